Background: an optimization exercise with open tools, aiming at small area, a short achievable clock period and few clock cycles. Do not read the settings as production practice.
RTL that was checked went through simulation tests only; none was proved equivalent to the original.
The runs stand in the order in which they began. Some may have run side by side, so a run need not build on the results above it, and the first need not be the original design.
Not every run is shown, and edits may drop behaviour that the tests do not exercise.
Only the layout flow was run in runs 2, 3 and 5 to 7; the RTL was not checked for function there.
No activity file was given, so power comes from the tool's default toggle rates.

$ cat flow/config.mk
export PLATFORM = sky130hd
export DESIGN_NAME = mips_pipeline
export DESIGN_NICKNAME = mips_pipeline
export VERILOG_FILES = /design/flow/design.v
export SDC_FILE = /design/flow/constraint.sdc
export NUM_CORES = 4
export LEC_CHECK = 0
export CAP_MARGIN = 20
export CORE_MARGIN = 2
export CORE_UTILIZATION = 40
export PLACE_DENSITY = 0.6
export SLEW_MARGIN = 20
$ cat flow/constraint.sdc
create_clock -name core_clock -period 10.0 [get_ports {clk}]
set_input_delay 2.0000 -clock core_clock [delete_from_list [all_inputs] [get_ports {clk}]]
set_output_delay 2.0000 -clock core_clock [all_outputs]
set_load 0.01 [all_outputs]
$ cat flow/design.v
module sign_ext (d_in, d_out);
  input [15:0] d_in;
  output [31:0] d_out;
  assign d_out = {{16{d_in[15]}}, d_in};
endmodule
module shl2_32b (d_in, d_out);
  input [31:0] d_in;
  output [31:0] d_out;
  assign d_out = d_in << 2;
endmodule
module shl2_26b (d_in, d_out);
  input [25:0] d_in;
  output [27:0] d_out;
  assign d_out = {d_in,2'b00};
endmodule
module adder_32b (a , b, cin, cout, sum);
  input [31:0] a, b;
  input cin;
  output cout;
  output [31:0] sum;
  assign {cout, sum} = a + b + cin;
endmodule
module mux2to1_32b (i0, i1, sel, y);
  input [31:0] i0, i1;
  input sel;
  output [31:0] y;
  assign y = (sel==1'b1) ? i1 : i0;
endmodule
module mux2to1_5b (i0, i1, sel, y);
  input [4:0] i0, i1;
  input sel;
  output [4:0] y;
  assign y = (sel==1'b1) ? i1 : i0;
endmodule
module mux2to1_9b (i0, i1, sel, y);
  input [8:0] i0, i1;
  input sel;
  output [8:0] y;
  assign y = (sel==1'b1) ? i1 : i0;
endmodule
module mux4to1_32b (i0, i1, i2, i3, sel, y);
  input [31:0] i0, i1, i2, i3;
  input[1:0] sel;
  output [31:0] y;
  assign y = (sel==2'b00) ? i0:
         (sel==2'b01) ? i1:
         (sel==2'b10) ? i2:i3;
endmodule
module reg_32b (d_in, sclr, ld, clk, d_out);
  input [31:0] d_in;
  input sclr, ld, clk;
  output [31:0] d_out;
  reg [31:0] d_out;
  always @(posedge clk)
  begin
    if (sclr==1'b1)
      d_out <= 32'd0;
    else if (ld)
      d_out <= d_in;
    else
      d_out <= d_out;
  end
endmodule
module reg_64b (d_in, asclr, ld, clk, d_out);
  input [63:0] d_in;
  input asclr, ld, clk;
  output reg[63:0] d_out;
  always @(posedge clk)
  begin
    if (asclr==1'b1)
      d_out <= 64'd0;
    else if (ld)
      d_out <= d_in;
  end
endmodule
module reg_120b (d_in, sclr, ld, clk, d_out);
  input [119:0] d_in;
  input sclr, ld, clk;
  output reg[119:0] d_out;
  always @(posedge clk)
  begin
    if (sclr==1'b1)
      d_out <= 120'd0;
    else if (ld)
      d_out <= d_in;
  end
endmodule
module reg_74b (d_in, sclr, ld, clk, d_out);
  input [73:0] d_in;
  input sclr, ld, clk;
  output reg[73:0] d_out;
  always @(posedge clk)
  begin
    if (sclr==1'b1)
      d_out <= 74'd0;
    else if (ld)
      d_out <= d_in;
  end
endmodule
module reg_71b (d_in, sclr, ld, clk, d_out);
  input [70:0] d_in;
  input sclr, ld, clk;
  output reg[70:0] d_out;
  always @(posedge clk)
  begin
    if (sclr==1'b1)
      d_out <= 71'd0;
    else if (ld)
      d_out <= d_in;
  end
endmodule
module alu (a, b, ctrl, y, zero);
  input [31:0] a, b;
  input [2:0] ctrl;
  output [31:0] y;
  output zero;
  assign y =  (ctrl == 3'b000) ? (a & b) :
              (ctrl == 3'b001) ? (a | b) : 
              (ctrl == 3'b010) ? (a + b) :
              (ctrl == 3'b110) ? (a - b) : (($signed(a)<$signed(b)) ? 32'd1: 32'd0);
  assign zero = (y == 32'd0) ? 1'b1 : 1'b0;
endmodule
module alu_controller (alu_op, func, operation);
  input [1:0] alu_op;
  input [5:0] func;
  output [2:0] operation;
  reg [2:0] operation;
  always @(*)
  begin
    operation = 3'b000;
    if (alu_op == 2'b00)         
      operation = 3'b010;
    else if (alu_op == 2'b01)    
      operation = 3'b110;
    else if (alu_op == 2'b11)    
      operation = 3'b111;
    else
      begin
        case (func)
          6'b100000: operation = 3'b010;   
          6'b100011: operation = 3'b110;   
          6'b100100: operation = 3'b000;   
          6'b100101: operation = 3'b001;   
          6'b101010: operation = 3'b111;   
          default:   operation = 3'b000;
        endcase
      end
  end
endmodule
module reg_file (wr_data, rd_reg1, rd_reg2, wr_reg, reg_write, rst, clk, rd_data1, rd_data2);
  input [31:0] wr_data;
  input [4:0] rd_reg1, rd_reg2, wr_reg;
  input reg_write, rst, clk;
  output [31:0] rd_data1, rd_data2;
  reg [31:0] register_file [1:31];
  integer i;
  always @(posedge clk)begin
    if (rst == 1'b1)
      for (i=1; i<32 ; i=i+1 )
        register_file[i] <= 32'd0;
    else if (reg_write == 1'b1 && wr_reg != 5'd0)
      register_file[wr_reg] <= wr_data;
  end
  assign rd_data1 = (rd_reg1 == 5'd0) ? 32'd0 :
                    (reg_write == 1'b1 && wr_reg == rd_reg1) ? wr_data : register_file[rd_reg1];
  assign rd_data2 = (rd_reg2 == 5'd0) ? 32'd0 :
                    (reg_write == 1'b1 && wr_reg == rd_reg2) ? wr_data : register_file[rd_reg2];
endmodule
module forwarding_unit (ID_EX_rs, ID_EX_rt, EX_MEM_rd, MEM_WB_rd, EX_MEM_reg_write, MEM_WB_reg_write, forward1, forward2);
  input[4:0] ID_EX_rs, ID_EX_rt, EX_MEM_rd, MEM_WB_rd;
  input EX_MEM_reg_write, MEM_WB_reg_write;
  output reg[1:0] forward1, forward2;
  always @(*)
  begin
    forward1 = 2'b0;
    if( EX_MEM_reg_write == 1'b1 && EX_MEM_rd == ID_EX_rs && EX_MEM_rd != 5'b0)
      forward1 = 2'b01;
    else if( MEM_WB_reg_write == 1'b1 && MEM_WB_rd == ID_EX_rs && MEM_WB_rd != 5'b0)
      forward1 = 2'b10;
  end
  always @(*)
  begin
    forward2 = 2'b0;
    if( EX_MEM_reg_write == 1'b1 && EX_MEM_rd == ID_EX_rt && EX_MEM_rd != 5'b0)
      forward2 = 2'b01;
    else if( MEM_WB_reg_write == 1'b1 && MEM_WB_rd == ID_EX_rt && MEM_WB_rd != 5'b0)
      forward2 = 2'b10;
  end
endmodule
module new_forwarding_unit (IF_ID_rs, IF_ID_rt, ID_EX_reg_write, ID_EX_rd, EX_MEM_rd, EX_MEM_reg_write, MEM_WB_rd, MEM_WB_reg_write, forward3, forward4);
  input[4:0] IF_ID_rs, IF_ID_rt, ID_EX_rd, EX_MEM_rd, MEM_WB_rd;
  input ID_EX_reg_write, EX_MEM_reg_write, MEM_WB_reg_write;
  output reg[1:0] forward3, forward4;
  always @(*)
  begin
    forward3 = 2'b0;
    if(ID_EX_reg_write == 1'b1 && IF_ID_rs == ID_EX_rd && ID_EX_rd != 5'b0)
      forward3 = 2'b01;
    else if(EX_MEM_reg_write == 1'b1 && IF_ID_rs == EX_MEM_rd && EX_MEM_rd != 5'b0)
      forward3 = 2'b10;
    else if(MEM_WB_reg_write == 1'b1 && IF_ID_rs == MEM_WB_rd && MEM_WB_rd != 5'b0)
      forward3 = 2'b11;
  end
  always @(*)
  begin
    forward4 = 2'b0;
    if(ID_EX_reg_write == 1'b1 && IF_ID_rt == ID_EX_rd && ID_EX_rd != 5'b0)
      forward4 = 2'b01;
    else if(EX_MEM_reg_write == 1'b1 && IF_ID_rt == EX_MEM_rd && EX_MEM_rd != 5'b0)
      forward4 = 2'b10;
    else if(MEM_WB_reg_write == 1'b1 && IF_ID_rt == MEM_WB_rd && MEM_WB_rd != 5'b0)
      forward4 = 2'b11;
  end
endmodule
module hazard_unit (ID_EX_rt, IF_ID_rs, IF_ID_rt, ID_EX_memread, pc_en, IF_ID_en, c_or_nop);
  input[4:0] ID_EX_rt, IF_ID_rs, IF_ID_rt;
  input ID_EX_memread;
  output reg pc_en, IF_ID_en, c_or_nop;
  always @(*)
  begin
    {pc_en, IF_ID_en, c_or_nop} = 3'b110;
    if(ID_EX_memread == 1 && (ID_EX_rt == IF_ID_rs || ID_EX_rt == IF_ID_rt))
      begin
        pc_en = 1'b0;
        IF_ID_en = 1'b0;
        c_or_nop = 1'b1;
      end
  end
endmodule
module new_hazard_unit(opcode, ID_EX_rd, EX_MEM_rd, IF_ID_rs, IF_ID_rt, ID_EX_memread, EX_MEM_memread, h1_pce, IF_ID_en, ID_flush, apply);
 input[4:0] ID_EX_rd, EX_MEM_rd, IF_ID_rs, IF_ID_rt;
 input[5:0] opcode;
 input ID_EX_memread, EX_MEM_memread;
 output reg h1_pce, IF_ID_en, ID_flush, apply;
  always@(*)
  begin
    {h1_pce, IF_ID_en, ID_flush, apply} = 4'b1101;
    if(opcode == 6'b000100 || opcode == 6'b000110)begin
     if(ID_EX_memread == 1 && (IF_ID_rs == ID_EX_rd || IF_ID_rt == ID_EX_rd) && ID_EX_rd != 5'b0)
        begin
          h1_pce = 1'b0;
          IF_ID_en = 1'b0;
          ID_flush = 1'b1;
          apply = 1'b0;
        end
      else if(EX_MEM_memread == 1 && (IF_ID_rs == EX_MEM_rd || IF_ID_rt == EX_MEM_rd) && EX_MEM_rd != 5'b0)
        begin
          h1_pce = 1'b0;
          IF_ID_en = 1'b0;
          ID_flush = 1'b1;
          apply = 1'b0;
        end
    end
  end
endmodule
module controller (pc_en,c_or_nop, IF_ID_en, IF_flush, ID_flush, pc_src, forwarda, forwardb, forwardc, forwardd, jump,
                      control_signals, are_equal, zero, ID_EX_memread, EX_MEM_memread, ID_EX_reg_write, EX_MEM_reg_write, MEM_WB_reg_write,
                      ID_EX_rs, ID_EX_rt, ID_EX_rd, IF_ID_rs, IF_ID_rt, EX_MEM_rd, MEM_WB_rd,
                      opcode, func);
    output pc_en, c_or_nop, IF_ID_en, ID_flush;
    output reg IF_flush, pc_src;
    output reg [1:0] jump;
    output[1:0] forwarda, forwardb, forwardc, forwardd;
    output [8:0] control_signals;
    input are_equal, zero, ID_EX_memread, EX_MEM_memread, ID_EX_reg_write, EX_MEM_reg_write, MEM_WB_reg_write;
    input[4:0] ID_EX_rs, ID_EX_rt, ID_EX_rd, IF_ID_rs, IF_ID_rt, EX_MEM_rd, MEM_WB_rd;
    input [5:0] opcode;
    input [5:0] func;
    reg reg_write, reg_dst, mem_read, mem_write, alu_src_b, ID_flush_taken, mem_to_reg;        
    reg [1:0] alu_op;
    wire h1_pce, h2_pce, h1_ie, h2_ie, ID_flush_stall, apply;        
    wire [2:0] operation;
assign control_signals = {mem_to_reg, reg_write, mem_write, mem_read, alu_src_b, operation, reg_dst}; 
    assign pc_en = h1_pce & h2_pce;
    assign IF_ID_en = h1_ie & h2_ie;
    assign ID_flush = ID_flush_stall | ID_flush_taken;
    alu_controller ALU_CTRL(
                           .alu_op(alu_op), 
                           .func(func), 	
			   .operation(operation)	
                           );
    forwarding_unit EX_FU(
			   .ID_EX_rs(ID_EX_rs), 
                           .ID_EX_rt(ID_EX_rt), 
                           .EX_MEM_rd(EX_MEM_rd), 
                           .MEM_WB_rd(MEM_WB_rd), 
                           .EX_MEM_reg_write(EX_MEM_reg_write), 
                           .MEM_WB_reg_write(MEM_WB_reg_write), 
                           .forward1(forwarda), 
                           .forward2(forwardb)
                          );
    hazard_unit MEMORY_HU(
                           .ID_EX_rt(ID_EX_rt), 
                           .IF_ID_rs(IF_ID_rs), 
                           .IF_ID_rt(IF_ID_rt), 
                           .ID_EX_memread(ID_EX_memread), 
                           .pc_en(h1_pce),
                           .IF_ID_en(h1_ie),
                           .c_or_nop(c_or_nop)
                          );
   new_forwarding_unit ID_FU(
                           .IF_ID_rs(IF_ID_rs), 
                           .IF_ID_rt(IF_ID_rt), 
                           .ID_EX_reg_write(ID_EX_reg_write), 
                           .ID_EX_rd(ID_EX_rd), 
                           .EX_MEM_rd(EX_MEM_rd), 
                           .EX_MEM_reg_write(EX_MEM_reg_write), 
                           .MEM_WB_rd(MEM_WB_rd), 
                           .MEM_WB_reg_write(MEM_WB_reg_write), 
                           .forward3(forwardc), 
                           .forward4(forwardd)
                           );
    new_hazard_unit BRANCH_HU(
                           .opcode(opcode),
                           .ID_EX_rd(ID_EX_rd), 
                           .EX_MEM_rd(EX_MEM_rd), 
                           .IF_ID_rs(IF_ID_rs), 
                           .IF_ID_rt(IF_ID_rt), 
                           .ID_EX_memread(ID_EX_memread), 
                           .EX_MEM_memread(EX_MEM_memread), 
                           .h1_pce(h2_pce), 
                           .IF_ID_en(h2_ie), 
                           .ID_flush(ID_flush_stall), 
                           .apply(apply)
                           );
    always @(*)
    begin
      {IF_flush, ID_flush_taken, mem_to_reg, reg_write, mem_write, mem_read, alu_src_b, reg_dst, alu_op, pc_src, jump} = 13'd0;
      case (opcode)
        6'b000000 : {mem_to_reg, reg_dst, reg_write, alu_op} = 5'b11110;   
        6'b100011 : {alu_src_b, reg_write, mem_read} = 3'b111; 
        6'b101011 : {mem_to_reg, alu_src_b, mem_write} = 3'b111;                                 
        6'b000100 : {pc_src, IF_flush, ID_flush_taken} = (are_equal & apply == 1'b1) ? 3'b111 : 1'b000; 
        6'b001001: {mem_to_reg, reg_write, alu_src_b} = 3'b111; 
        6'b001010: {mem_to_reg, reg_write, alu_src_b, alu_op} = 5'b11111;
        6'b000010: {pc_src, jump, ID_flush_taken, IF_flush} = 5'b10111;    
        6'b000110: {pc_src, jump, ID_flush_taken, IF_flush} = 5'b11011;
      endcase
      if (pc_en == 1'b0)
        {pc_src, IF_flush, ID_flush_taken} = 3'b000; 
    end
endmodule
module datapath ( clk, rst, control_signals, pc_en, c_or_nop, IF_ID_en, IF_flush, ID_flush, pc_src,
                  jump, ID_EX_memread, EX_MEM_memread, ID_EX_rd, IF_ID_rs, IF_ID_rt, ID_EX_rs,
                  ID_EX_rt, EX_MEM_rd,ID_EX_reg_write, EX_MEM_reg_write, MEM_WB_reg_write,MEM_WB_rd,
                  forwarda, forwardb, forwardc, forwardd, mem_read, mem_write, are_equal, zero, inst_adr, data_adr,
                  data_out, inst, data_in, opcode, func);
  input clk, rst;
  input pc_en, c_or_nop, IF_ID_en, IF_flush, ID_flush, pc_src;
  input[1:0] jump, forwarda, forwardb, forwardc, forwardd;
  input[8:0] control_signals;
  input[31:0] inst, data_in;
  output are_equal, zero, ID_EX_memread, EX_MEM_memread, ID_EX_reg_write, EX_MEM_reg_write, MEM_WB_reg_write, mem_read, mem_write;
  output[5:0] opcode, func;
  output[4:0] ID_EX_rs, ID_EX_rt, ID_EX_rd, IF_ID_rs, IF_ID_rt, EX_MEM_rd, MEM_WB_rd;
  output[31:0] inst_adr, data_adr, data_out;
  wire[31:0] mux1_out;
  wire[31:0] mux2_out;
  wire[8:0] mux3_out;
  wire[31:0] mux4_out;
  wire[31:0] mux5_out;
  wire[31:0] mux5_0_out;
  wire[4:0]  mux6_out;
  wire[31:0] mux7_out;
  wire[31:0] mux8_out;
  wire[31:0] mux9_out;
  wire[63:0] IF_ID_out; 
  wire[119:0] ID_EX_out;
  wire[73:0] EX_MEM_out;
  wire[70:0] MEM_WB_out;
  wire[31:0] pc_out;
  wire[31:0] read_data1, read_data2;
  wire[31:0] adder1_out, adder2_out, alu_out;
  wire[31:0] sgn_ext_out;
  wire[31:0] shl2_32_out;
  wire[27:0] shl2_26_out;
  wire cout;
      reg_32b PC(
                 .d_in(mux1_out), 
                 .sclr(rst), 
                 .ld(pc_en), 
                 .clk(clk), 
                 .d_out(pc_out)
                );
     adder_32b ADDER_1(
                 .a(pc_out),
                 .b(32'd4),
                 .cin(1'b0),
                 .cout(cout),
                 .sum(adder1_out)
                      );
    reg_64b IF_ID_reg(
                 .d_in({adder1_out, inst}), 
                 .asclr((rst | IF_flush)), 
                 .ld(IF_ID_en), 
                 .clk(clk), 
                 .d_out(IF_ID_out)
);
   mux2to1_32b MUX1(
                 .i0(adder1_out), 
                 .i1(mux2_out), 
                 .sel(pc_src), 
                 .y(mux1_out)
                   );
  mux4to1_32b MUX2(
                 .i0(adder2_out),
                 .i1({IF_ID_out[63:60],shl2_26_out}),
                 .i2(mux8_out),
                 .i3(32'd0),
                 .sel(jump),
                 .y(mux2_out)
                   );
  reg_file  RF(
                 .wr_data(mux7_out),
                 .rd_reg1(IF_ID_out[25:21]),
                 .rd_reg2(IF_ID_out[20:16]),
                 .wr_reg(MEM_WB_out[4:0]),
                 .reg_write(MEM_WB_out[69]),
                 .rst(rst),
                 .clk(clk),
                 .rd_data1(read_data1),
                 .rd_data2(read_data2)
                  );
  sign_ext SGN_EXT(
                 .d_in(IF_ID_out[15:0]),
                 .d_out(sgn_ext_out)
);
  shl2_32b SHL2_32(
                 .d_in(sgn_ext_out),
                 .d_out(shl2_32_out)
);
  shl2_26b SHL2_26(
                 .d_in(IF_ID_out[25:0]),
                 .d_out(shl2_26_out)
);
  adder_32b ADDER_2(
                 .a(IF_ID_out[63:32]),
                 .b(shl2_32_out),
                 .cin(1'b0),
                 .cout(),
                 .sum(adder2_out)
                  );
  mux2to1_9b MUX3(.i0(control_signals),.i1(9'b0),.sel(c_or_nop),.y(mux3_out)
);
  mux4to1_32b MUX8(
                 .i0(read_data1),
                 .i1(alu_out),
                 .i2(EX_MEM_out[68:37]),
                 .i3(mux7_out),
                 .sel(forwardc),
                 .y(mux8_out)
);
  mux4to1_32b MUX9(
                .i0(read_data2),
                .i1(alu_out),
                .i2(EX_MEM_out[68:37]),
                .i3(mux7_out),
                .sel(forwardd),
                .y(mux9_out));
  reg_120b ID_EX_reg(
               .d_in({mux3_out,sgn_ext_out,read_data1,read_data2,IF_ID_out[25:11]}),
               .sclr((rst | ID_flush)),
               .ld(1'b1),
               .clk(clk),
               .d_out(ID_EX_out)
);
  mux4to1_32b MUX4(
               .i0(ID_EX_out[78:47]),
               .i1(EX_MEM_out[68:37]),
               .i2(mux7_out),
               .i3(32'd0),
               .sel(forwarda),
               .y(mux4_out)
);
  mux4to1_32b MUX5(
               .i0(ID_EX_out[46:15]),
               .i1(EX_MEM_out[68:37]),
               .i2(mux7_out),
               .i3(32'd0),
               .sel(forwardb),
               .y(mux5_out)
);
  mux2to1_32b MUX5_0(
               .i0(mux5_out),
               .i1(ID_EX_out[110:79]),
               .sel(ID_EX_out[115]),
               .y(mux5_0_out)
);
  alu ALU(
               .a(mux4_out),
               .b(mux5_0_out),
               .ctrl(ID_EX_out[114:112]),
               .y(alu_out),
               .zero(zero)
);
  mux2to1_5b MUX6(
               .i0(ID_EX_out[9:5]),
               .i1(ID_EX_out[4:0]),
               .sel(ID_EX_out[111]),
               .y(mux6_out)
);
  reg_74b EX_MEM_reg(
               .d_in({ID_EX_out[119:116],zero,alu_out,mux5_out,mux6_out}),
               .sclr(rst),
               .ld(1'b1),
               .clk(clk),
               .d_out(EX_MEM_out)
);
  reg_71b MEM_WB_reg(
               .d_in({EX_MEM_out[73:72], data_in, EX_MEM_out[68:37], EX_MEM_out[4:0]}),
               .sclr(rst),
               .ld(1'b1),
               .clk(clk),
               .d_out(MEM_WB_out)
);
  mux2to1_32b MUX7(
              .i0(MEM_WB_out[68:37]),
              .i1(MEM_WB_out[36:5]),
              .sel(MEM_WB_out[70]),
              .y(mux7_out)
);
  assign ID_EX_reg_write = ID_EX_out[118];
  assign EX_MEM_memread = EX_MEM_out[70];
  assign MEM_WB_reg_write = MEM_WB_out[69];
  assign MEM_WB_rd = MEM_WB_out[4:0]; 
  assign mem_read = EX_MEM_out[70];
  assign mem_write = EX_MEM_out[71];
  assign opcode = IF_ID_out[31:26];
  assign func = IF_ID_out[5:0];
  assign IF_ID_rs = IF_ID_out[25:21];
  assign IF_ID_rt = IF_ID_out[20:16];
  assign EX_MEM_rd = EX_MEM_out[4:0];
  assign EX_MEM_reg_write = EX_MEM_out[72];
  assign inst_adr = pc_out;
  assign data_adr = EX_MEM_out[68:37];
  assign data_out = EX_MEM_out[36:5];
  assign are_equal = (mux8_out == mux9_out) ? 1'b1 : 1'b0;
  assign ID_EX_memread = ID_EX_out[116];
  assign ID_EX_rs = ID_EX_out[14:10];
  assign ID_EX_rt = ID_EX_out[9:5];
  assign ID_EX_rd = mux6_out;
endmodule
module mips_pipeline (rst, clk, inst_adr, inst, data_adr, data_in, data_out, mem_read, mem_write);
  input rst, clk;
  output [31:0] inst_adr;
  input  [31:0] inst;
  output [31:0] data_adr;
  input  [31:0] data_in;
  output [31:0] data_out;
  output mem_read, mem_write;
  wire pc_en, c_or_nop, IF_ID_en, IF_flush, ID_flush, pc_src, ID_EX_memread, EX_MEM_memread, ID_EX_reg_write, EX_MEM_reg_write, MEM_WB_reg_write,
         are_equal, zero;
  wire[1:0] jump, forwarda, forwardb, forwardc, forwardd;
  wire[4:0] ID_EX_rd, IF_ID_rs, IF_ID_rt, ID_EX_rs, ID_EX_rt, EX_MEM_rd, MEM_WB_rd;
  wire[5:0] opcode, func;
  wire[8:0] control_signals; 
  wire [2:0] alu_ctrl;
  datapath DP(  clk, rst, control_signals, pc_en, c_or_nop, IF_ID_en, IF_flush, ID_flush, pc_src,
                  jump, ID_EX_memread, EX_MEM_memread, ID_EX_rd, IF_ID_rs, IF_ID_rt, ID_EX_rs,
                  ID_EX_rt, EX_MEM_rd,ID_EX_reg_write, EX_MEM_reg_write, MEM_WB_reg_write,MEM_WB_rd,
                  forwarda, forwardb, forwardc, forwardd, mem_read, mem_write, are_equal, zero, inst_adr, data_adr,
                   data_out, inst, data_in, opcode, func
            );
  controller CU(  pc_en, c_or_nop, IF_ID_en, IF_flush, ID_flush, pc_src, forwarda, forwardb, forwardc, forwardd, jump,
                      control_signals, are_equal, zero, ID_EX_memread, EX_MEM_memread, ID_EX_reg_write, EX_MEM_reg_write, MEM_WB_reg_write,
                      ID_EX_rs, ID_EX_rt, ID_EX_rd, IF_ID_rs, IF_ID_rt, EX_MEM_rd, MEM_WB_rd,
                      opcode, func 
                );
endmodule
$ cat flow/run.sh
#!/bin/bash
# synth_recipe.tcl (not shown) runs the flow's synth.tcl, then flattens the netlist and writes it again
# the make line also repeats each setting of config.mk as NAME=value (left out here)
make -C /OpenROAD-flow-scripts/flow DESIGN_CONFIG=/design/flow/config.mk WORK_HOME=/design/flow/orfs CLKGATE_MAP_FILE= SYNTH_SCRIPT=/design/flow/synth_recipe.tcl finish
==> flow_summary.yaml, run 1 <==
yosys:
  synth_enable_flop_cells: 1024
  syn-cell-area_mm2: 0.0768
  synth_largest_area_cell: "edfxtp_1"
  synth-seq-cells: 1373
  synth_cell_types: 101
  yosysMostFrequentCell: "nor2_1"
  ys_warn_count: 12
  avgSynthCellArea_um2: 11.1
  synth_top_flop_cell: "edfxtp_1"
  synthTopCellsByArea: "edfxtp_1 40%, mux4_2 15%, dfxtp_1 9.1%"
  synth_common_cells: "1361 x nor2_1, 1024 x edfxtp_1, 511 x mux4_2, 465 x nand2_1, 443 x clkbuf_1"
  async_flop_share_pct: 0
  yosysSeqAreaShare_pct: 49.1
  yosysTopAreaCellShare_pct: 40.0
  postSynthCellCount: 6896
clock_network:
  cts.sinks: 1373
  post_cts_buffers: 0
  postCtsHoldBufs: 0
  post_cts_resized: 0
  cts_buffer_depth: 3
  cts_buffers: 154
  cts_root_buffer: "clkbuf_16"
  cts_tree: "done"
  path_clk_slew_ns: 0.06
  htree_levels: 4
  clkLatencyLatePin_ns: 0.85
setup_path:
  worst_setup_path_end_kind: "flop"
  path_max_fanout: 42
  cp-start-kind: "flop"
  worstPathCellList: "nor3_1 > nand2_1 > nand2_1 > nor4_1 > nand3_2 > a21oi_1 > o21ai_0 > ha_1 > nor2_1 > a2111oi_0 > o221a_2 > a21bo_2 > a211oi_1 > nor2_1 > mux2i_1 > a21oi_1 > nor4_1 > a21oi_1 > nand4_2 > nor2_4 > nor2_1 > buf_4 > nand4b_1 > a41oi_1"
  worst-path-buf-inv: 1
  cpPeakStageDelay_ns: 1.04
  critPathTopFamily: "simple AND/OR/NAND/NOR gates"
  crit_slowest_cell: "nor4_1"
  path_class: "flop to flop"
  cp_data_arrival_time_ns: 9.85
  required_ns: 10.76
timing:
  worstMarginPinSlew_ns: 1.26
  period_share_pct: 90.9
  maxSlewViolCount: 0
  rsz0062_at_grt: "no"
  worst_clock_skew_ns: 0.0584
  period_minus_slack_ns: 9.09
  finalSetupTns_ns: 0
  fmax_mhz: 110
  maxSlewHeadroom_pct: 15.5
  finalSetupViolCount: 0
  hold_viol_final: 0
power:
  p_total_mw: 14.9
  power_density_mw_per_mm2: 173
  p_leak_nw: 30.2
  ir_drop_v: 0.000194
run_status:
  outcome: "timing/DRC/antenna clean"
floorplan:
  die_w_um: 442
  start_util_pct: 40.3
  dieArea_mm2: 0.195
  num_io_pins: 164
  rows: 160
  die_h_um: 442
  coreArea_mm2: 0.190
global_route:
  grt_pass1_wl_um: 435000
  track_usage_pct: 30.8
  overflow: 0
  antenna_found_initial: 10
  grt_max_degree: 93
  grt_pass1_vias: 58805
place:
  port-buffer-count: 163
  hpwl_um: 205000
  place.gp.congestion: 0.965
final_layout:
  nets: 6981
  drive_gt1_share_pct: 16.7
  syn_to_final_growth_pct: 12.3
route:
  drt-total-wl_um: 308000
  ant_nets: 0
  route.detailed.drc: 0
  via_count: 60750
  drt_first_pass_iters: 9
  drt_iter0_drc: 9631
  wire_per_inst_um: 32.7
  vias_per_cell: 6.44
hold_path:
  hold_path_class: "flop to flop"
run:
  cap_violations: 0
-- worst register-to-register path, cell delays in order (launching register included) --
cell	delay [ns]
dfxtp_1	0.60
nor3_1	0.21
nand2_1	0.13
nand2_1	0.12
nor4_1	0.36
nand3_2	0.84
a21oi_1	0.48
o21ai_0	0.21
ha_1	0.62
nor2_1	0.14
a2111oi_0	0.95
o221a_2	0.42
a21bo_2	0.23
a211oi_1	0.14
nor2_1	0.28
mux2i_1	0.34
a21oi_1	0.10
nor4_1	1.04
a21oi_1	0.19
nand4_2	0.20
nor2_4	0.09
nor2_1	0.63
buf_4	0.32
nand4b_1	0.12
a41oi_1	0.25
-- worst paths after layout --
check,from,end,cells past startpoint,slack (ns)
max,DP.MEM_WB_reg.d_out[4]$_SDFF_PP0_,DP.PC.d_out[13]$_SDFFE_PP0P_,24,0.91
min,DP.EX_MEM_reg.d_out[73]$_SDFF_PP0_,DP.MEM_WB_reg.d_out[70]$_SDFF_PP0_,1,0.44
max reg2reg,DP.MEM_WB_reg.d_out[4]$_SDFF_PP0_,DP.PC.d_out[13]$_SDFFE_PP0P_,24,0.91
min reg2reg,DP.EX_MEM_reg.d_out[73]$_SDFF_PP0_,DP.MEM_WB_reg.d_out[70]$_SDFF_PP0_,1,0.44
-- per-stage QoR --
step	setup slack [ns]	util (%)	hold WS, ns	cell area [um2]	instances
after floorplan	3.30	-	0.414	76900	6927
after global placement	1.33	42.6	0.419	81100	9137
after detailed placement	1.32	42.6	0.432	81200	9140
after CTS	1.29	45.3	0.439	86200	9425
after global routing	0.558	45.3	0.458	86200	9426
final	0.912	45.3	0.436	86200	9427
-- cell usage in the layout, fill, tap and decap left out, drive strengths merged, types with 23 or more instances in the layout --
master	n
nor2b	125
a21oi	255
buf	225
o22ai	72
inv	188
edfxtp	1024
nand4	33
a22oi	131
nand3	97
a22o	31
nor4	38
mux4	511
or2	23
or3	28
and3	33
and2	62
nor2	1364
o211ai	34
clkinv	74
a31oi	37
dfxtp	349
nor3	76
xor2	60
o21ai	252
nand2	465
ha	126
a221o	25
o21a	23
mux2i	165
a221oi	50
nand2b	45
xnor2	82
a21o	29
a211oi	112
clkbuf	198
clkdlybuf4s50	162
conb	32
-- report_power, final --
part | total [mW] | internal (mW) | switching, mW
clock | 5.74 | 3.21 | 2.53
sequential | 6.56 | 6.34 | 0.221
combinational | 2.59 | 0.923 | 1.67
-- layout make-up --
cell class | instances | area [um2]
multi-input combinational | 4683 | 36100
tap | 2511 | 3140
clock inverter | 87 | 930
clock buffer | 198 | 4120
antenna | 1 | 2.50
timing repair buffer | 387 | 3490
inverter | 187 | 703
sequential | 1373 | 37800
fill | 17289 | 104000
-- layer usage --
layer	GRT usage, %	vias to the layer above	share of wire, %
li1	-	25184	-
met1	39.3	30369	36
met2	48.2	4334	45
met3	7.68	861	12
met4	16.7	2	6.3
met5	0	-	0.0068
-- registers in the layout, indices dropped and copies added (netlist names), named ones only --
signal               cells
DP.EX_MEM_reg.d_out     73
DP.PC.d_out             32
DP.MEM_WB_reg.d_out     71
DP.IF_ID_reg.d_out      64
DP.RF.register_file   1024
DP.ID_EX_reg.d_out      99
-- kinds of logic after synthesis --
kind of cell               synth area share (%)
other                                   0.00488
buffers and inverters                      4.87
muxes                                      17.4
xor gates and xnor gates                   1.62
DFF                                        49.1
adders and majority gates                  2.13
and+or+nand+nor                            14.0
AOI/OAI and AO/OA                          10.8
Testbench counts, summed over its fixed seeds: cycles 56,775.
==> run 2, diff against run 1 <==
==> flow/design.v (replaced) <==
module adder_32b (a, b, cin, sum);
  input  [31:0] a, b;
  input         cin;
  output [31:0] sum;
  wire [31:0] p0 = a ^ b;
  wire [31:0] g0 = a & b;
  wire [31:0] g1i = {g0[31:1], g0[0] | (p0[0] & cin)};
  wire [31:0] g [0:5];
  wire [31:0] p [0:5];
  assign g[0] = g1i;
  assign p[0] = p0;
  genvar l, k;
  generate
    for (l = 0; l < 5; l = l + 1) begin : g_lvl
      for (k = 0; k < 32; k = k + 1) begin : g_bit
        if (k >= (1 << l)) begin : g_op
          assign g[l+1][k] = g[l][k] | (p[l][k] & g[l][k - (1 << l)]);
          assign p[l+1][k] = p[l][k] & p[l][k - (1 << l)];
        end else begin : g_pass
          assign g[l+1][k] = g[l][k];
          assign p[l+1][k] = p[l][k];
        end
      end
    end
  endgenerate
  assign sum = p0 ^ {g[5][30:0], cin};
endmodule
module ks_add #(parameter W = 16) (a, b, cin, sum, cout);
  input  [W-1:0] a, b;
  input          cin;
  output [W-1:0] sum;
  output         cout;
  localparam L = $clog2(W);
  wire [W-1:0] g [0:L];
  wire [W-1:0] p [0:L];
  wire [W-1:0] x = a ^ b;
  assign g[0] = {a[W-1:1] & b[W-1:1], (a[0] & b[0]) | (x[0] & cin)};
  assign p[0] = x;
  genvar l, k;
  generate
    for (l = 0; l < L; l = l + 1) begin : g_lvl
      for (k = 0; k < W; k = k + 1) begin : g_bit
        if (k >= (1 << l)) begin : g_op
          assign g[l+1][k] = g[l][k] | (p[l][k] & g[l][k - (1 << l)]);
          assign p[l+1][k] = p[l][k] & p[l][k - (1 << l)];
        end else begin : g_pass
          assign g[l+1][k] = g[l][k];
          assign p[l+1][k] = p[l][k];
        end
      end
    end
  endgenerate
  assign sum  = x ^ {g[L][W-2:0], cin};
  assign cout = g[L][W-1];
endmodule
module reg_file (clk, we, wa, wd, ra1, ra2, rd1, rd2);
  input         clk, we;
  input  [4:0]  wa, ra1, ra2;
  input  [31:0] wd;
  output [31:0] rd1, rd2;
  wire [31:0] r [0:31];
  assign r[0] = 32'd0;
  genvar i;
  generate
    for (i = 1; i < 32; i = i + 1) begin : g_reg
      reg [31:0] q;
      always @(posedge clk)
        if (we && wa == i) q <= wd;
      assign r[i] = q;
    end
  endgenerate
  assign rd1 = r[ra1];
  assign rd2 = r[ra2];
endmodule
module mips_pipeline (rst, clk, inst_adr, inst, data_adr, data_in, data_out, mem_read, mem_write);
  input rst, clk;
  output [31:0] inst_adr;
  input  [31:0] inst;
  output [31:0] data_adr;
  input  [31:0] data_in;
  output [31:0] data_out;
  output mem_read, mem_write;
  localparam [5:0] OP_R = 6'b000000, OP_LW = 6'b100011, OP_SW = 6'b101011,
                   OP_BEQ = 6'b000100, OP_ADDI = 6'b001001, OP_SLTI = 6'b001010,
                   OP_J = 6'b000010, OP_JR = 6'b000110;
  reg [31:0] pc;
  reg [31:0] x_a, x_b, x_bt;
  reg [15:0] x_imm;
  reg        x_wen, x_load, x_store, x_beq, x_jr;
  reg [4:0]  x_dst;
  reg        x_sub, x_and, x_or, x_slt;
  reg        x_a_fw;                     
  reg        x_b_fw;                     
  reg        x_o_fw, x_o_rf, x_o_imm;    
  reg        x_d_ld;                     
  reg [31:0] m_res, m_sd;
  reg        m_wen, m_load, m_store;
  reg [4:0]  m_dst;
  wire [31:0] m_val = m_load ? data_in : m_res;
  assign data_adr  = m_res;
  assign data_out  = m_sd;
  assign mem_read  = m_load;
  assign mem_write = m_store;
  wire [31:0] x_se  = {{16{x_imm[15]}}, x_imm};
  wire [31:0] e_a   = x_a_fw ? m_res : x_a;
  wire [31:0] e_rt  = x_b_fw ? m_res : x_b;
  wire [31:0] e_b   = ({32{x_o_fw}} & m_res) | ({32{x_o_rf}} & x_b) | ({32{x_o_imm}} & x_se);
  wire        e_inv = x_sub | x_slt;
  wire [31:0] e_sum;
  adder_32b ALU_ADD (.a(e_a), .b(e_b ^ {32{e_inv}}), .cin(e_inv), .sum(e_sum));
  wire        e_lt  = (e_a[31] ^ e_b[31]) ? e_a[31] : e_sum[31];
  wire [31:0] e_res = x_and ? (e_a & e_b) :
                      x_or  ? (e_a | e_b) :
                      x_slt ? {31'd0, e_lt} : e_sum;
  wire        e_eq  = (e_a == e_rt);
  wire        e_taken = x_beq & e_eq;
  wire        redirect = e_taken | x_jr;
  wire [31:0] redirect_pc = x_jr ? e_a : x_bt;
  always @(posedge clk) begin
    if (rst) begin
      m_wen   <= 1'b0;
      m_load  <= 1'b0;
      m_store <= 1'b0;
    end else begin
      m_wen   <= x_wen;
      m_load  <= x_load;
      m_store <= x_store;
    end
    m_res <= e_res;
    m_sd  <= x_d_ld ? data_in : e_rt;
    m_dst <= x_dst;
  end
  assign inst_adr = pc;
  wire [5:0]  op    = inst[31:26];
  wire [4:0]  rs    = inst[25:21];
  wire [4:0]  rt    = inst[20:16];
  wire [4:0]  rd    = inst[15:11];
  wire [5:0]  funct = inst[5:0];
  wire [15:0] imm   = inst[15:0];
  wire is_r    = (op == OP_R);
  wire is_lw   = (op == OP_LW);
  wire is_sw   = (op == OP_SW);
  wire is_beq  = (op == OP_BEQ);
  wire is_addi = (op == OP_ADDI);
  wire is_slti = (op == OP_SLTI);
  wire is_j    = (op == OP_J);
  wire is_jr   = (op == OP_JR);
  wire [4:0] dst = is_r ? rd : rt;
  wire       wen = (is_r | is_lw | is_addi | is_slti) & (dst != 5'd0);
  wire f_add = is_r & (funct == 6'b100000);
  wire f_sub = is_r & (funct == 6'b100011);
  wire f_or  = is_r & (funct == 6'b100101);
  wire f_slt = is_r & (funct == 6'b101010);
  wire f_and = is_r & ~(f_add | f_sub | f_or | f_slt);
  wire use_rs = is_r | is_addi | is_slti | is_lw | is_sw | is_beq | is_jr;
  wire use_rt = is_r | is_beq;
  wire hit_rs = x_wen & (x_dst == rs);
  wire hit_rt = x_wen & (x_dst == rt);
  wire stall  = x_load & ((hit_rs & use_rs) | (hit_rt & use_rt));
  wire        w_en = m_wen;
  wire [31:0] rf_a, rf_b;
  reg_file RF (.clk(clk), .we(w_en), .wa(m_dst), .wd(m_val),
               .ra1(rs), .ra2(rt), .rd1(rf_a), .rd2(rf_b));
  wire [31:0] d_a = (w_en && m_dst == rs) ? m_val : rf_a;
  wire [31:0] d_b = (w_en && m_dst == rt) ? m_val : rf_b;
  wire [31:0] pc4 = pc + 32'd4;
  wire [13:0] hi    = pc[31:18];
  wire [13:0] hi_p1 = hi + 14'd1;
  wire [13:0] hi_m1 = hi - 14'd1;
  wire [16:0] lo;
  ks_add #(16) BT_ADD (.a(pc[17:2]), .b(imm), .cin(1'b1), .sum(lo[15:0]), .cout(lo[16]));
  wire        hi_0  = lo[16] ~^ imm[15];
  wire        hi_up = lo[16] & ~imm[15];
  wire        hi_dn = ~lo[16] & imm[15];
  wire [13:0] bt_hi = ({14{hi_0}} & hi) | ({14{hi_up}} & hi_p1) | ({14{hi_dn}} & hi_m1);
  wire [31:0] bt    = {bt_hi, lo[15:0], pc[1:0]};
  wire        beq_same = is_beq & (rs == rt);
  always @(posedge clk) begin
    if (rst)
      pc <= 32'd0;
    else if (redirect)
      pc <= redirect_pc;
    else if (stall)
      pc <= pc;
    else if (is_j)
      pc <= {pc4[31:28], inst[25:0], 2'b00};
    else if (beq_same)
      pc <= bt;
    else
      pc <= pc4;
  end
  wire kill = rst | redirect | stall;
  always @(posedge clk) begin
    if (kill) begin
      x_wen   <= 1'b0;
      x_load  <= 1'b0;
      x_store <= 1'b0;
      x_beq   <= 1'b0;
      x_jr    <= 1'b0;
    end else begin
      x_wen   <= wen;
      x_load  <= is_lw;
      x_store <= is_sw;
      x_beq   <= is_beq & ~beq_same;
      x_jr    <= is_jr;
    end
    x_a     <= d_a;
    x_b     <= d_b;
    x_bt    <= bt;
    x_imm   <= imm;
    x_dst   <= dst;
    x_sub   <= f_sub;
    x_and   <= f_and;
    x_or    <= f_or;
    x_slt   <= f_slt | is_slti;
    x_a_fw  <= hit_rs & ~x_load;
    x_b_fw  <= hit_rt & ~x_load;
    x_o_fw  <= is_r & hit_rt & ~x_load;
    x_o_rf  <= is_r & ~(hit_rt & ~x_load);
    x_o_imm <= ~is_r;
    x_d_ld  <= hit_rt & x_load;
  end
endmodule
--- a/flow/config.mk
+++ b/flow/config.mk
@@ -9,4 +9,5 @@
 export CORE_MARGIN = 2
-export CORE_UTILIZATION = 40
-export PLACE_DENSITY = 0.6
+export CORE_UTILIZATION = 35
+export PLACE_DENSITY = 0.55
+export SETUP_SLACK_MARGIN = 5
 export SLEW_MARGIN = 20
==> flow_summary.yaml, run 2 <==
power:
  p_clk_share_pct: 36.9
  p_sw_share_pct: 29.0
  p_int_mw: 9.70
  p_leak_nw: 21.4
  ir_drop_v: 0.000192
  power_density_mw_per_mm2: 208
  comb_power_share_pct: 15.4
  p_seq_share_pct: 47.7
  p_switching_mw: 3.97
final_layout:
  nets: 4678
  largest_reg_flops: 992
  fin_util_pct: 41.6
  final_cell_mix: "992 x edfxtp_1, 413 x a22oi_1, 263 x a221oi_1"
  drive_gt1_share_pct: 13.8
  final_common_cell: "edfxtp_1"
  largest-register: "RF.g.q"
  fill_cells: 14550
  syn_to_final_growth_pct: 18.0
setup_path:
  path_max_fanout: 20
  required_ns: 10.70
  r2r_slack_ns: 5.19
  cpPeakStageDelay_ns: 0.88
  worst_setup_path_end_kind: "flop"
  crit_slowest_cell: "nor2_4"
  r2r_end: "m_res[30]$_DFF_P_"
  cp_data_arrival_time_ns: 5.81
  worstPathCellList: "clkdlybuf4s50_1 > or3_1 > nor2_4 > buf_4 > a22o_1 > a221oi_1 > nand3_1 > nor3_2 > o22ai_1"
  reg2reg_depth: 13
  rr_startpoint: "x_a_fw$_DFF_P_"
  cp-start-kind: "primary input"
  path_class: "primary input to flop"
yosys:
  ys_warn_count: 4
  synth_common_cells: "992 x edfxtp_1, 414 x a22oi_1, 277 x clkbuf_1, 267 x a221oi_1, 246 x a22o_1"
  async_flop_share_pct: 0
  postSynthCellCount: 4404
  synthTopCellsByArea: "edfxtp_1 53%, dfxtp_1 8.5%, a22oi_1 5.6%"
  yosysTopAreaCellShare_pct: 53.4
  synth_cell_types: 86
  yosysMostFrequentCell: "edfxtp_1"
  synth_enable_flop_cells: 992
  syn-cell-area_mm2: 0.0558
  synth_largest_area_cell: "edfxtp_1"
  synth_top_flop_cell: "edfxtp_1"
  yosysSeqAreaShare_pct: 61.8
  synth-seq-cells: 1228
  avgSynthCellArea_um2: 12.7
timing:
  worstMarginPinSlew_ns: 1.25
  hold_viol_final: 0
  period_share_pct: 51.2
  rsz0062_at_grt: "yes"
  maxSlewViolCount: 0
  finalSetupTns_ns: 0
  worst_clock_skew_ns: 0.0371
  fmax_mhz: 195
  maxSlewHeadroom_pct: 14.6
  finalSetupViolCount: 0
  period_minus_slack_ns: 5.12
  postLayoutSetupSlackWorst_ns: 4.88
route:
  drt_iter0_drc: 9836
  via_count: 48199
  ant_nets: 0
  drt-total-wl_um: 280000
  drt_first_pass_iters: 13
  wire_per_inst_um: 41.6
  route.detailed.drc: 0
  vias_per_cell: 7.15
floorplan:
  coreArea_mm2: 0.158
  die_w_um: 403
  die_h_um: 403
  start_util_pct: 35.2
  dieArea_mm2: 0.163
  rows: 146
  num_io_pins: 164
hold_path:
  min_from: "pc[1]$_SDFFE_PP0P_"
  holdPathStages: 0
  hold_path_class: "flop to flop"
  hold_end: "x_bt[1]$_DFF_P_"
place:
  dp_slack_ns: 3.32
  place.gp.congestion: 0.964
  hpwl_um: 162000
  port-buffer-count: 163
clock_network:
  cts_buffer_depth: 3
  cts.sinks: 1228
  htree_levels: 4
  clkLatencyLatePin_ns: 0.80
  cts_buffers: 131
  path_clk_slew_ns: 0.06
  cts_tree: "done"
  cts_root_buffer: "clkbuf_16"
global_route:
  overflow: 0
  grt_pass1_wl_um: 376000
  grt_max_degree: 52
  antenna_found_initial: 8
  track_usage_pct: 33.3
  grt_pass1_vias: 45123
run:
  cap_violations: 0
run_status:
  outcome: "timing/DRC/antenna clean"
[run 2: changes by cell type after synthesis, moves of 178 or more]
cell / before / now
nor2_1: 1361 / 182
a221oi_1: 50 / 267
mux4_2: 511 / 0
nand2_1: 465 / 122
a22oi_1: 130 / 414
a21oi_1: 255 / 77
a22o_1: 31 / 246
[run 2: per-layer routing]
metal | share of wire, % | vias up | global-route usage, %
met5 | 0.21 | - | 1.34
met4 | 9.1 | 22 | 22.8
met3 | 16 | 1512 | 13.9
met2 | 41 | 4797 | 48.8
met1 | 33 | 23497 | 39.6
li1 | - | 18371 | -
[run 2: cell families (layout without fill, tap and decap cells)]
family	after synthesis	in the layout	synth area share, %
buf+inv	460	715	3.17
compound gates	1486	1486	20.6
fa+ha+maj	55	55	1.26
mux	141	141	2.63
simple gates	874	874	7.98
other cells	0	9	0
xor+xnor	160	160	2.51
flops	1228	1228	61.8
[run 2: final cells by class]
cell class | instances | area (um2) | area share [%]
flip-flops and latches | 1228 | 34500 | 52.4
diodes | 9 | 22.5 | 0.0342
multi-input cells | 2716 | 20800 | 31.5
clock inverters | 67 | 711 | 1.08
repair buffers | 349 | 3080 | 4.67
clock buffers | 168 | 3640 | 5.54
inverters | 131 | 519 | 0.789
well taps | 2072 | 2590 | 3.94
[run 2: power groups by stage]
stage	sequential, mW	clock [mW]	combinational [mW]
after floorplan	6.46	0	1.03
after global placement	6.62	0	1.97
after detailed placement	6.61	0	1.99
after CTS	6.51	5.03	1.99
after global routing	6.53	5.23	2.21
final	6.52	5.04	2.11
[run 2: what timing repair did]
| action | CTS | global route |
|---|---|---|
| gates cloned | 0 | 0 |
| setup endpoints to repair | 62 | 48 |
| pin swaps | 3 | 28 |
| gates resized for setup | 29 | 74 |
| buffers inserted | 9 | 16 |
| hold buffers | 0 | 0 |
[run 2: how the worst max path moves through the flow]
stage,end,startpoint,slack (ns),depth (start not counted)
detailed placement,pc[21]$_SDFFE_PP0P_,inst[0],3.32,23
global route,pc[18]$_SDFFE_PP0P_,inst[0],4.88,23
floorplan,pc[22]$_SDFFE_PP0P_,inst[0],4.77,23
CTS,x_b[10]$_DFF_P_,inst[16],5.00,10
global placement,pc[20]$_SDFFE_PP0P_,inst[0],3.38,24
finish,x_a[19]$_DFF_P_,inst[24],4.88,9
[run 2: worst max-delay path: cells and delay by family]
| family | cells | cell delay, ns |
|---|---|---|
| compound gates | 3 | 0.41 |
| buf+inv | 2 | 1.40 |
| simple gates | 4 | 1.95 |
[run 2: per-stage QoR]
stage	power, mW	area [um2]	cells	hold slack, ns
after floorplan	7.49	56000	4404	0.352
after global placement	8.59	60800	6470	0.359
after detailed placement	8.60	60800	6470	0.361
after CTS	13.5	65300	6714	0.366
after global routing	14.0	65800	6731	0.384
final	13.7	65800	6740	0.364
==> run 3, diff against run 2 <==
==> flow/flow/run.sh (new file) <==
#!/bin/bash
set -euo pipefail
bash standard.sh SETUP_SLACK_MARGIN=7 finish > standard_flow.log 2>&1
==> flow/standard.sh (new file) <==
#!/bin/bash
# synth_recipe.tcl (not shown) runs the flow's synth.tcl, then flattens the netlist and writes it again
# the make line also repeats each setting of config.mk as NAME=value (left out here)
make -C /OpenROAD-flow-scripts/flow DESIGN_CONFIG=/design/flow/config.mk WORK_HOME=/design/flow/orfs CLKGATE_MAP_FILE= SYNTH_SCRIPT=/design/flow/synth_recipe.tcl "${@:-finish}"
removed: flow/run.sh
==> flow_summary.yaml, run 3 <==
timing:
  period_share_pct: 47.4
  worst_clock_skew_ns: 0.0510
  hold_viol_final: 0
  fmax_mhz: 211
  maxSlewHeadroom_pct: 15.5
  hold_ws_ns: 0.398
  finalSetupTns_ns: 0
  maxSlewViolCount: 0
  finalSetupViolCount: 0
  period_minus_slack_ns: 4.74
  worstMarginPinSlew_ns: 1.27
  rsz0062_at_grt: "yes"
yosys:
  synth_enable_flop_cells: 992
  avgSynthCellArea_um2: 12.7
  syn-cell-area_mm2: 0.0558
  ys_warn_count: 4
  yosysTopAreaCellShare_pct: 53.4
  synth_cell_types: 86
  async_flop_share_pct: 0
  synthTopCellsByArea: "edfxtp_1 53%, dfxtp_1 8.5%, a22oi_1 5.6%"
  synth-seq-cells: 1228
  yosysMostFrequentCell: "edfxtp_1"
  synth_common_cells: "992 x edfxtp_1, 414 x a22oi_1, 277 x clkbuf_1, 267 x a221oi_1, 246 x a22o_1"
  synth_largest_area_cell: "edfxtp_1"
  synth_top_flop_cell: "edfxtp_1"
  yosysSeqAreaShare_pct: 61.8
  postSynthCellCount: 4404
clock_network:
  cts_buffers: 132
  path_clk_slew_ns: 0.06
  postCtsHoldBufs: 0
  clkLatencyLatePin_ns: 0.83
  cts.sinks: 1228
  htree_levels: 4
  cts_root_buffer: "clkbuf_16"
  cts_buffer_depth: 3
  cts_tree: "done"
final_layout:
  final_cell_mix: "992 x edfxtp_1, 583 x buf_4, 339 x a22oi_1"
  largest-register: "RF.g.q"
  drive_gt1_share_pct: 41.2
  final_common_cell: "edfxtp_1"
  final_area_mm2: 0.0818
  fill_cells: 12882
  nets: 5548
  syn_to_final_growth_pct: 46.6
  largest_reg_flops: 992
route:
  drt_iter0_drc: 11447
  route.detailed.drc: 0
  drt-total-wl_um: 339000
  vias_per_cell: 7.27
  wire_per_inst_um: 44.5
  wl_met3_um: 58600
  via_count: 55375
  ant_nets: 0
  drt_first_pass_iters: 14
  wl_met1_um: 106000
  dr_wl_met2_um: 133000
  top_layer_used: "met5"
place:
  hpwl_um: 166000
  place.gp.congestion: 0.982
  port-buffer-count: 163
  dpl_cell_area_mm2: 0.0624
setup_path:
  cp-start-kind: "primary input"
  worst_setup_path_end_kind: "flop"
  path_max_fanout: 12
  required_ns: 10.74
  cp_data_arrival_time_ns: 5.49
  path_class: "primary input to flop"
power:
  power_density_mw_per_mm2: 181
  ir_drop_v: 0.000148
  p_total_mw: 14.8
  p_leak_nw: 28.5
run_status:
  outcome: "timing/DRC/antenna clean"
floorplan:
  coreArea_mm2: 0.158
  start_util_pct: 35.2
  rows: 146
  dieArea_mm2: 0.163
  num_io_pins: 164
  die_w_um: 403
  die_h_um: 403
global_route:
  grt_max_degree: 50
  overflow: 0
  grt_pass1_wl_um: 441000
  antenna_found_initial: 19
  track_usage_pct: 39.6
  grt_pass1_vias: 51210
run:
  cap_violations: 0
hold_path:
  hold_path_class: "flop to flop"
## run 3: changes by cell type in the layout (fill, tap and decap cells not counted), sizes merged, moves of 3 or more
cell           change
clkbuf             +9
nand3              +4
clkinv            +10
clkinvlp          +57
inv               -32
dlygate4sd2        +4
clkdlybuf4s50    -121
buf              +914
bufbuf            +22
diode              +7
clkdlybuf4s15      +3
## run 3: what timing repair did
action | in CTS | in global routing
pin swaps | 359 | 259
resized for setup | 1730 | 261
cloned | 84 | 17
buffers inserted | 626 | 160
setup endpoints to repair | 1111 | 768
## run 3: report_power, final
part,switching [mW],internal [mW],leakage [nW],total (mW)
combinational,2.17,1.20,15.5,3.37
clock,2.21,2.79,2.07,5.00
sequential,0.204,6.23,10.9,6.43
## run 3: worst max-delay path, stage by stage
cell       delay, ns
buf_12          0.11
inv_12          0.04
ha_4            0.12
inv_2           0.04
fa_2            0.35
a21oi_2         0.17
o211ai_1        0.14
o41ai_2         0.42
o2111ai_2       0.18
nand2_2         0.11
a21oi_2         0.07
o21ai_1         0.14
nand2b_1        0.14
inv_2           0.10
ha_4            0.16
inv_6           0.07
o221a_2         0.30
a21oi_2         0.12
mux2i_1         0.08
o21ai_1         0.16
mux2i_1         0.10
o211ai_1        0.18
o211a_1         0.17
## run 3: kinds of logic (layout without fill, tap and decap cells)
logic type	count (synthesis)	count (layout)	share of synthesized area (%)
adders and majority gates	55	55	1.26
and+or+nand+nor	874	878	7.98
DFF	1228	1228	61.8
xor gates and xnor gates	160	160	2.51
buffers and inverters	460	1579	3.17
other	0	16	0
AOI/OAI and AO/OA	1486	1487	20.6
muxes	141	141	2.63
## run 3: path summary, 6_finish.rpt
kind	start	end	slack (ns)	cells past startpoint
max	inst[0]	pc[21]$_SDFFE_PP0P_	5.26	23
min	x_dst[1]$_DFF_P_	m_dst[1]$_DFF_P_	0.40	0
max reg2reg	pc[2]$_SDFFE_PP0P_	pc[21]$_SDFFE_PP0P_	6.11	22
min reg2reg	x_dst[1]$_DFF_P_	m_dst[1]$_DFF_P_	0.40	0
## run 3: stage by stage
stage	utilization [%]	instances	setup WS (ns)
global route	51.7	7604	5.02
floorplan	-	4404	4.78
detailed placement	39.4	6478	3.36
global placement	39.4	6477	3.45
finish	51.7	7616	5.26
CTS	49.8	7423	5.39
## run 3: area by class of cell
| cell class | instances | area (um2) | area share, % |
|---|---|---|---|
| Antenna cell | 16 | 40.0 | 0.0489 |
| Clock buffer | 166 | 3550 | 4.34 |
| Clock inverter | 69 | 707 | 0.864 |
| Inverter | 131 | 642 | 0.784 |
| Multi-Input combinational cell | 2721 | 25100 | 30.7 |
| Sequential cell | 1228 | 34800 | 42.5 |
| Tap cell | 2072 | 2590 | 3.17 |
| Timing Repair Buffer | 1181 | 14200 | 17.3 |
| Timing Repair inverter | 32 | 239 | 0.292 |
## run 3: metal layers
metal  vias to the layer above  GRT usage (%)
met5                         -          0.803
met4                        30           34.1
met3                      2233           21.2
met2                      6093           55.4
met1                     26771           43.7
li1                      20248              -
==> run 4, diff against run 3 <==
--- a/flow/design.v
+++ b/flow/design.v
@@ -26,30 +26,2 @@
   assign sum = p0 ^ {g[5][30:0], cin};
-endmodule
-module ks_add #(parameter W = 16) (a, b, cin, sum, cout);
-  input  [W-1:0] a, b;
-  input          cin;
-  output [W-1:0] sum;
-  output         cout;
-  localparam L = $clog2(W);
-  wire [W-1:0] g [0:L];
-  wire [W-1:0] p [0:L];
-  wire [W-1:0] x = a ^ b;
-  assign g[0] = {a[W-1:1] & b[W-1:1], (a[0] & b[0]) | (x[0] & cin)};
-  assign p[0] = x;
-  genvar l, k;
-  generate
-    for (l = 0; l < L; l = l + 1) begin : g_lvl
-      for (k = 0; k < W; k = k + 1) begin : g_bit
-        if (k >= (1 << l)) begin : g_op
-          assign g[l+1][k] = g[l][k] | (p[l][k] & g[l][k - (1 << l)]);
-          assign p[l+1][k] = p[l][k] & p[l][k - (1 << l)];
-        end else begin : g_pass
-          assign g[l+1][k] = g[l][k];
-          assign p[l+1][k] = p[l][k];
-        end
-      end
-    end
-  endgenerate
-  assign sum  = x ^ {g[L][W-2:0], cin};
-  assign cout = g[L][W-1];
 endmodule
@@ -90,7 +62,4 @@
   reg [4:0]  x_dst;
-  reg        x_sub, x_and, x_or, x_slt;
-  reg        x_a_fw;                     
-  reg        x_b_fw;                     
-  reg        x_o_fw, x_o_rf, x_o_imm;    
-  reg        x_d_ld;                     
+  reg        x_imm_sel, x_sub, x_and, x_or, x_slt;
+  reg        x_fa, x_fb;
   reg [31:0] m_res, m_sd;
@@ -103,6 +72,5 @@
   assign mem_write = m_store;
-  wire [31:0] x_se  = {{16{x_imm[15]}}, x_imm};
-  wire [31:0] e_a   = x_a_fw ? m_res : x_a;
-  wire [31:0] e_rt  = x_b_fw ? m_res : x_b;
-  wire [31:0] e_b   = ({32{x_o_fw}} & m_res) | ({32{x_o_rf}} & x_b) | ({32{x_o_imm}} & x_se);
+  wire [31:0] e_a   = x_fa ? m_val : x_a;
+  wire [31:0] e_rt  = x_fb ? m_val : x_b;
+  wire [31:0] e_b   = x_imm_sel ? {{16{x_imm[15]}}, x_imm} : e_rt;
   wire        e_inv = x_sub | x_slt;
@@ -129,3 +97,3 @@
     m_res <= e_res;
-    m_sd  <= x_d_ld ? data_in : e_rt;
+    m_sd  <= e_rt;
     m_dst <= x_dst;
@@ -154,7 +122,2 @@
   wire f_and = is_r & ~(f_add | f_sub | f_or | f_slt);
-  wire use_rs = is_r | is_addi | is_slti | is_lw | is_sw | is_beq | is_jr;
-  wire use_rt = is_r | is_beq;
-  wire hit_rs = x_wen & (x_dst == rs);
-  wire hit_rt = x_wen & (x_dst == rt);
-  wire stall  = x_load & ((hit_rs & use_rs) | (hit_rt & use_rt));
   wire        w_en = m_wen;
@@ -166,12 +129,4 @@
   wire [31:0] pc4 = pc + 32'd4;
-  wire [13:0] hi    = pc[31:18];
-  wire [13:0] hi_p1 = hi + 14'd1;
-  wire [13:0] hi_m1 = hi - 14'd1;
-  wire [16:0] lo;
-  ks_add #(16) BT_ADD (.a(pc[17:2]), .b(imm), .cin(1'b1), .sum(lo[15:0]), .cout(lo[16]));
-  wire        hi_0  = lo[16] ~^ imm[15];
-  wire        hi_up = lo[16] & ~imm[15];
-  wire        hi_dn = ~lo[16] & imm[15];
-  wire [13:0] bt_hi = ({14{hi_0}} & hi) | ({14{hi_up}} & hi_p1) | ({14{hi_dn}} & hi_m1);
-  wire [31:0] bt    = {bt_hi, lo[15:0], pc[1:0]};
+  wire [31:0] bt;
+  adder_32b BT_ADD (.a(pc4), .b({{14{imm[15]}}, imm, 2'b00}), .cin(1'b0), .sum(bt));
   wire        beq_same = is_beq & (rs == rt);
@@ -182,4 +137,2 @@
       pc <= redirect_pc;
-    else if (stall)
-      pc <= pc;
     else if (is_j)
@@ -191,3 +144,3 @@
   end
-  wire kill = rst | redirect | stall;
+  wire kill = rst | redirect;
   always @(posedge clk) begin
@@ -206,17 +159,14 @@
     end
-    x_a     <= d_a;
-    x_b     <= d_b;
-    x_bt    <= bt;
-    x_imm   <= imm;
-    x_dst   <= dst;
-    x_sub   <= f_sub;
-    x_and   <= f_and;
-    x_or    <= f_or;
-    x_slt   <= f_slt | is_slti;
-    x_a_fw  <= hit_rs & ~x_load;
-    x_b_fw  <= hit_rt & ~x_load;
-    x_o_fw  <= is_r & hit_rt & ~x_load;
-    x_o_rf  <= is_r & ~(hit_rt & ~x_load);
-    x_o_imm <= ~is_r;
-    x_d_ld  <= hit_rt & x_load;
+    x_a       <= d_a;
+    x_b       <= d_b;
+    x_bt      <= bt;
+    x_imm     <= imm;
+    x_dst     <= dst;
+    x_imm_sel <= ~is_r;
+    x_sub     <= f_sub;
+    x_and     <= f_and;
+    x_or      <= f_or;
+    x_slt     <= f_slt | is_slti;
+    x_fa      <= x_wen & (x_dst == rs);
+    x_fb      <= x_wen & (x_dst == rt);
   end
==> flow/run.sh (new file) <==
#!/bin/bash
# synth_recipe.tcl (not shown) runs the flow's synth.tcl, then flattens the netlist and writes it again
# the make line also repeats each setting of config.mk as NAME=value (left out here)
make -C /OpenROAD-flow-scripts/flow DESIGN_CONFIG=/design/flow/config.mk WORK_HOME=/design/flow/orfs CLKGATE_MAP_FILE= SYNTH_SCRIPT=/design/flow/synth_recipe.tcl finish
--- a/flow/config.mk
+++ b/flow/config.mk
@@ -9,4 +9,4 @@
 export CORE_MARGIN = 2
-export CORE_UTILIZATION = 35
-export PLACE_DENSITY = 0.55
+export CORE_UTILIZATION = 40
+export PLACE_DENSITY = 0.6
 export SETUP_SLACK_MARGIN = 5
removed: flow/flow/run.sh
removed: flow/standard.sh
==> flow_summary.yaml, run 4 <==
yosys:
  synth_enable_flop_cells: 992
  yosysSeqAreaShare_pct: 62.8
  synth-seq-cells: 1225
  synth_cell_types: 85
  postSynthCellCount: 4255
  synth_top_flop_cell: "edfxtp_1"
  async_flop_share_pct: 0
  yosysMostFrequentCell: "edfxtp_1"
  synth_common_cells: "992 x edfxtp_1, 403 x a22oi_1, 258 x clkbuf_1, 249 x a221oi_1, 249 x a22o_1"
  ys_warn_count: 3
  avgSynthCellArea_um2: 12.9
  yosysTopAreaCellShare_pct: 54.3
  synth_largest_area_cell: "edfxtp_1"
  synthTopCellsByArea: "edfxtp_1 54%, dfxtp_1 8.5%, a22oi_1 5.5%"
  syn-cell-area_mm2: 0.0549
timing:
  finalSetupTns_ns: 0
  maxSlewHeadroom_pct: 18.1
  hold_ws_ns: 0.381
  period_minus_slack_ns: 5.15
  worst_clock_skew_ns: 0.0352
  hold_viol_final: 0
  maxSlewViolCount: 0
  rsz0062_at_grt: "yes"
  worstMarginPinSlew_ns: 1.23
  postLayoutSetupSlackWorst_ns: 4.85
  finalSetupViolCount: 0
  fmax_mhz: 194
  period_share_pct: 51.5
route:
  ant_nets: 0
  wire_per_inst_um: 41.8
  route.detailed.drc: 0
  drt_iter0_drc: 9924
  drt-total-wl_um: 266000
  vias_per_cell: 7.47
  drt_first_pass_iters: 12
  via_count: 47423
setup_path:
  cpPeakStageDelay_ns: 0.82
  worstPathCellList: "clkdlybuf4s50_1 > or3b_2 > nor2_4 > buf_4 > buf_4 > a22oi_1 > nand4_1 > nor3_4 > o22ai_1"
  worst_setup_path_end_kind: "flop"
  crit_top_cell: "buf_4"
  critPathTopFamily: "simple AND/OR/NAND/NOR gates"
  required_ns: 10.67
  cp_data_arrival_time_ns: 5.82
  crit_slowest_cell: "clkdlybuf4s50_1"
  path_class: "primary input to flop"
  worst-path-buf-inv: 3
  path_max_fanout: 14
  cp-start-kind: "primary input"
final_layout:
  final_cell_mix: "992 x edfxtp_1, 403 x a22oi_1, 249 x a221oi_1, 249 x a22o_1, 229 x dfxtp_1"
  fin_util_pct: 47.9
  multiInputGateArea_mm2: 0.0204
  nets: 4597
  largest-register: "RF.g.q"
  largest_reg_flops: 992
  final_cells: 6349
  final_common_cell: "edfxtp_1"
  fill_cells: 11909
  final-seq-area_mm2: 0.0345
  drive_gt1_share_pct: 14.7
  syn_to_final_growth_pct: 18.5
place:
  port-buffer-count: 163
  place.gp.congestion: 0.991
  hpwl_um: 149000
  dp_slack_ns: 3.57
  place_inst: 6046
clock_network:
  cts_tree: "done"
  cts_buffer_depth: 3
  cts.sinks: 1225
  cts_buffers: 131
  clkLatencyLatePin_ns: 0.79
  path_clk_slew_ns: 0.06
  htree_levels: 4
  cts_root_buffer: "clkbuf_16"
global_route:
  track_usage_pct: 36.5
  grt_max_degree: 53
  overflow: 0
  grt_pass1_wl_um: 356000
  antenna_found_initial: 13
  grt_pass1_vias: 44004
run:
  cap_violations: 0
floorplan:
  rows: 135
  dieArea_mm2: 0.140
  num_io_pins: 164
  die_h_um: 374
  start_util_pct: 40.4
  die_w_um: 374
  coreArea_mm2: 0.136
power:
  ir_drop_v: 0.000167
  p_leak_nw: 21.5
  power_density_mw_per_mm2: 212
run_status:
  outcome: "timing/DRC/antenna clean"
hold_path:
  hold_path_class: "flop to flop"
run 4: changes by cell type in the layout (fill, tap and decap cells not counted), sizes merged, moves of 34 or more:
| cell | before | now |
|---|---|---|
| a21o | 14 | 48 |
| mux2 | 42 | 6 |
| clkdlybuf4s50 | 34 | 159 |
| a21oi | 77 | 137 |
| buf | 1101 | 194 |
| clkinvlp | 67 | 32 |
run 4: cells by family (layout without fill, tap and decap cells):
group                    count (synthesis)  in the layout  synth area share, %
other                                    0              2                    0
flip-flops                            1225           1225                 62.8
multiplexers                            97             97                 2.08
XOR/XNOR                               172            172                 2.74
AND/OR/NAND/NOR                        821            821                 7.53
AO/OA/AOI/OAI                         1470           1470                 20.4
adder cells (fa/ha/maj)                 71             71                 1.65
buffers and inverters                  399            710                 2.87
run 4: repair_timing:
action | 4_1_cts | 5_1_grt
buffers inserted | 21 | 25
setup endpoints to repair | 83 | 51
resized for setup | 100 | 68
pin swaps | 2 | 12
gates cloned | 14 | 0
hold buffers | 0 | 0
run 4: worst paths after layout:
check	start	end	slack [ns]	cells after the start
worst max-delay path	inst[19]	x_b[21]$_DFF_P_	4.85	9
worst min-delay path	pc[1]$_SDFFE_PP0P_	x_bt[1]$_DFF_P_	0.38	0
worst max register to register	m_load$_SDFF_PP0_	pc[9]$_SDFF_PP0_	5.30	11
worst min register to register	pc[1]$_SDFFE_PP0P_	x_bt[1]$_DFF_P_	0.38	0
run 4: routing by layer:
layer	track usage, %	up-vias	share of wire [%]
li1	-	17864	-
met2	51.1	5153	39
met4	23.3	25	8.9
met1	44.5	22865	33
met3	17.8	1516	18
met5	0.377	-	0.21
run 4: area by class of cell:
class	instances	share of cell area, %
inverters	100	0.693
flip-flops and latches	1225	53.0
repair inverters	14	0.108
clock buffers	166	5.43
diodes	2	0.00770
clock inverters	73	1.14
repair buffers	357	4.86
well taps	1781	3.43
multi-input cells	2631	31.4
run 4: per-stage QoR:
stage | cell area (um2) | power, mW
floorplan | 54900 | 7.42
global placement | 59400 | 8.43
detailed placement | 59500 | 8.45
CTS | 64500 | 13.5
global route | 65000 | 14.0
finish | 65000 | 13.8
run 4: report_power, final:
group          leakage, nW  internal (mW)  switching (mW)
clock network         2.08           2.85            2.11
registers             10.9           6.21           0.132
logic                 8.59          0.740            1.72
total                 21.5           9.80            3.97
Testbench counts for the RTL of run 4, summed over its fixed seeds: cycles 45,965.
==> run 5, diff against run 4 <==
--- a/flow/design.v
+++ b/flow/design.v
@@ -27,2 +27,49 @@
 endmodule
+module ks_add #(parameter W = 16) (a, b, cin, sum, cout);
+  input  [W-1:0] a, b;
+  input          cin;
+  output [W-1:0] sum;
+  output         cout;
+  localparam L = $clog2(W);
+  wire [W-1:0] g [0:L];
+  wire [W-1:0] p [0:L];
+  wire [W-1:0] x = a ^ b;
+  assign g[0] = {a[W-1:1] & b[W-1:1], (a[0] & b[0]) | (x[0] & cin)};
+  assign p[0] = x;
+  genvar l, k;
+  generate
+    for (l = 0; l < L; l = l + 1) begin : g_lvl
+      for (k = 0; k < W; k = k + 1) begin : g_bit
+        if (k >= (1 << l)) begin : g_op
+          assign g[l+1][k] = g[l][k] | (p[l][k] & g[l][k - (1 << l)]);
+          assign p[l+1][k] = p[l][k] & p[l][k - (1 << l)];
+        end else begin : g_pass
+          assign g[l+1][k] = g[l][k];
+          assign p[l+1][k] = p[l][k];
+        end
+      end
+    end
+  endgenerate
+  assign sum  = x ^ {g[L][W-2:0], cin};
+  assign cout = g[L][W-1];
+endmodule
+module cs_add #(parameter W = 16, parameter B = 4) (a, b, cin, sum, cout);
+  input  [W-1:0] a, b;
+  input          cin;
+  output [W-1:0] sum;
+  output         cout;
+  localparam N = W / B;
+  wire [N:0] c;
+  assign c[0] = cin;
+  genvar i;
+  generate
+    for (i = 0; i < N; i = i + 1) begin : g_blk
+      wire [B:0] s0 = {1'b0, a[i*B +: B]} + {1'b0, b[i*B +: B]};
+      wire [B:0] s1 = {1'b0, a[i*B +: B]} + {1'b0, b[i*B +: B]} + {{B{1'b0}}, 1'b1};
+      assign sum[i*B +: B] = c[i] ? s1[B-1:0] : s0[B-1:0];
+      assign c[i+1] = c[i] ? s1[B] : s0[B];
+    end
+  endgenerate
+  assign cout = c[N];
+endmodule
 module reg_file (clk, we, wa, wd, ra1, ra2, rd1, rd2);
@@ -58,8 +105,14 @@
   reg [31:0] pc;
-  reg [31:0] x_a, x_b, x_bt;
+  reg [31:0] x_a, x_b;
+  reg [15:0] x_lo;                       
+  reg [13:0] x_hi;                       
+  reg [1:0]  x_pcl;
+  reg        x_c;                        
   reg [15:0] x_imm;
-  reg        x_wen, x_load, x_store, x_beq, x_jr;
+  reg        x_wen, x_load, x_store, x_beq, x_jr, x_same;
   reg [4:0]  x_dst;
-  reg        x_imm_sel, x_sub, x_and, x_or, x_slt;
-  reg        x_fa, x_fb;
+  reg        x_sub, x_and, x_or, x_slt;
+  reg        x_a_ld, x_a_fw, x_a_rf;             
+  reg        x_b_ld, x_b_fw, x_b_rf;             
+  reg        x_o_ld, x_o_fw, x_o_rf, x_o_imm;    
   reg [31:0] m_res, m_sd;
@@ -72,5 +125,7 @@
   assign mem_write = m_store;
-  wire [31:0] e_a   = x_fa ? m_val : x_a;
-  wire [31:0] e_rt  = x_fb ? m_val : x_b;
-  wire [31:0] e_b   = x_imm_sel ? {{16{x_imm[15]}}, x_imm} : e_rt;
+  wire [31:0] x_se  = {{16{x_imm[15]}}, x_imm};
+  wire [31:0] e_a   = ({32{x_a_ld}} & data_in) | ({32{x_a_fw}} & m_res) | ({32{x_a_rf}} & x_a);
+  wire [31:0] e_rt  = ({32{x_b_ld}} & data_in) | ({32{x_b_fw}} & m_res) | ({32{x_b_rf}} & x_b);
+  wire [31:0] e_b   = ({32{x_o_ld}} & data_in) | ({32{x_o_fw}} & m_res) | ({32{x_o_rf}} & x_b) |
+                      ({32{x_o_imm}} & x_se);
   wire        e_inv = x_sub | x_slt;
@@ -84,4 +139,7 @@
   wire        e_taken = x_beq & e_eq;
-  wire        redirect = e_taken | x_jr;
-  wire [31:0] redirect_pc = x_jr ? e_a : x_bt;
+  wire        e_cross = x_c ^ x_imm[15];
+  wire [13:0] e_hi    = e_cross ? (x_c ? x_hi + 14'd1 : x_hi - 14'd1) : x_hi;
+  wire [31:0] e_bt    = {e_hi, x_lo, x_pcl};
+  wire        redirect = e_taken | x_jr | (x_same & e_cross);
+  wire [31:0] redirect_pc = x_jr ? e_a : e_bt;
   always @(posedge clk) begin
@@ -122,2 +180,4 @@
   wire f_and = is_r & ~(f_add | f_sub | f_or | f_slt);
+  wire hit_rs = x_wen & (x_dst == rs);
+  wire hit_rt = x_wen & (x_dst == rt);
   wire        w_en = m_wen;
@@ -129,5 +189,14 @@
   wire [31:0] pc4 = pc + 32'd4;
-  wire [31:0] bt;
-  adder_32b BT_ADD (.a(pc4), .b({{14{imm[15]}}, imm, 2'b00}), .cin(1'b0), .sum(bt));
+  wire [16:0] lo;
+  cs_add #(16, 4) BT_ADD (.a(pc[17:2]), .b(imm), .cin(1'b1), .sum(lo[15:0]), .cout(lo[16]));
   wire        beq_same = is_beq & (rs == rt);
+  wire        go    = ~redirect;
+  wire        s_red = redirect;
+  wire        s_j   = go & is_j;
+  wire        s_bt  = go & beq_same;
+  wire        s_inc = go & ~is_j & ~beq_same;
+  wire [31:0] pc_next = ({32{s_red}} & redirect_pc) |
+                        ({32{s_j}}   & {pc4[31:28], inst[25:0], 2'b00}) |
+                        ({32{s_inc}} & pc4) |
+                        ({32{s_bt}}  & {pc[31:18], lo[15:0], pc[1:0]});
   always @(posedge clk) begin
@@ -135,10 +204,4 @@
       pc <= 32'd0;
-    else if (redirect)
-      pc <= redirect_pc;
-    else if (is_j)
-      pc <= {pc4[31:28], inst[25:0], 2'b00};
-    else if (beq_same)
-      pc <= bt;
     else
-      pc <= pc4;
+      pc <= pc_next;
   end
@@ -152,2 +215,3 @@
       x_jr    <= 1'b0;
+      x_same  <= 1'b0;
     end else begin
@@ -158,15 +222,26 @@
       x_jr    <= is_jr;
-    end
-    x_a       <= d_a;
-    x_b       <= d_b;
-    x_bt      <= bt;
-    x_imm     <= imm;
-    x_dst     <= dst;
-    x_imm_sel <= ~is_r;
-    x_sub     <= f_sub;
-    x_and     <= f_and;
-    x_or      <= f_or;
-    x_slt     <= f_slt | is_slti;
-    x_fa      <= x_wen & (x_dst == rs);
-    x_fb      <= x_wen & (x_dst == rt);
+      x_same  <= beq_same;
+    end
+    x_a     <= d_a;
+    x_b     <= d_b;
+    x_lo    <= lo[15:0];
+    x_c     <= lo[16];
+    x_hi    <= pc[31:18];
+    x_pcl   <= pc[1:0];
+    x_imm   <= imm;
+    x_dst   <= dst;
+    x_sub   <= f_sub;
+    x_and   <= f_and;
+    x_or    <= f_or;
+    x_slt   <= f_slt | is_slti;
+    x_a_ld  <= hit_rs & x_load;
+    x_a_fw  <= hit_rs & ~x_load;
+    x_a_rf  <= ~hit_rs;
+    x_b_ld  <= hit_rt & x_load;
+    x_b_fw  <= hit_rt & ~x_load;
+    x_b_rf  <= ~hit_rt;
+    x_o_ld  <= is_r & hit_rt & x_load;
+    x_o_fw  <= is_r & hit_rt & ~x_load;
+    x_o_rf  <= is_r & ~hit_rt;
+    x_o_imm <= ~is_r;
   end
--- a/flow/config.mk
+++ b/flow/config.mk
@@ -10,2 +10,3 @@
 export CORE_UTILIZATION = 40
+export CTS_BUF_LIST = sky130_fd_sc_hd__clkbuf_8
 export PLACE_DENSITY = 0.6
==> flow_summary.yaml, run 5 <==
setup_path:
  path_max_fanout: 26
  required_ns: 10.77
  path_class: "primary input to flop"
  r2r_slack_ns: 5.68
  cp_data_arrival_time_ns: 5.96
  rr_startpoint: "x_o_imm$_DFF_P_"
  worst_setup_path_end_kind: "flop"
  reg2reg_depth: 14
  cp-start-kind: "primary input"
  r2r_end: "m_res[31]$_DFF_P_"
clock_network:
  path_clk_slew_ns: 0.07
  cts_root_buffer: "clkbuf_8"
  cts_buffer_depth: 3
  htree_levels: 4
  cts.sinks: 1234
  cts_tree: "done"
  clkLatencyLatePin_ns: 0.99
  cts_buffers: 196
timing:
  period_share_pct: 51.9
  finalSetupTns_ns: 0
  fmax_mhz: 193
  maxSlewHeadroom_pct: 8.50
  period_minus_slack_ns: 5.19
  finalSetupViolCount: 0
  hold_viol_final: 0
  rsz0062_at_grt: "no"
  postLayoutSetupSlackWorst_ns: 4.81
  worst_clock_skew_ns: 0.0577
  worstMarginPinSlew_ns: 1.33
  maxSlewViolCount: 0
yosys:
  synth_cell_types: 71
  synth_top_flop_cell: "edfxtp_1"
  synth-seq-cells: 1234
  ys_warn_count: 3
  avgSynthCellArea_um2: 13.0
  yosysSeqAreaShare_pct: 63.1
  yosysTopAreaCellShare_pct: 54.3
  yosysMostFrequentCell: "edfxtp_1"
  synth_largest_area_cell: "edfxtp_1"
  synth_common_cells: "992 x edfxtp_1, 476 x a22oi_1, 256 x clkbuf_1, 254 x a221oi_1"
  syn-cell-area_mm2: 0.0549
  async_flop_share_pct: 0
  synthTopCellsByArea: "edfxtp_1 54%, dfxtp_1 8.8%, a22oi_1 6.5%"
  postSynthCellCount: 4226
  synth_enable_flop_cells: 992
power:
  p_clk_share_pct: 35.8
  p_sw_share_pct: 29.1
  comb_power_share_pct: 15.1
  p_seq_share_pct: 49.1
  power_density_mw_per_mm2: 202
  p_leak_nw: 21.5
  ir_drop_v: 0.000181
  p_switching_mw: 3.79
  p_int_mw: 9.22
route:
  drt_iter0_drc: 11132
  vias_per_cell: 7.52
  route.detailed.drc: 0
  drt_first_pass_iters: 15
  drt-total-wl_um: 266000
  wire_per_inst_um: 41.3
  via_count: 48424
  ant_nets: 0
place:
  port-buffer-count: 163
  hpwl_um: 149000
  dp_slack_ns: 3.73
  place.gp.congestion: 0.991
global_route:
  overflow: 0
  grt_max_degree: 50
  grt_pass1_wl_um: 359000
  antenna_found_initial: 12
  track_usage_pct: 36.6
  grt_pass1_vias: 44949
final_layout:
  fill_cells: 11988
  nets: 4612
  drive_gt1_share_pct: 13.9
  syn_to_final_growth_pct: 17.2
  final_common_cell: "edfxtp_1"
  largest_reg_flops: 992
  final_cell_mix: "992 x edfxtp_1, 476 x a22oi_1, 249 x a221oi_1"
  largest-register: "RF.g.q"
hold_path:
  holdPathStages: 0
  min_from: "pc[1]$_SDFF_PP0_"
  hold_path_class: "flop to flop"
  hold_end: "x_pcl[1]$_DFF_P_"
floorplan:
  rows: 135
  coreArea_mm2: 0.136
  die_h_um: 374
  die_w_um: 374
  start_util_pct: 40.4
  dieArea_mm2: 0.140
  num_io_pins: 164
run:
  cap_violations: 0
run_status:
  outcome: "timing/DRC/antenna clean"
==> run 5: cell count changes after synthesis, sizes merged, moves of 49 or more <==
| cell | change |
|---|---|
| a21oi | -59 |
| a222oi | +63 |
| a22oi | +73 |
| mux2i | -53 |
| nor2 | -49 |
| o21ai | -51 |
==> run 5: power by group through the flow <==
stage	logic, mW	registers (mW)	clock network [mW]
detailed placement	1.79	6.47	0
global route	2.04	6.39	4.86
floorplan	0.907	6.41	0
global placement	1.77	6.47	0
finish	1.96	6.39	4.66
CTS	1.80	6.37	4.63
==> run 5: worst max-delay path by stage <==
| stage | startpoint | end | slack, ns | cells after the start |
|---|---|---|---|---|
| floorplan | data_in[18] | m_res[31]$_DFF_P_ | 5.01 | 12 |
| global placement | data_in[19] | pc[19]$_SDFF_PP0_ | 3.34 | 11 |
| finish | inst[21] | x_a[11]$_DFF_P_ | 4.81 | 9 |
| global route | data_in[0] | m_res[28]$_DFF_P_ | 4.96 | 14 |
| detailed placement | data_in[15] | pc[19]$_SDFF_PP0_ | 3.73 | 11 |
| CTS | data_in[15] | pc[19]$_SDFF_PP0_ | 4.97 | 11 |
==> run 5: layout make-up <==
class	count	area (um2)	area share, %
flip-flops and latches	1234	34600	53.9
multi-input cells	2570	19700	30.6
repair buffers	358	3170	4.93
clock buffers	207	2850	4.43
well taps	1781	2230	3.46
clock inverters	161	1310	2.04
inverters	116	435	0.677
diodes	11	27.5	0.0428
==> run 5: through the flow <==
step | cell area, um2 | instances | util (%) | hold WS [ns] | power [mW]
after global routing | 64300 | 6430 | 47.3 | 0.392 | 13.3
final | 64300 | 6438 | 47.4 | 0.373 | 13.0
after floorplan | 54900 | 4226 | - | 0.373 | 7.32
after CTS | 63800 | 6395 | 47.0 | 0.379 | 12.8
after global placement | 59500 | 6013 | 43.8 | 0.370 | 8.25
after detailed placement | 59600 | 6019 | 43.9 | 0.369 | 8.26
==> run 5: critical path, stage by stage <==
cell and delay [ns]:
clkdlybuf4s50_1 0.71, nand2_1 0.73, nor2_4 0.23, buf_4 0.44, a22o_1 0.29, a221oi_1 0.32, nand3_1 0.16, nor3_1 0.87
o22ai_1 0.15
==> run 5: logic make-up (layout without fill, tap and decap cells) <==
family,Yosys count,after routing,synth area share [%]
adder cells (fa/ha/maj),70,70,1.68
flip-flops,1234,1234,63.1
buffers and inverters,422,842,2.95
AO/OA/AOI/OAI,1457,1457,21.0
AND/OR/NAND/NOR,832,832,7.76
other,0,11,0
multiplexers,47,47,0.878
XOR/XNOR,164,164,2.62
==> run 5: what timing repair did <==
item / in CTS / in global routing
endpoints found under the setup margin: 37 / 60
gates resized for setup: 9 / 24
pin swaps: 8 / 20
endpoints found under the hold margin: 0 / 0
hold buffers: 0 / 0
buffers inserted: 8 / 31
==> run 5: layer usage <==
metal | vias up | part of all wire (%) | routed length [um] | track usage, %
met3 | 1600 | 18 | 47500 | 18.0
li1 | 18095 | - | - | -
met2 | 5360 | 41 | 108000 | 52.4
met1 | 23346 | 32 | 85100 | 43.0
met4 | 23 | 9.2 | 24500 | 24.2
met5 | - | 0.27 | 719 | 2.54
==> run 6, diff against run 5 <==
==> flow/flow/run.sh (new file) <==
#!/bin/bash
set -euo pipefail
bash standard.sh SETUP_SLACK_MARGIN=7 finish > standard_flow.log 2>&1
==> flow/standard.sh (new file) <==
#!/bin/bash
# synth_recipe.tcl (not shown) runs the flow's synth.tcl, then flattens the netlist and writes it again
# the make line also repeats each setting of config.mk as NAME=value (left out here)
make -C /OpenROAD-flow-scripts/flow DESIGN_CONFIG=/design/flow/config.mk WORK_HOME=/design/flow/orfs CLKGATE_MAP_FILE= SYNTH_SCRIPT=/design/flow/synth_recipe.tcl "${@:-finish}"
--- a/flow/config.mk
+++ b/flow/config.mk
@@ -14 +14,2 @@
 export SLEW_MARGIN = 20
+export TNS_END_PERCENT = 0
removed: flow/run.sh
==> flow_summary.yaml, run 6 <==
run_status:
  outcome: "timing/DRC/antenna clean"
setup_path:
  r2r_slack_ns: 6.04
  path_max_fanout: 17
  r2r_end: "m_res[28]$_DFF_P_"
  crit_end: "x_b[10]$_DFF_P_"
  rr_startpoint: "x_o_rf$_DFF_P_"
  required_ns: 10.78
  path_class: "primary input to flop"
  crit_start: "inst[17]"
  cp_data_arrival_time_ns: 5.08
  worst_setup_path_end_kind: "flop"
  reg2reg_depth: 14
  cp-start-kind: "primary input"
yosys:
  async_flop_share_pct: 0
  synth-seq-cells: 1234
  yosysTopAreaCellShare_pct: 54.3
  synth_enable_flop_cells: 992
  synth_largest_area_cell: "edfxtp_1"
  synthTopCellsByArea: "edfxtp_1 54%, dfxtp_1 8.8%, a22oi_1 6.5%"
  synth_top_flop_cell: "edfxtp_1"
  postSynthCellCount: 4226
  ys_warn_count: 3
  avgSynthCellArea_um2: 13.0
  synth_cell_types: 71
  yosysSeqAreaShare_pct: 63.1
  yosysMostFrequentCell: "edfxtp_1"
  syn-cell-area_mm2: 0.0549
  synth_common_cells: "992 x edfxtp_1, 476 x a22oi_1, 256 x clkbuf_1, 254 x a221oi_1"
timing:
  hold_ws_ns: 0.401
  maxSlewHeadroom_pct: 15.6
  hold_viol_final: 0
  maxSlewViolCount: 0
  period_share_pct: 43.0
  period_minus_slack_ns: 4.30
  rsz0062_at_grt: "yes"
  worstMarginPinSlew_ns: 1.23
  worst_clock_skew_ns: 0.0680
  fmax_mhz: 233
  finalSetupTns_ns: 0
  finalSetupViolCount: 0
clock_network:
  cts_root_buffer: "clkbuf_8"
  cts_buffer_depth: 3
  clkLatencyLatePin_ns: 0.97
  htree_levels: 4
  cts_buffers: 196
  path_clk_slew_ns: 0.07
  cts.sinks: 1234
  postCtsHoldBufs: 0
  cts_tree: "done"
power:
  p_switching_mw: 3.90
  p_leak_nw: 22.6
  ir_drop_v: 0.000136
  p_int_mw: 9.06
  p_total_mw: 13.0
  comb_power_share_pct: 17.1
  p_sw_share_pct: 30.1
  p_clk_share_pct: 33.7
  p_seq_share_pct: 49.2
  power_density_mw_per_mm2: 196
floorplan:
  dieArea_mm2: 0.140
  start_util_pct: 40.4
  rows: 135
  die_w_um: 374
  coreArea_mm2: 0.136
  num_io_pins: 164
  die_h_um: 374
place:
  hpwl_um: 151000
  place.gp.congestion: 0.973
  port-buffer-count: 163
route:
  drt-total-wl_um: 273000
  ant_nets: 0
  route.detailed.drc: 0
  wire_per_inst_um: 41.4
  vias_per_cell: 7.44
  via_count: 49016
  drt_iter0_drc: 10712
  drt_first_pass_iters: 14
global_route:
  track_usage_pct: 37.5
  overflow: 0
  grt_pass1_wl_um: 367000
  antenna_found_initial: 11
  grt_max_degree: 47
  grt_pass1_vias: 45856
run:
  cap_violations: 0
final_layout:
  largest_reg_flops: 992
  fill_cells: 11913
  drive_gt1_share_pct: 19.7
  largest-register: "RF.g.q"
  syn_to_final_growth_pct: 20.7
  nets: 4772
  final_common_cell: "edfxtp_1"
  final_cell_mix: "992 x edfxtp_1, 470 x a22oi_1, 330 x buf_4"
hold_path:
  min_from: "x_dst[1]$_DFF_P_"
  hold_path_class: "flop to flop"
run 6: per-stage QoR:
stage	setup WS, ns	cell area, um2	util (%)	instances
2_1_floorplan	5.05	54900	-	4226
3_3_place_gp	2.44	59600	43.9	6021
3_5_place_dp	3.48	59600	43.9	6025
4_1_cts	5.83	65600	48.3	6543
5_1_grt	5.65	66300	48.8	6585
6_report	5.70	66300	48.8	6592
run 6: what timing repair did:
item                       in CTS  in global routing
gates resized for setup       242                 86
pin swaps                     108                 70
setup endpoints to repair     818                703
cloned                          3                  2
buffers inserted              150                 37
run 6: per-layer routing:
layer	vias up	track usage, %	wire, um
li1	18410	-	-
met1	23702	44.2	87700
met2	5243	52.6	109000
met3	1641	18.4	49200
met4	20	27.3	26900
met5	-	1.78	396
run 6: cells by family after synthesis:
group	after synthesis	synth area share [%]
AND/OR/NAND/NOR	832	7.76
multiplexers	47	0.878
flip-flops	1234	63.1
AO/OA/AOI/OAI	1457	21.0
buffers and inverters	422	2.95
XOR/XNOR	164	2.62
adder cells (fa/ha/maj)	70	1.68
run 6: layout make-up:
cell class | instances | area (um2) | area share (%)
Clock inverter | 162 | 1070 | 1.61
Sequential cell | 1234 | 34600 | 52.3
Timing Repair Buffer | 517 | 4460 | 6.73
Antenna cell | 8 | 20.0 | 0.0302
Tap cell | 1781 | 2230 | 3.36
Clock buffer | 203 | 2790 | 4.22
Multi-Input combinational cell | 2571 | 20600 | 31.1
Inverter | 116 | 443 | 0.668
run 6: power by group through the flow:
stage	clock (mW)	sequential [mW]	combinational [mW]
2_1_floorplan	0	6.41	0.911
3_3_place_gp	0	6.47	1.81
3_5_place_dp	0	6.47	1.82
4_1_cts	4.34	6.36	2.02
5_1_grt	4.58	6.39	2.29
6_report	4.37	6.38	2.21
run 6: worst min path at each step:
stage,end,slack [ns],cells past startpoint
after detailed placement,m_dst[2]$_DFF_P_,0.39,0
after floorplan,m_dst[1]$_DFF_P_,0.37,0
after CTS,m_dst[1]$_DFF_P_,0.40,0
after global placement,m_dst[1]$_DFF_P_,0.39,0
final,m_dst[1]$_DFF_P_,0.40,0
after global routing,x_pcl[1]$_DFF_P_,0.41,0
run 6: worst max-delay path, stage by stage:
cell and delay [ns]:
clkdlybuf4s15_2 0.38, nand2b_4 0.36, nor2_4 0.04, buf_4 0.30
buf_4 0.38, a22o_1 0.29, a221oi_1 0.38, nand4_1 0.19
nor3_1 0.53, o22ai_1 0.16
==> run 7, diff against run 6 <==
==> flow/flow/run.sh (replaced) <==
#!/bin/bash
set -euo pipefail
bash standard.sh SETUP_SLACK_MARGIN=9 finish > standard_flow.log 2>&1
--- a/flow/config.mk
+++ b/flow/config.mk
@@ -9,5 +9,5 @@
 export CORE_MARGIN = 2
-export CORE_UTILIZATION = 40
+export CORE_UTILIZATION = 35
 export CTS_BUF_LIST = sky130_fd_sc_hd__clkbuf_8
-export PLACE_DENSITY = 0.6
+export PLACE_DENSITY = 0.55
 export SETUP_SLACK_MARGIN = 5
==> flow_summary.yaml, run 7 <==
clock_network:
  cts_buffers: 204
  postCtsHoldBufs: 0
  path_clk_slew_ns: 0.08
  cts_buffer_depth: 3
  cts_root_buffer: "clkbuf_8"
  htree_levels: 4
  cts.sinks: 1234
  clkLatencyLatePin_ns: 1.00
  cts_tree: "done"
setup_path:
  cp_data_arrival_time_ns: 5.25
  reg2reg_depth: 14
  crit_end: "x_a[8]$_DFF_P_"
  cp-start-kind: "primary input"
  path_class: "primary input to flop"
  r2r_end: "m_res[31]$_DFF_P_"
  path_max_fanout: 22
  crit_start: "inst[25]"
  rr_startpoint: "x_o_imm$_DFF_P_"
  required_ns: 10.81
  r2r_slack_ns: 5.98
  worst_setup_path_end_kind: "flop"
place:
  place.gp.congestion: 0.953
  port-buffer-count: 163
  dpl_cell_area_mm2: 0.0602
  hpwl_um: 159000
floorplan:
  coreArea_mm2: 0.156
  die_h_um: 400
  rows: 145
  die_w_um: 400
  dieArea_mm2: 0.160
  start_util_pct: 35.2
  num_io_pins: 164
yosys:
  synth_common_cells: "992 x edfxtp_1, 476 x a22oi_1, 256 x clkbuf_1, 254 x a221oi_1"
  postSynthCellCount: 4226
  avgSynthCellArea_um2: 13.0
  synthTopCellsByArea: "edfxtp_1 54%, dfxtp_1 8.8%, a22oi_1 6.5%"
  synth-seq-cells: 1234
  synth_largest_area_cell: "edfxtp_1"
  yosysSeqAreaShare_pct: 63.1
  synth_cell_types: 71
  syn-cell-area_mm2: 0.0549
  async_flop_share_pct: 0
  yosysMostFrequentCell: "edfxtp_1"
  ys_warn_count: 3
  yosysTopAreaCellShare_pct: 54.3
  synth_top_flop_cell: "edfxtp_1"
  synth_enable_flop_cells: 992
global_route:
  grt_max_degree: 50
  grt_pass1_wl_um: 379000
  antenna_found_initial: 15
  overflow: 0
  track_usage_pct: 34.4
  grt_pass1_vias: 45550
final_layout:
  largest_reg_flops: 992
  syn_to_final_growth_pct: 21.5
  final_area_mm2: 0.0667
  nets: 4788
  drive_gt1_share_pct: 19.3
  multiInputGateArea_mm2: 0.0204
  largest-register: "RF.g.q"
  fill_cells: 14373
  final_cell_mix: "992 x edfxtp_1, 473 x a22oi_1, 333 x buf_4"
  final_common_cell: "edfxtp_1"
  final-seq-area_mm2: 0.0346
timing:
  worst_clock_skew_ns: 0.0715
  hold_viol_final: 0
  period_minus_slack_ns: 4.44
  finalSetupTns_ns: 0
  finalSetupViolCount: 0
  fmax_mhz: 225
  worstMarginPinSlew_ns: 1.27
  rsz0062_at_grt: "yes"
  maxSlewViolCount: 0
  maxSlewHeadroom_pct: 12.9
  period_share_pct: 44.4
power:
  power_density_mw_per_mm2: 196
  ir_drop_v: 0.000112
  p_leak_nw: 22.6
route:
  drt_first_pass_iters: 17
  drt_iter0_drc: 9555
  ant_nets: 0
  route.detailed.drc: 0
  via_count: 48988
  drt-total-wl_um: 285000
  wire_per_inst_um: 41.4
  vias_per_cell: 7.11
run:
  cap_violations: 0
hold_path:
  hold_path_class: "flop to flop"
  min_from: "x_dst[2]$_DFF_P_"
  holdPathStages: 0
run_status:
  outcome: "timing/DRC/antenna clean"
run 7: changes by cell type in the layout (fill, tap and decap cells not counted), moves of 4 or more:
| cell | change |
|---|---|
| clkinv_1 | +6 |
| clkdlybuf4s50_1 | +4 |
| inv_12 | -6 |
| a211oi_2 | -4 |
| nor3_4 | -7 |
| nor4_1 | +5 |
| clkbuf_8 | +15 |
| a211oi_1 | +4 |
| nor3_1 | +9 |
| dlygate4sd2_1 | -8 |
| clkinv_2 | -10 |
run 7: report_power, final:
part           switching, mW  total, mW  internal (mW)  leakage, nW
Sequential             0.181       6.38           6.20         10.9
Clock                   2.22       4.46           2.24         2.25
Combinational           1.51       2.20          0.688         9.47
Total                   3.92       13.0           9.13         22.6
run 7: metrics by stage:
step / cells / util (%) / worst slack, ns / hold slack [ns] / power, mW
floorplan: 4226 / - / 5.05 / 0.373 / 7.32
global placement: 6312 / 38.5 / 2.73 / 0.390 / 8.31
detailed placement: 6321 / 38.6 / 3.58 / 0.390 / 8.33
CTS: 6850 / 42.4 / 5.82 / 0.401 / 12.8
global route: 6880 / 42.7 / 5.71 / 0.405 / 13.4
finish: 6887 / 42.8 / 5.56 / 0.403 / 13.0
run 7: how the worst min path moves through the flow:
stage | end | slack [ns]
floorplan | m_dst[1]$_DFF_P_ | 0.37
global placement | x_hi[13]$_DFF_P_ | 0.39
detailed placement | x_hi[13]$_DFF_P_ | 0.39
CTS | x_hi[13]$_DFF_P_ | 0.40
global route | m_dst[1]$_DFF_P_ | 0.41
finish | m_dst[2]$_DFF_P_ | 0.40
run 7: final cells by class:
class	instances	share of cell area (%)
Sequential cell	1234	51.9
Multi-Input combinational cell	2570	30.6
Timing Repair Buffer	526	6.92
Clock buffer	218	4.50
Tap cell	2058	3.86
Clock inverter	155	1.46
Inverter	116	0.658
Antenna cell	10	0.0375
run 7: cells by family after synthesis:
group,count (synthesis),share of synthesized area [%]
adder cells (fa/ha/maj),70,1.68
XOR/XNOR,164,2.62
multiplexers,47,0.878
buffers and inverters,422,2.95
AO/OA/AOI/OAI,1457,21.0
AND/OR/NAND/NOR,832,7.76
flip-flops,1234,63.1
run 7: critical path: stages:
cell             delay (ns)
clkdlybuf4s15_1        0.52
nand3b_1               0.45
buf_4                  0.21
nor2_4                 0.03
buf_4                  0.27
buf_4                  0.39
a221oi_1               0.37
nand4_1                0.18
nor3_2                 0.66
o22ai_1                0.14
run 7: what timing repair did:
action / in CTS / in global routing
hold endpoints to repair: 0 / 0
endpoints found under the setup margin: 2303 / 2303
resized for setup: 195 / 95
gates cloned: 3 / 1
buffers inserted: 153 / 26
pin swaps: 101 / 64
run 7: layer usage:
| layer | track usage, % | wire length [um] | up-vias | share of wire [%] |
|---|---|---|---|---|
| met1 | 41.6 | 95700 | 23829 | 34 |
| met3 | 15.5 | 48800 | 1455 | 17 |
| li1 | - | - | 18430 | - |
| met4 | 23.3 | 25400 | 10 | 8.9 |
| met5 | 0.272 | 116 | - | 0.041 |
| met2 | 49.1 | 115000 | 5264 | 40 |
==> run 8, diff against run 7 <==
--- a/flow/design.v
+++ b/flow/design.v
@@ -26,30 +26,2 @@
   assign sum = p0 ^ {g[5][30:0], cin};
-endmodule
-module ks_add #(parameter W = 16) (a, b, cin, sum, cout);
-  input  [W-1:0] a, b;
-  input          cin;
-  output [W-1:0] sum;
-  output         cout;
-  localparam L = $clog2(W);
-  wire [W-1:0] g [0:L];
-  wire [W-1:0] p [0:L];
-  wire [W-1:0] x = a ^ b;
-  assign g[0] = {a[W-1:1] & b[W-1:1], (a[0] & b[0]) | (x[0] & cin)};
-  assign p[0] = x;
-  genvar l, k;
-  generate
-    for (l = 0; l < L; l = l + 1) begin : g_lvl
-      for (k = 0; k < W; k = k + 1) begin : g_bit
-        if (k >= (1 << l)) begin : g_op
-          assign g[l+1][k] = g[l][k] | (p[l][k] & g[l][k - (1 << l)]);
-          assign p[l+1][k] = p[l][k] & p[l][k - (1 << l)];
-        end else begin : g_pass
-          assign g[l+1][k] = g[l][k];
-          assign p[l+1][k] = p[l][k];
-        end
-      end
-    end
-  endgenerate
-  assign sum  = x ^ {g[L][W-2:0], cin};
-  assign cout = g[L][W-1];
 endmodule
==> flow/flow/run.sh (replaced) <==
#!/bin/bash
set -euo pipefail
bash standard.sh SETUP_SLACK_MARGIN=7 finish > standard_flow.log 2>&1
--- a/flow/config.mk
+++ b/flow/config.mk
@@ -9,5 +9,5 @@
 export CORE_MARGIN = 2
-export CORE_UTILIZATION = 35
+export CORE_UTILIZATION = 40
 export CTS_BUF_LIST = sky130_fd_sc_hd__clkbuf_8
-export PLACE_DENSITY = 0.55
+export PLACE_DENSITY = 0.6
 export SETUP_SLACK_MARGIN = 5
==> flow_summary.yaml, run 8 <==
run_status:
  outcome: "timing/DRC/antenna clean"
setup_path:
  crit_start: "inst[18]"
  critPathTopFamily: "buffers and inverters"
  worst_setup_path_end_kind: "flop"
  crit_top_cell: "buf_4"
  path_max_fanout: 19
  cpPeakStageDelay_ns: 0.69
  r2r_slack_ns: 6.08
  required_ns: 10.83
  rr_startpoint: "x_o_rf$_DFF_P_"
  cp-start-kind: "primary input"
  reg2reg_depth: 14
  r2r_end: "m_res[26]$_DFF_P_"
  worst-path-buf-inv: 4
  cp_data_arrival_time_ns: 5.15
  path_class: "primary input to flop"
  crit_slowest_cell: "nor4_4"
  worstPathCellList: "clkdlybuf4s15_2 > nand3b_1 > buf_4 > nor2_4 > buf_4 > buf_4 > a22o_1 > a221oi_1 > nand3_1 > nor4_4 > o22ai_1"
clock_network:
  cts_buffers: 199
  htree_levels: 4
  path_clk_slew_ns: 0.07
  cts_root_buffer: "clkbuf_8"
  clkLatencyLatePin_ns: 1.00
  cts_tree: "done"
  cts_buffer_depth: 3
  cts.sinks: 1234
route:
  drt_iter0_drc: 10917
  via_count: 49185
  route.detailed.drc: 0
  drt_first_pass_iters: 14
  wire_per_inst_um: 41.8
  ant_nets: 0
  drt-total-wl_um: 275000
  vias_per_cell: 7.47
yosys:
  yosysTopAreaCellShare_pct: 54.3
  yosysMostFrequentCell: "edfxtp_1"
  synth_enable_flop_cells: 992
  postSynthCellCount: 4226
  synth-seq-cells: 1234
  synthTopCellsByArea: "edfxtp_1 54%, dfxtp_1 8.8%, a22oi_1 6.5%"
  avgSynthCellArea_um2: 13.0
  synth_cell_types: 71
  synth_largest_area_cell: "edfxtp_1"
  ys_warn_count: 3
  syn-cell-area_mm2: 0.0549
  synth_top_flop_cell: "edfxtp_1"
  synth_common_cells: "992 x edfxtp_1, 476 x a22oi_1, 254 x a221oi_1, 249 x clkbuf_1"
  yosysSeqAreaShare_pct: 63.1
  async_flop_share_pct: 0
timing:
  fmax_mhz: 232
  rsz0062_at_grt: "yes"
  maxSlewViolCount: 0
  worstMarginPinSlew_ns: 1.29
  worst_clock_skew_ns: 0.0765
  maxSlewHeadroom_pct: 11.4
  hold_viol_final: 0
  finalSetupTns_ns: 0
  period_share_pct: 43.2
  finalSetupViolCount: 0
  period_minus_slack_ns: 4.32
power:
  ir_drop_v: 0.000151
  power_density_mw_per_mm2: 197
  p_leak_nw: 22.6
place:
  hpwl_um: 153000
  place.gp.congestion: 0.959
  port-buffer-count: 163
hold_path:
  hold_path_class: "flop to flop"
  holdPathStages: 0
  hold_end: "m_dst[0]$_DFF_P_"
  min_from: "x_dst[0]$_DFF_P_"
final_layout:
  largest-register: "RF.g.q"
  nets: 4768
  final_cell_mix: "992 x edfxtp_1, 469 x a22oi_1, 324 x buf_4"
  fill_cells: 11845
  syn_to_final_growth_pct: 21.0
  fin_util_pct: 48.9
  largest_reg_flops: 992
  drive_gt1_share_pct: 19.6
  final_common_cell: "edfxtp_1"
global_route:
  overflow: 0
  antenna_found_initial: 16
  track_usage_pct: 37.9
  grt_pass1_wl_um: 371000
  grt_pass1_vias: 46032
  grt_max_degree: 47
floorplan:
  dieArea_mm2: 0.140
  die_h_um: 374
  start_util_pct: 40.4
  coreArea_mm2: 0.136
  die_w_um: 374
  num_io_pins: 164
  rows: 135
run:
  cap_violations: 0
-- run 8: cell count changes in the layout (fill, tap and decap cells not counted), moves of 6 or more --
cell / delta
buf_4: -9
clkinv_1: -15
clkinvlp_4: +6
inv_1: +6
nor3_4: +8
-- run 8: worst reg2reg max path, cell delays in order, from the launching register on --
cell	delay (ns)
dfxtp_1	0.30
buf_4	0.55
a22oi_1	0.27
and2_1	0.28
mux2i_1	0.16
fa_2	0.45
a21oi_4	0.21
o21ai_4	0.10
a2111oi_4	0.44
nor3_2	0.11
o2111ai_2	0.25
nand2_2	0.14
a211oi_1	0.31
o31ai_2	0.08
and3_1	0.19
-- run 8: final cells by class --
class                           instances  area [um2]  area share, %
Tap cell                             1781        2230           3.35
Sequential cell                      1234       34600           52.2
Timing Repair Buffer                  510        4450           6.70
Multi-Input combinational cell       2571       20600           31.0
Clock buffer                          213        2930           4.41
Clock inverter                        153        1080           1.63
Antenna cell                            9        22.5         0.0339
Inverter                              116         450          0.678
-- run 8: stage by stage --
| step | hold slack [ns] | setup slack (ns) | area (um2) | instances | total power, mW |
|---|---|---|---|---|---|
| floorplan | 0.373 | 5.05 | 54900 | 4226 | 7.32 |
| global placement | 0.399 | 3.50 | 59600 | 6026 | 8.28 |
| detailed placement | 0.386 | 3.62 | 59600 | 6027 | 8.30 |
| CTS | 0.408 | 5.86 | 65700 | 6536 | 12.9 |
| global route | 0.423 | 5.67 | 66400 | 6580 | 13.4 |
| finish | 0.408 | 5.68 | 66400 | 6587 | 13.1 |
-- run 8: kinds of logic after synthesis --
| logic type | Yosys count | synth area share [%] |
|---|---|---|
| adder cells (fa/ha/maj) | 70 | 1.68 |
| AO/OA/AOI/OAI | 1457 | 21.0 |
| AND/OR/NAND/NOR | 832 | 7.76 |
| flip-flops | 1234 | 63.1 |
| buffers and inverters | 422 | 2.95 |
| multiplexers | 47 | 0.877 |
| XOR/XNOR | 164 | 2.62 |
-- run 8: routing by layer --
| metal | GRT usage (%) | vias up | part of all wire [%] |
|---|---|---|---|
| met5 | 0.755 | - | 0.12 |
| met4 | 27.5 | 27 | 9.6 |
| met3 | 17.6 | 1633 | 17 |
| met2 | 53.6 | 5386 | 40 |
| met1 | 45.2 | 23742 | 33 |
| li1 | - | 18397 | - |
-- run 8: how the worst max path moves through the flow --
| stage | to | cells after the start |
|---|---|---|
| 2_1_floorplan | m_res[28]$_DFF_P_ | 12 |
| 3_3_place_gp | pc[19]$_SDFF_PP0_ | 11 |
| 3_5_place_dp | pc[19]$_SDFF_PP0_ | 11 |
| 4_1_cts | m_res[28]$_DFF_P_ | 15 |
| 5_1_grt | pc[4]$_SDFF_PP0_ | 17 |
| 6_report | x_b[29]$_DFF_P_ | 11 |
-- run 8: timing repair --
item | in CTS | in global routing
gates resized for setup | 240 | 94
pin swaps | 95 | 66
buffers inserted | 139 | 41
gates cloned | 4 | 0
hold buffers | 0 | 0
setup endpoints to repair | 810 | 836
-- run 8: power by group --
part           leakage, nW  switching [mW]  total, mW  internal, mW
Sequential            10.9           0.179       6.38          6.20
Clock                 2.28            2.24       4.52          2.28
Combinational         9.41            1.52       2.22         0.699
Testbench counts for the RTL of run 8, summed over its fixed seeds: cycles 45,965.
==> run 9, diff against run 8 <==
--- a/flow/config.mk
+++ b/flow/config.mk
@@ -11,2 +11,4 @@
 export CTS_BUF_LIST = sky130_fd_sc_hd__clkbuf_8
+export CTS_CLUSTER_DIAMETER = 60
+export CTS_CLUSTER_SIZE = 15
 export PLACE_DENSITY = 0.6
==> flow_summary.yaml, run 9 <==
power:
  ir_drop_v: 0.000104
  power_density_mw_per_mm2: 181
  p_total_mw: 11.6
  p_leak_nw: 21.4
yosys:
  yosysSeqAreaShare_pct: 63.1
  synth_cell_types: 71
  synth_enable_flop_cells: 992
  postSynthCellCount: 4226
  avgSynthCellArea_um2: 13.0
  synth_top_flop_cell: "edfxtp_1"
  synthTopCellsByArea: "edfxtp_1 54%, dfxtp_1 8.8%, a22oi_1 6.5%"
  synth-seq-cells: 1234
  yosysMostFrequentCell: "edfxtp_1"
  syn-cell-area_mm2: 0.0549
  async_flop_share_pct: 0
  ys_warn_count: 3
  synth_largest_area_cell: "edfxtp_1"
  yosysTopAreaCellShare_pct: 54.3
  synth_common_cells: "992 x edfxtp_1, 476 x a22oi_1, 254 x a221oi_1, 249 x clkbuf_1"
timing:
  rsz0062_at_grt: "yes"
  worstMarginPinSlew_ns: 1.35
  finalSetupTns_ns: 0
  hold_viol_final: 0
  period_minus_slack_ns: 4.43
  worst_clock_skew_ns: 0.0778
  period_share_pct: 44.3
  finalSetupViolCount: 0
  maxSlewHeadroom_pct: 7.71
  fmax_mhz: 226
  maxSlewViolCount: 0
clock_network:
  cts_root_buffer: "clkbuf_8"
  cts_buffers: 108
  htree_levels: 3
  cts_buffer_depth: 3
  clkLatencyLatePin_ns: 0.92
  path_clk_slew_ns: 0.10
  cts_tree: "done"
  cts.sinks: 1234
route:
  drt_first_pass_iters: 13
  ant_nets: 0
  route.detailed.drc: 0
  drt_iter0_drc: 10608
  via_count: 48143
  wire_per_inst_um: 42.7
  vias_per_cell: 7.52
  drt-total-wl_um: 273000
final_layout:
  final_common_cell: "edfxtp_1"
  nets: 4670
  largest-register: "RF.g.q"
  fill_cells: 11977
  drive_gt1_share_pct: 17.2
  final-seq-area_mm2: 0.0346
  syn_to_final_growth_pct: 17.1
  largest_reg_flops: 992
  fin_util_pct: 47.3
  final_cell_mix: "992 x edfxtp_1, 471 x a22oi_1, 318 x buf_4"
  multiInputGateArea_mm2: 0.0205
global_route:
  grt_pass1_wl_um: 368000
  antenna_found_initial: 20
  grt_max_degree: 47
  grt_pass1_vias: 45144
  track_usage_pct: 37.6
  overflow: 0
setup_path:
  required_ns: 10.69
  reg2reg_depth: 14
  path_class: "primary input to flop"
  worst_setup_path_end_kind: "flop"
  path_max_fanout: 17
  cp_data_arrival_time_ns: 5.11
  cp-start-kind: "primary input"
floorplan:
  rows: 135
  start_util_pct: 40.4
  num_io_pins: 164
  coreArea_mm2: 0.136
  die_h_um: 374
  die_w_um: 374
  dieArea_mm2: 0.140
place:
  hpwl_um: 153000
  port-buffer-count: 163
  place.gp.congestion: 0.959
hold_path:
  holdPathStages: 0
  hold_path_class: "flop to flop"
run:
  cap_violations: 0
run_status:
  outcome: "timing/DRC/antenna clean"
## run 9: report_power, final
group	internal, mW	leakage, nW	total, mW	switching [mW]
clock network	1.17	1.15	3.08	1.91
registers	6.19	10.9	6.37	0.180
logic	0.686	9.30	2.19	1.51
## run 9: layout make-up
cell class,instances,area share (%)
clock inverter,74,0.893
tap,1781,3.47
inverter,116,0.695
sequential,1234,53.9
multi-input combinational,2571,31.9
timing repair buffer,503,6.79
clock buffer,110,2.36
antenna,9,0.0350
## run 9: cell families after synthesis
family	share of synthesized area (%)
adders and majority gates	1.68
AOI/OAI and AO/OA	21.0
DFF	63.1
xor gates and xnor gates	2.62
and+or+nand+nor	7.76
buffers and inverters	2.95
muxes	0.877
## run 9: per-layer routing
metal	wire, um	vias to the layer above	GRT usage (%)	part of all wire, %
li1	-	18104	-	-
met1	89800	23311	45.3	33
met2	110000	5174	53.6	40
met3	46800	1532	16.3	17
met4	26100	22	26.1	9.5
met5	344	-	1.20	0.13
## run 9: repair_timing
action,4_1_cts,5_1_grt
hold buffers,0,0
gates resized for setup,243,53
cloned,2,1
setup buffers,156,19
pin swaps,109,28
endpoints found under the setup margin,874,901
## run 9: worst paths after layout
check / from / end / slack, ns
max: inst[23] / x_a[2]$_DFF_P_ / 5.57
max reg2reg: x_o_rf$_DFF_P_ / m_res[26]$_DFF_P_ / 6.11
min reg2reg: x_dst[0]$_DFF_P_ / m_dst[0]$_DFF_P_ / 0.41
min: x_dst[0]$_DFF_P_ / m_dst[0]$_DFF_P_ / 0.41
## run 9: worst max-delay path: stages
cell and delay, ns:
clkdlybuf4s15_2 0.46, nand3b_1 0.17, buf_4 0.19, nor2_4 0.03
buf_4 0.27, buf_4 0.39, a22o_1 0.30, a221oi_1 0.22
nand4_1 0.17, nor3_2 0.65, o22ai_1 0.14
## run 9: through the flow
| stage | instances | area (um2) | worst slack, ns | hold slack (ns) |
|---|---|---|---|---|
| final | 6398 | 64300 | 5.57 | 0.409 |
| after global routing | 6391 | 64300 | 5.59 | 0.422 |
| after CTS | 6369 | 63900 | 5.81 | 0.406 |
| after detailed placement | 6027 | 59600 | 3.62 | 0.386 |
| after global placement | 6026 | 59600 | 3.50 | 0.399 |
| after floorplan | 4226 | 54900 | 5.05 | 0.373 |
==> run 10, diff against run 9 <==
==> flow/flow/run.sh (replaced) <==
#!/bin/bash
set -euo pipefail
bash standard.sh SETUP_SLACK_MARGIN=8 finish > standard_flow.log 2>&1
--- a/flow/config.mk
+++ b/flow/config.mk
@@ -11,4 +11,2 @@
 export CTS_BUF_LIST = sky130_fd_sc_hd__clkbuf_8
-export CTS_CLUSTER_DIAMETER = 60
-export CTS_CLUSTER_SIZE = 15
 export PLACE_DENSITY = 0.6
==> flow_summary.yaml, run 10 <==
route:
  drt_first_pass_iters: 14
  via_count: 49185
  route.detailed.drc: 0
  drt-total-wl_um: 275000
  wire_per_inst_um: 41.8
  ant_nets: 0
  drt_iter0_drc: 10917
  vias_per_cell: 7.47
floorplan:
  die_h_um: 374
  rows: 135
  dieArea_mm2: 0.140
  die_w_um: 374
  num_io_pins: 164
  coreArea_mm2: 0.136
  start_util_pct: 40.4
timing:
  period_minus_slack_ns: 4.32
  rsz0062_at_grt: "yes"
  maxSlewViolCount: 0
  worstMarginPinSlew_ns: 1.29
  finalSetupTns_ns: 0
  worst_clock_skew_ns: 0.0765
  fmax_mhz: 232
  period_share_pct: 43.2
  maxSlewHeadroom_pct: 11.4
  finalSetupViolCount: 0
  hold_viol_final: 0
yosys:
  synth_common_cells: "992 x edfxtp_1, 476 x a22oi_1, 254 x a221oi_1, 249 x clkbuf_1"
  synth_cell_types: 71
  yosysTopAreaCellShare_pct: 54.3
  synth_top_flop_cell: "edfxtp_1"
  async_flop_share_pct: 0
  avgSynthCellArea_um2: 13.0
  synth-seq-cells: 1234
  syn-cell-area_mm2: 0.0549
  synth_largest_area_cell: "edfxtp_1"
  synthTopCellsByArea: "edfxtp_1 54%, dfxtp_1 8.8%, a22oi_1 6.5%"
  postSynthCellCount: 4226
  yosysMostFrequentCell: "edfxtp_1"
  synth_enable_flop_cells: 992
  ys_warn_count: 3
  yosysSeqAreaShare_pct: 63.1
global_route:
  antenna_found_initial: 16
  track_usage_pct: 37.9
  grt_pass1_vias: 46032
  grt_max_degree: 47
  grt_pass1_wl_um: 371000
  overflow: 0
setup_path:
  worst-path-buf-inv: 4
  cp-start-kind: "primary input"
  cpPeakStageDelay_ns: 0.69
  worstPathCellList: "clkdlybuf4s15_2 > nand3b_1 > buf_4 > nor2_4 > buf_4 > buf_4 > a22o_1 > a221oi_1 > nand3_1 > nor4_4 > o22ai_1"
  critPathTopFamily: "buffers and inverters"
  cp_data_arrival_time_ns: 5.15
  required_ns: 10.83
  worst_setup_path_end_kind: "flop"
  path_class: "primary input to flop"
  path_max_fanout: 19
  crit_slowest_cell: "nor4_4"
  crit_top_cell: "buf_4"
place:
  hpwl_um: 153000
  place.gp.congestion: 0.959
  port-buffer-count: 163
  dpl_cell_area_mm2: 0.0596
clock_network:
  cts_tree: "done"
  path_clk_slew_ns: 0.07
  cts.sinks: 1234
  cts_root_buffer: "clkbuf_8"
  clkLatencyLatePin_ns: 1.00
  postCtsHoldBufs: 0
  cts_buffers: 199
  htree_levels: 4
  cts_buffer_depth: 3
final_layout:
  final_common_cell: "edfxtp_1"
  nets: 4768
  final_cell_mix: "992 x edfxtp_1, 469 x a22oi_1, 324 x buf_4"
  drive_gt1_share_pct: 19.6
  largest_reg_flops: 992
  syn_to_final_growth_pct: 21.0
  largest-register: "RF.g.q"
  final_area_mm2: 0.0664
power:
  comb_power_share_pct: 16.9
  p_leak_nw: 22.6
  p_seq_share_pct: 48.6
  power_density_mw_per_mm2: 197
  p_sw_share_pct: 30.0
  p_int_mw: 9.18
  p_switching_mw: 3.94
  ir_drop_v: 0.000151
  p_clk_share_pct: 34.5
run:
  cap_violations: 0
hold_path:
  hold_path_class: "flop to flop"
run_status:
  outcome: "timing/DRC/antenna clean"
[run 10: area by class of cell]
class / count / area (um2)
antenna: 9 / 22.5
clock buffer: 213 / 2930
sequential: 1234 / 34600
timing repair buffer: 510 / 4450
tap: 1781 / 2230
inverter: 116 / 450
clock inverter: 153 / 1080
multi-input combinational: 2571 / 20600
fill: 11845 / 69400
[run 10: worst reg2reg max path, cell delays in order, from the launching register on]
cell and delay [ns]:
dfxtp_1 0.30, buf_4 0.55, a22oi_1 0.27, and2_1 0.28, mux2i_1 0.16, fa_2 0.45, a21oi_4 0.21, o21ai_4 0.10
a2111oi_4 0.44, nor3_2 0.11, o2111ai_2 0.25, nand2_2 0.14, a211oi_1 0.31, o31ai_2 0.08, and3_1 0.19
[run 10: path summary, 6_finish.rpt]
| kind | from | to | slack, ns | cells after the start |
|---|---|---|---|---|
| setup / recovery | inst[18] | x_b[29]$_DFF_P_ | 5.68 | 11 |
| hold / removal | x_dst[0]$_DFF_P_ | m_dst[0]$_DFF_P_ | 0.41 | 0 |
| hold reg to reg | x_dst[0]$_DFF_P_ | m_dst[0]$_DFF_P_ | 0.41 | 0 |
| setup reg to reg | x_o_rf$_DFF_P_ | m_res[26]$_DFF_P_ | 6.08 | 14 |
[run 10: stage by stage]
step / hold slack (ns) / util (%) / total power, mW / cells / worst slack [ns]
after global placement: 0.399 / 43.9 / 8.28 / 6026 / 3.50
after CTS: 0.408 / 48.4 / 12.9 / 6536 / 5.86
after floorplan: 0.373 / - / 7.32 / 4226 / 5.05
after detailed placement: 0.386 / 43.9 / 8.30 / 6027 / 3.62
final: 0.408 / 48.9 / 13.1 / 6587 / 5.68
after global routing: 0.423 / 48.9 / 13.4 / 6580 / 5.67
[run 10: cell families after synthesis]
group	synth area share [%]
buf+inv	2.95
fa+ha+maj	1.68
xor+xnor	2.62
mux	0.877
compound gates	21.0
flops	63.1
simple gates	7.76
[run 10: power groups by stage]
stage                     registers, mW  logic (mW)  clock network [mW]
final                              6.38        2.22                4.52
after global routing               6.39        2.30                4.71
after CTS                          6.36        2.03                4.50
after detailed placement           6.47        1.84                   0
after global placement             6.46        1.82                   0
after floorplan                    6.41       0.911                   0
[run 10: repair_timing]
| item | 4_1_cts | 5_1_grt |
|---|---|---|
| endpoints found under the setup margin | 2279 | 2283 |
| resized for setup | 240 | 94 |
| setup buffers | 139 | 41 |
| pin swaps | 95 | 66 |
| cloned | 4 | 0 |
| endpoints found under the hold margin | 0 | 0 |
[run 10: layer usage]
layer	share of wire, %	global-route usage, %	up-vias	wire length, um
li1	-	-	18397	-
met5	0.12	0.755	-	342
met3	17	17.6	1633	48000
met2	40	53.6	5386	111000
met4	9.6	27.5	27	26600
met1	33	45.2	23742	89800

## afterwards: timing with drivers on the ports
In the flow no input, the clock included, has a driving cell. The finished layouts below were timed again as built, in two steps.
Step 1 sets driving cells, clkbuf_16 on the clock port and buf_2 on the other inputs (assumed; they add their load-dependent delay and slew).
Step 2 adds t to the input delays and takes it off the output delays; t is the mean of the earliest and latest rising clock arrival at the registers after step 1. Input paths then give back, and output paths get back, about the clock's delay inside the block.
a / b / c = no drivers / after step 1 / after step 2; a / b = the first two.
run	t, ns	setup WS [ns]	clock arrival spread, ns	slew at the worst register clock pin (ns)	pins driven straight from the clock port
run 1	0.913	0.912 / 0.912 / 0.912	0.073 / 0.074	0.07 / 0.07	1
run 2	0.863	4.882 / 4.933 / 4.071	0.038 / 0.039	0.07 / 0.07	1
run 3	0.883	5.257 / 5.287 / 4.404	0.052 / 0.051	0.08 / 0.08	1
run 4	0.844	4.854 / 4.757 / 3.913	0.040 / 0.040	0.07 / 0.07	1
run 5	1.038	4.813 / 4.856 / 3.818	0.064 / 0.063	0.07 / 0.07	1
run 6	1.019	5.700 / 5.733 / 4.714	0.083 / 0.083	0.07 / 0.07	1
run 7	1.036	5.556 / 5.554 / 4.518	0.071 / 0.072	0.08 / 0.08	1
run 8	1.035	5.680 / 5.705 / 4.670	0.082 / 0.082	0.08 / 0.08	1
run 9	0.968	5.573 / 5.618 / 4.650	0.087 / 0.087	0.11 / 0.11	1
run 10	1.035	5.680 / 5.705 / 4.670	0.082 / 0.082	0.08 / 0.08	1
After both steps setup and hold are still met in every run listed. For run 7, which loses most, drivers alone change the setup slack by -0.002 ns; drivers and shift together by -1.038 ns.
